Context: an optimization exercise on an open-source flow, tuned for small area and a short achievable clock period. The choices shown serve that exercise and are no tape-out recipe. RTL that was checked went through simulation tests only; none was proved equivalent to the original. Runs are listed by start time; runs that overlapped did not see each other's results, and the first one shown may already differ from the original design. Not every run is shown, and edits may drop behaviour that the tests do not exercise. Function not checked in runs 2 to 5: the RTL went through the layout flow alone. Power figures rest on the tool's default switching activity, not on a simulated workload.

==> flow/constraint.sdc <==
create_clock -name core_clock -period 9.0 [get_ports {clk}]
set_input_delay 1.8000 -clock core_clock [delete_from_list [all_inputs] [get_ports {clk}]]
set_output_delay 1.8000 -clock core_clock [all_outputs]
set_load 0.01 [all_outputs]
==> flow/design.v <==
`timescale 1ns / 1ps
module reg_32x32(clk,WE,RA,RB,RW,busA,busB,busW
    );
	input clk,WE;
	input [4:0]RA,RB,RW;
	input [31:0]busW;
	output [31:0]busA,busB;
	reg[31:0] file_array[31:1];
	assign busA=(RA==0)?32'd0:file_array[RA];
	assign busB=(RB==0)?32'd0:file_array[RB];
	always@(negedge clk)
		if(WE&&(RW!=0)) file_array[RW]<=busW;
endmodule
==> flow/run.sh <==
#!/bin/bash
# synth_recipe.tcl (not shown) runs the flow's synth.tcl, then flattens the netlist and writes it again
# the make line also repeats each setting of config.mk as NAME=value (left out here)
make -C /OpenROAD-flow-scripts/flow DESIGN_CONFIG=/design/flow/config.mk WORK_HOME=/design/flow/orfs CLKGATE_MAP_FILE= SYNTH_SCRIPT=/design/flow/synth_recipe.tcl finish
==> flow/config.mk <==
export PLATFORM = sky130hd
export DESIGN_NAME = reg_32x32
export DESIGN_NICKNAME = reg_32x32
export VERILOG_FILES = /design/flow/design.v
export SDC_FILE = /design/flow/constraint.sdc
export NUM_CORES = 4
export LEC_CHECK = 0
export CAP_MARGIN = 20
export CORE_MARGIN = 2
export CORE_UTILIZATION = 40
export SETUP_SLACK_MARGIN = 0.3
export SLEW_MARGIN = 20
==> flow_summary.yaml, run 1 <==
outcome:
  status: "finished clean"
synth:
  synthCells: 2756
  post_synth_and_or_nand_nor_area_fraction: 0.0307
  ys_seq_area_frac: 0.645
  ys_types: 39
  ys_seq_elements: 992
  synth_mux_area_frac: 0.236
  yosysTopAreaCell: "edfxtp_1"
  synth.avg_cell_area_um2: 16.8
  synth_compound_area_frac: 0.0671
  synth_xor_area_frac: 0
  synth-adder-area-share: 0
  ys_warn_count: 1
  syn-cell-area_um2: 46200
  synth_top_area_share: 0.645
  yosys-top-cells-area: "edfxtp_1 64%, mux4_2 11%, mux2i_1 8.4%, mux2_2 4.0%, o22ai_1 1.8%"
  syn-num-nets: 2805
  synth_top_family_by_area: "multiplexers"
sta:
  hold_viol: 0
  slew_headroom: 0.157
  fin_tns_setup_ns: 0
  fin_ws_ns: 0.140
  setup_viol: 0
  tightest_slew_ns: 1.26
  rsz0062_at_grt: "true"
  slew_viol_final: 0
setup_path:
  critical_path_class: "flop to primary output"
  critPathTopFamily: "multiplexers"
  endpoint_kind: "primary output"
  cp-start-kind: "flop"
  path_cells: "mux4_2 > mux2_4 > a221oi_4 > buf_6 > a211oi_2 > buf_2"
  path_buf_inv: 2
  slowest_stage: "mux4_2"
  critPathMaxFanout: 2
  cp.required_ns: 7.20
  crit_arrival_ns: 7.06
  worst_path_largest_cell_delay_ns: 0.49
job:
  cap_violations: 0
clocking:
  path_clk_slew_ns: 0.06
  cts_made_buffers: 105
  cts_max_level: 3
  clkSinkCount: 992
  cts_root_buffer: "clkbuf_16"
  clockBufferDepth: 3
  cts_tree: "done"
hold_path:
  worstHoldEndpoint: "busA[31]"
  hold_start: "RA[2]"
  whs_path_depth: 4
  hp-class: "input port to primary output"
placed_design:
  placed_cell_area_um2: 50000
  port_buffers: 112
  dp_hpwl_mm: 91.1
  place_inst: 4292
  place_ws_ns: 0.298
  place.gp.congestion: 0.848
finish:
  regMostFlops: "file_array"
  final_area_um2: 58000
  nets: 3946
  largest_reg_flops: 992
  top_regs: "file_array (992)"
  final_cells: 5495
  synthToLayoutAreaGrowth_pct: 25.6
  finish.utilization: 0.507
  final_layout_size_suffix_gt1_frac: 0.224
die:
  std_cell_rows: 124
  dieArea_um2: 118000
  die_h_um: 344
  start_util: 0.403
  dieWidth_um: 344
  core_um2: 115000
  ios: 113
route:
  post_drt_wl_per_cell_um: 30.9
  wirelength_mm: 170
  num_vias: 33700
  first_pass_iters: 5
  via_per_inst: 6.13
  drt_first_iter_violations: 4093
  drcViolationCount: 0
  detail-route-antenna-nets: 0
grt:
  grt_max_degree: 119
  use_met1: 0.354
  antenna_found_initial: 12
  busiest_layer: "met2"
  overflow: 0
  grt_pass1_vias: 36400
  grt_usage: 0.285
  grt_util_met2: 0.449
  grt_use_met3: 0.0860
  grt_pass1_wl_mm: 239
power_and_ir_drop:
  vdd_ir_drop_max_mv: 0.215
  leakage_uw: 0.0233
  power_density_nw_per_um2: 217
==> through the flow <==
step,hold WS [ns],power [µW]
after CTS,4.43,12600
after detailed placement,4.80,6890
after floorplan,3.97,6430
final,4.41,12600
after global placement,4.81,6880
after global routing,4.47,13200
==> what timing repair did <==
item                                    CTS  global route
pin swaps                                61            42
hold buffers                              0             0
resized for setup                       300            63
setup buffers                            11             8
endpoints found under the setup margin   63            49
==> report_power, final <==
part | leakage (µW) | total (µW) | internal (µW) | switching [µW]
logic | 0.00727 | 1030 | 380 | 647
clock network | 0.00708 | 6340 | 3320 | 3020
registers | 0.00894 | 5210 | 5180 | 24.4
total | 0.0233 | 12600 | 8880 | 3690
==> layout make-up <==
class                      instances  area, µm²
tap                             1512       1890
fill                            9700      56500
sequential                       992      29800
clock inverter                  1074       4610
clock buffer                     109       2730
multi-input combinational       1546      16500
timing repair buffer             260       2490
antenna                            2       5.00
==> placed cells by master, fill, tap and decap left out, types with 26 or more instances in the layout <==
cell             count
a211oi_1            31
a21oi_1             31
a22oi_1             85
buf_12              34
buf_2               38
buf_4              114
clkbuf_16          109
clkdlybuf4s50_1     33
clkinvlp_2          26
edfxtp_1           992
inv_1             1015
mux2_2             139
mux2i_1            386
mux4_2             218
nand2_1             58
nand3_1             37
nand4_1             30
nor2_1              98
nor2_4              37
o21ai_1             31
o221ai_1            32
o22ai_1            132
==> how the worst max path moves through the flow <==
| stage | start | to | slack (ns) | cells past startpoint |
|---|---|---|---|---|
| 6_report | file_array[29][9] | busB[9] | 0.14 | 6 |
| 5_1_grt | file_array[29][9] | busB[9] | 0.09 | 6 |
| 4_1_cts | file_array[29][9] | busB[9] | 0.09 | 6 |
| 3_5_place_dp | file_array[29][9] | busB[9] | 0.30 | 6 |
| 3_3_place_gp | file_array[29][9] | busB[9] | 0.31 | 6 |
| 2_1_floorplan | RW[1] | file_array[12][0] | 0.28 | 3 |
==> routing by layer <==
metal	part of all wire	up-vias
li1	-	13800
met1	0.37	17100
met2	0.47	2319
met3	0.11	443
met4	0.042	6
met5	0.00026	-
==> cells by family after synthesis <==
family / count (synthesis)
compound gates: 442
buf+inv: 218
flops: 992
mux: 793
simple gates: 311
==> synth_stat cells <==
cell       instances
a2111oi_0         14
a211o_1            2
a211oi_1          44
a21oi_1           39
a221oi_1          50
a22oi_1           93
a31oi_1            2
a32oi_1            1
and2_1             4
buf_1             18
buf_2             63
buf_4             17
buf_6              4
clkbuf_1         115
edfxtp_1         992
inv_1              1
mux2_1            25
mux2_2           164
mux2i_1          386
mux4_2           218
nand2_1           62
nand2b_1           4
nand3_1           37
nand3b_1           9
nand4_1           30
nand4b_1           1
nor2_1           145
nor2b_1            7
nor3_1             1
nor3_2             1
nor3b_2            1
o211ai_1           1
o21ai_1           31
o221ai_1          32
o22ai_1          133
or2_2              1
or3_1              4
or3_4              1
or3b_2             3
==> run 2, diff against run 1 <==
==> flow/design.v (replaced) <==
`timescale 1ns / 1ps
module rf_rdsel(A, WE, RW, wen, sel);
	input [4:0] A, RW;
	input WE;
	input [31:1] wen;
	output [31:0] sel;
	genvar r;
	generate for (r = 1; r < 32; r = r + 1) begin : g
		assign sel[r] = (A == r) && !wen[r];
	end endgenerate
	assign sel[0] = WE && (RW == A) && (A != 0);
endmodule
module rf_rdbit(sel, d, y);
	input [31:0] sel, d;
	output y;
	assign y = |(sel & d);
endmodule
module reg_32x32(clk,WE,RA,RB,RW,busA,busB,busW
    );
	input clk,WE;
	input [4:0]RA,RB,RW;
	input [31:0]busW;
	output [31:0]busA,busB;
	reg [31:0] file_array [31:1];
	wire [31:1] wen;
	wire [31:0] selA, selB;
	genvar r, j;
	generate for (r = 1; r < 32; r = r + 1) begin : g
		assign wen[r] = WE && (RW == r);
		always @(posedge clk)
			if (wen[r]) file_array[r] <= busW;
	end endgenerate
	rf_rdsel sa(.A(RA), .WE(WE), .RW(RW), .wen(wen), .sel(selA));
	rf_rdsel sb(.A(RB), .WE(WE), .RW(RW), .wen(wen), .sel(selB));
	generate for (j = 0; j < 32; j = j + 1) begin : b
		wire [31:0] col;
		assign col[0] = busW[j];
		for (r = 1; r < 32; r = r + 1) begin : c
			assign col[r] = file_array[r][j];
		end
		rf_rdbit ra(.sel(selA), .d(col), .y(busA[j]));
		rf_rdbit rb(.sel(selB), .d(col), .y(busB[j]));
	end endgenerate
endmodule
--- a/flow/config.mk
+++ b/flow/config.mk
@@ -10,3 +10,4 @@
 export CORE_UTILIZATION = 40
-export SETUP_SLACK_MARGIN = 0.3
+export SETUP_SLACK_MARGIN = 5
 export SLEW_MARGIN = 20
+export SYNTH_HIERARCHICAL = 1
==> flow_summary.yaml, run 2 <==
finish:
  top_regs: "file_array (992)"
  mostFrequentLayoutCells: "992 x edfxtp_1, 824 x a22oi_1, 257 x nand4_1, 248 x buf_4, 200 x a22oi_2"
  nets: 3151
  final_area_um2: 53900
  final_layout_size_suffix_gt1_frac: 0.325
  final_common_cell: "edfxtp_1"
  synthToLayoutAreaGrowth_pct: 31.6
  largest_reg_flops: 992
  regMostFlops: "file_array"
  fillers: 8027
route:
  drcViolationCount: 0
  first_pass_iters: 8
  wirelength_mm: 177
  post_drt_wl_per_cell_um: 38.7
  detail-route-antenna-nets: 0
  drt_first_iter_violations: 5645
  via_per_inst: 7.25
  num_vias: 33100
die:
  die_h_um: 324
  core_um2: 102000
  start_util: 0.403
  ios: 113
  dieArea_um2: 105000
  dieWidth_um: 324
  std_cell_rows: 117
power_and_ir_drop:
  clkPwrFrac: 0.435
  net-switching-power_uw: 2350
  combPwrFrac: 0.073
  switching_share: 0.224
  vdd_ir_drop_max_mv: 0.180
  finalPower_uw: 10500
  pwr-share-seq: 0.492
  leakage_uw: 0.0166
  power_density_nw_per_um2: 195
  p_int_uw: 8160
job:
  cap_violations: 0
synth:
  synth_ff_type: "edfxtp_1"
  yosysTopAreaCell: "edfxtp_1"
  synth_edf_count: 992
  ys_seq_area_frac: 0.727
  synth_most_common_cell: "edfxtp_1"
  async_flop_share: 0
  syn-num-nets: 2554
  syn-cell-area_um2: 41000
  ys_seq_elements: 992
  synth_top_area_share: 0.727
  yosys-top-cells-area: "edfxtp_1 73%, a22oi_1 18%, nand4_1 3.9%, a22oi_2 2.0%, or4_1 1.2%"
  synth.avg_cell_area_um2: 16.3
  ys_types: 24
  ys_warn_count: 8
  synthCells: 2505
  synth_common_cells: "992 x edfxtp_1, 960 x a22oi_1, 257 x nand4_1, 64 x a22oi_2, 64 x or4_1"
clocking:
  cts_hold_repair.buffers: 0
  cts_max_level: 3
  cts_made_buffers: 101
  clkSinkCount: 992
  clockBufferDepth: 3
  cts_tree: "done"
  cts_root_buffer: "clkbuf_16"
  path_clk_slew_ns: 0.06
setup_path:
  slowest_stage: "or4b_4"
  worst_path_largest_cell_delay_ns: 0.60
  cp.required_ns: 7.20
  critPathMaxFanout: 8
  crit_path_end: "busA[3]"
  crit_arrival_ns: 4.43
  endpoint_kind: "primary output"
  cp-start-kind: "input port"
  path_cells: "buf_16 > or4b_4 > buf_6 > nor2_4 > nor3_4 > buf_12 > buf_16 > buf_4 > a22oi_1 > nand4_1 > or4_4 > buf_2"
  crit_top_cell: "buf_16"
  critical_path_class: "input port to primary output"
  crit_start: "RW[0]"
grt:
  grt_pass1_vias: 31900
  overflow: 0
  grt_pass1_wl_mm: 237
  antenna_found_initial: 9
  grt_usage: 0.324
  grt_max_degree: 34
placed_design:
  port_buffers: 112
  placed_cell_area_um2: 45800
  dp_hpwl_mm: 97.3
  place.gp.congestion: 0.927
sta:
  fin_tns_setup_ns: 0
  slew_viol_final: 0
  fmax_ghz: 0.160
  post-route-period-util: 0.692
  tightest_slew_ns: 1.05
  rsz0062_at_grt: "true"
  hold_viol: 0
  setup_viol: 0
  fin_crit_ns: 6.23
  slew_headroom: 0.297
hold_path:
  hp-class: "input port to flop"
  hold_start: "busW[27]"
outcome:
  status: "finished clean"
## run 2: changes by cell type after synthesis, sizes merged, moves of 67 or more
cell and delta:
clkbuf -110, mux2i -386, nor2 -117, buf -91, a22oi +931, o22ai -133, nor3 +67, mux2 -189
nand4 +227, mux4 -218
## run 2: layer usage
layer	GRT usage	share of wire	wire, µm
met5	0	0.00044	78
met4	0.182	0.070	12300
met3	0.122	0.15	27100
met2	0.489	0.44	77300
met1	0.401	0.34	59800
## run 2: kinds of logic (layout without fill, tap and decap cells)
logic type / count (synthesis) / after routing / share of synthesized area
AOI/OAI and AO/OA: 1028 / 1028 / 0.196
xor gates and xnor gates: 8 / 8 / 0.00171
buffers and inverters: 16 / 699 / 0.00272
DFF: 992 / 992 / 0.727
other: 0 / 3 / 0
and+or+nand+nor: 461 / 461 / 0.0719
## run 2: Yosys stat by module, one instance, submodules excluded
module | cells | cell area, µm² | copies in the design
reg_32x32 | 1041 | 30000 | 1
rf_rdsel | 60 | 412 | 2
rf_rdbit | 21 | 158 | 64
## run 2: how the worst min path moves through the flow
stage,endpoint,slack [ns],depth (start not counted)
2_1_floorplan,file_array[10][0],1.90,0
3_3_place_gp,file_array[23][22],2.63,2
3_5_place_dp,file_array[22][10],2.40,1
4_1_cts,file_array[5][10],1.67,1
5_1_grt,file_array[17][18],1.65,1
6_report,file_array[1][27],1.63,1
## run 2: power groups by stage
stage	clock network [µW]	logic, µW	registers (µW)
floorplan	0	236	5260
global placement	0	606	5260
detailed placement	0	616	5270
CTS	4570	728	5170
global route	4770	793	5170
finish	4570	772	5170
## run 2: layout make-up
type	count	area [µm²]	share of cell area
Clock inverter	77	1050	0.0195
Tap cell	1368	1710	0.0318
Sequential cell	992	29800	0.553
Antenna cell	3	7.51	0.000139
Clock buffer	112	2570	0.0477
Multi-Input combinational cell	1497	13000	0.241
Timing Repair Buffer	510	5780	0.107
## run 2: stage by stage
stage,instances,utilization,hold slack (ns),worst slack (ns)
2_1_floorplan,2505,-,1.90,2.49
3_3_place_gp,4117,0.450,2.63,1.03
3_5_place_dp,4121,0.451,2.40,0.939
4_1_cts,4513,0.521,1.67,2.88
5_1_grt,4556,0.530,1.65,2.74
6_report,4559,0.530,1.63,2.77
## run 2: timing repair
action	4_1_cts	5_1_grt
pin swaps	228	138
gates resized for setup	714	114
cloned	20	6
endpoints found under the setup margin	201	64
setup buffers	183	37
## run 2: critical path, delay by kind of cell
family | cells | cell delay (ns)
simple gates | 5 | 1.53
buf+inv | 6 | 0.91
compound gates | 1 | 0.19
==> run 3, diff against run 2 <==
==> flow/design.v (replaced) <==
`timescale 1ns / 1ps
module rf_inv(a, y);
	input a;
	output y;
	assign y = !a;
endmodule
module rf_nand2(a, b, y);
	input a, b;
	output y;
	assign y = !(a & b);
endmodule
module rf_nand3(a, b, c, y);
	input a, b, c;
	output y;
	assign y = !(a & b & c);
endmodule
module rf_nand4(a, b, c, d, y);
	input a, b, c, d;
	output y;
	assign y = !(a & b & c & d);
endmodule
module rf_nor2(a, b, y);
	input a, b;
	output y;
	assign y = !(a | b);
endmodule
module rf_nor3(a, b, c, y);
	input a, b, c;
	output y;
	assign y = !(a | b | c);
endmodule
module rf_xnor2(a, b, y);
	input a, b;
	output y;
	assign y = !(a ^ b);
endmodule
module rf_aoi22(s0, d0, s1, d1, y);
	input s0, d0, s1, d1;
	output y;
	assign y = !((s0 & d0) | (s1 & d1));
endmodule
module rf_aoi222(s0, d0, s1, d1, s2, d2, y);
	input s0, d0, s1, d1, s2, d2;
	output y;
	assign y = !((s0 & d0) | (s1 & d1) | (s2 & d2));
endmodule
module rf_next(q, b, we, nwe, d);
	input q, b, we, nwe;
	output d;
	assign d = (q & nwe) | (b & we);
endmodule
module rf_pdec2(a, an, yn);
	input [1:0] a, an;
	output [3:0] yn;
	genvar k;
	generate for (k = 0; k < 4; k = k + 1) begin : g
		rf_nand2 n(.a(k[0] ? a[0] : an[0]), .b(k[1] ? a[1] : an[1]), .y(yn[k]));
	end endgenerate
endmodule
module rf_pdec3(a, an, yn);
	input [2:0] a, an;
	output [7:0] yn;
	genvar k;
	generate for (k = 0; k < 8; k = k + 1) begin : g
		rf_nand3 n(.a(k[0] ? a[0] : an[0]), .b(k[1] ? a[1] : an[1]),
		           .c(k[2] ? a[2] : an[2]), .y(yn[k]));
	end endgenerate
endmodule
module rf_rdsel(A, RW, WE, wnz, we, sel);
	input [4:0] A, RW;
	input WE, wnz;
	input [31:1] we;
	output [31:0] sel;
	wire [4:0] An, eq;
	wire [3:0] lo;
	wire [7:0] hi;
	wire h1, h2;
	genvar i, r;
	generate for (i = 0; i < 5; i = i + 1) begin : b
		rf_inv inv(.a(A[i]), .y(An[i]));
		rf_xnor2 x(.a(A[i]), .b(RW[i]), .y(eq[i]));
	end endgenerate
	rf_pdec2 pl(.a(A[1:0]), .an(An[1:0]), .yn(lo));
	rf_pdec3 ph(.a(A[4:2]), .an(An[4:2]), .yn(hi));
	generate for (r = 1; r < 32; r = r + 1) begin : s
		rf_nor3 n(.a(lo[r % 4]), .b(hi[r / 4]), .c(we[r]), .y(sel[r]));
	end endgenerate
	rf_nand3 n1(.a(eq[0]), .b(eq[1]), .c(eq[2]), .y(h1));
	rf_nand4 n2(.a(eq[3]), .b(eq[4]), .c(WE), .d(wnz), .y(h2));
	rf_nor2 n3(.a(h1), .b(h2), .y(sel[0]));
endmodule
module rf_rdbit(sel, d, y);
	input [31:0] sel, d;
	output y;
	wire [10:0] g;
	wire [2:0] o;
	wire yn;
	genvar k;
	generate for (k = 0; k < 10; k = k + 1) begin : a
		rf_aoi222 x(.s0(sel[3*k]), .d0(d[3*k]), .s1(sel[3*k+1]), .d1(d[3*k+1]),
		            .s2(sel[3*k+2]), .d2(d[3*k+2]), .y(g[k]));
	end endgenerate
	rf_aoi22 x10(.s0(sel[30]), .d0(d[30]), .s1(sel[31]), .d1(d[31]), .y(g[10]));
	rf_nand4 n0(.a(g[0]), .b(g[1]), .c(g[2]), .d(g[3]), .y(o[0]));
	rf_nand4 n1(.a(g[4]), .b(g[5]), .c(g[6]), .d(g[7]), .y(o[1]));
	rf_nand3 n2(.a(g[8]), .b(g[9]), .c(g[10]), .y(o[2]));
	rf_nor3 n3(.a(o[0]), .b(o[1]), .c(o[2]), .y(yn));
	rf_inv n4(.a(yn), .y(y));
endmodule
module reg_32x32(clk,WE,RA,RB,RW,busA,busB,busW
    );
	input clk,WE;
	input [4:0]RA,RB,RW;
	input [31:0]busW;
	output [31:0]busA,busB;
	wire [4:0] RWn;
	wire WEn, z1, z2, wnz;
	wire [3:0] wlo;
	wire [7:0] whi;
	wire [31:1] we, nwe;
	wire [31:0] selA, selB;
	genvar i, r, j;
	generate for (i = 0; i < 5; i = i + 1) begin : wb
		rf_inv inv(.a(RW[i]), .y(RWn[i]));
	end endgenerate
	rf_inv wei(.a(WE), .y(WEn));
	rf_pdec2 wpl(.a(RW[1:0]), .an(RWn[1:0]), .yn(wlo));
	rf_pdec3 wph(.a(RW[4:2]), .an(RWn[4:2]), .yn(whi));
	rf_nor3 wz1(.a(RW[0]), .b(RW[1]), .c(RW[2]), .y(z1));
	rf_nor2 wz2(.a(RW[3]), .b(RW[4]), .y(z2));
	rf_nand2 wz(.a(z1), .b(z2), .y(wnz));
	generate for (r = 1; r < 32; r = r + 1) begin : g
		reg [31:0] q;
		wire [31:0] d;
		rf_nor3 w(.a(wlo[r % 4]), .b(whi[r / 4]), .c(WEn), .y(we[r]));
		rf_inv wn(.a(we[r]), .y(nwe[r]));
		for (j = 0; j < 32; j = j + 1) begin : n
			rf_next n(.q(q[j]), .b(busW[j]), .we(we[r]), .nwe(nwe[r]), .d(d[j]));
		end
		always @(posedge clk)
			q <= d;
	end endgenerate
	rf_rdsel sa(.A(RA), .RW(RW), .WE(WE), .wnz(wnz), .we(we), .sel(selA));
	rf_rdsel sb(.A(RB), .RW(RW), .WE(WE), .wnz(wnz), .we(we), .sel(selB));
	generate for (j = 0; j < 32; j = j + 1) begin : b
		wire [31:0] col;
		assign col[0] = busW[j];
		for (r = 1; r < 32; r = r + 1) begin : c
			assign col[r] = g[r].q[j];
		end
		rf_rdbit ra(.sel(selA), .d(col), .y(busA[j]));
		rf_rdbit rb(.sel(selB), .d(col), .y(busB[j]));
	end endgenerate
endmodule
--- a/flow/config.mk
+++ b/flow/config.mk
@@ -9,3 +9,3 @@
 export CORE_MARGIN = 2
-export CORE_UTILIZATION = 40
+export CORE_UTILIZATION = 55
 export SETUP_SLACK_MARGIN = 5
==> flow_summary.yaml, run 3 <==
grt:
  grt_max_degree: 34
  grt_pass1_wl_mm: 268
  grt_pass1_vias: 39100
  overflow: 0
  antenna_found_initial: 3
  grt_usage: 0.484
synth:
  ys_warn_count: 7
  ys_seq_area_frac: 0.507
  yosys-top-cells-area: "dfxtp_1 51%, a22o_1 22%, a222oi_1 16%, nor3_2 4.0%, nand4_1 2.1%"
  synth_ff_type: "dfxtp_1"
  synth.avg_cell_area_um2: 12.2
  synthCells: 3203
  syn-cell-area_um2: 39200
  synth_top_area_share: 0.507
  synth_common_cells: "992 x a22o_1, 992 x dfxtp_1, 640 x a222oi_1, 158 x nor3_2, 130 x nand4_1"
  ys_seq_elements: 992
  yosysTopAreaCell: "dfxtp_1"
  async_flop_share: 0
  syn-num-nets: 3252
  ys_types: 11
  synth_edf_count: 0
placed_design:
  place_inst: 4435
  place.gp.congestion: 0.952
  dp_hpwl_mm: 110
  port_buffers: 112
  placed_cell_area_um2: 43500
die:
  std_cell_rows: 97
  dieWidth_um: 271
  start_util: 0.557
  die_h_um: 271
  ios: 113
  dieArea_um2: 73400
  core_um2: 70300
power_and_ir_drop:
  combPwrFrac: 0.147
  pwr-share-seq: 0.486
  finalPower_uw: 12400
  net-switching-power_uw: 3420
  switching_share: 0.276
  leakage_uw: 0.0197
  clkPwrFrac: 0.367
  vdd_ir_drop_max_mv: 0.191
  power_density_nw_per_um2: 243
  p_int_uw: 8970
sta:
  fin_crit_ns: 6.48
  holdWs_ns: 0.512
  hold_viol: 0
  post-route-period-util: 0.720
  tightest_slew_ns: 1.23
  slew_viol_final: 0
  setup_viol: 0
  slew_headroom: 0.178
  fin_tns_setup_ns: 0
  fmax_ghz: 0.154
  rsz0062_at_grt: "true"
  fin_skew_ns: 0
clocking:
  clk_latency_ns: 0.68
  clockBufferDepth: 3
  path_clk_slew_ns: 0.06
  cts_made_buffers: 100
  cts_root_buffer: "clkbuf_16"
  clkSinkCount: 992
  cts_tree: "done"
  cts_max_level: 3
finish:
  final_area_um2: 50900
  diodes: 0
  nets: 3903
  regMostFlops: "g.q"
  top_regs: "g.q (992)"
  synthToLayoutAreaGrowth_pct: 30.0
  mostFrequentLayoutCells: "992 x a22o_1, 992 x dfxtp_1, 640 x a222oi_1, 271 x buf_4, 130 x nand4_1"
  final_layout_size_suffix_gt1_frac: 0.248
  largest_reg_flops: 992
  fillers: 4777
  final_cells: 4875
setup_path:
  critical_path_class: "input port to primary output"
  endpoint_kind: "primary output"
  critPathMaxFanout: 8
  cp-start-kind: "input port"
  cp.required_ns: 7.20
  crit_arrival_ns: 4.68
route:
  detail-route-antenna-nets: 0
  wirelength_mm: 189
  drcViolationCount: 0
  drt_first_iter_violations: 10900
  num_vias: 42100
  first_pass_iters: 22
  via_per_inst: 8.63
  post_drt_wl_per_cell_um: 38.8
hold_path:
  hp-class: "flop to flop"
job:
  cap_violations: 0
outcome:
  status: "finished clean"
==> run 3: logic make-up (layout without fill, tap and decap cells) <==
kind of cell / after synthesis / count (layout) / share of synthesized area
AO/OA/AOI/OAI: 1696 / 1696 / 0.406
XOR/XNOR: 10 / 10 / 0.00224
buffers and inverters: 111 / 841 / 0.0106
AND/OR/NAND/NOR: 394 / 396 / 0.0742
flip-flops: 992 / 992 / 0.507
==> run 3: layer usage <==
metal / vias to the layer above / track usage / wire length (µm)
li1: 16200 / - / -
met4: 8 / 0.239 / 13200
met3: 1124 / 0.199 / 33400
met2: 4453 / 0.703 / 77700
met5: - / 0 / 69
met1: 20200 / 0.619 / 64900
==> run 3: power by group through the flow <==
stage	Sequential [µW]	Combinational, µW	Clock [µW]
final	6020	1820	4540
after global routing	6100	1890	4670
after CTS	5960	1730	4500
after detailed placement	6040	1710	0
after global placement	5970	1650	0
after floorplan	5850	1130	0
==> run 3: through the flow <==
step	setup slack [ns]	utilization
after CTS	2.79	0.712
after floorplan	2.33	-
final	2.52	0.724
after detailed placement	0.997	0.619
after global routing	2.54	0.724
after global placement	0.897	0.617
==> run 3: worst max-delay path: stages <==
cell	delay, ns
clkdlybuf4s15_2	0.33
inv_2	0.15
nand2_8	0.24
nor3_4	0.13
buf_4	0.17
buf_6	0.13
a222oi_1	0.55
nand4_1	0.53
nor3_2	0.41
inv_1	0.08
buf_2	0.15
==> run 3: final timing paths <==
check / endpoint / from / cells past startpoint / slack [ns]
setup reg to reg: g[14].q[2] / g[14].q[2] / 1 / 8.26
hold reg to reg: g[4].q[18] / g[4].q[18] / 1 / 0.51
setup / recovery: busB[17] / RB[1] / 11 / 2.52
hold / removal: g[4].q[18] / g[4].q[18] / 1 / 0.51
==> run 3: repair_timing <==
action                                  4_1_cts  5_1_grt
endpoints found under the setup margin      797       75
cloned                                       31        7
pin swaps                                   327      134
setup buffers                               153       66
hold buffers                                  0        0
resized for setup                           589       55
==> run 3: cell type report <==
cell class / count / area, µm² / area share
Clock buffer: 144 / 2980 / 0.0585
Clock inverter: 39 / 579 / 0.0114
Timing Repair Buffer: 547 / 5910 / 0.116
Sequential cell: 992 / 19900 / 0.390
Inverter: 111 / 464 / 0.00912
Multi-Input combinational cell: 2102 / 19900 / 0.392
Tap cell: 940 / 1180 / 0.0231
==> run 3: modules after synthesis (local to each module, per instance), excerpt <==
module     cells  copies in the design
rf_nand3       1                    90
rf_xnor2       1                    10
rf_next        1                   992
rf_nor3        1                   158
rf_nand4       1                   130
rf_inv         1                   111
rf_aoi22       1                    64
reg_32x32    992                     1
rf_aoi222      1                   640
rf_nand2       1                    13
==> run 4, diff against run 3 <==
--- a/flow/config.mk
+++ b/flow/config.mk
@@ -10,2 +10,3 @@
 export CORE_UTILIZATION = 55
+export CTS_BUF_LIST = sky130_fd_sc_hd__clkbuf_8
 export SETUP_SLACK_MARGIN = 5
==> flow_summary.yaml, run 4 <==
job:
  cap_violations: 0
sta:
  fin_crit_ns: 6.53
  fin_skew_ns: 0
  fin_ws_ns: 2.47
  setup_viol: 0
  rsz0062_at_grt: "true"
  slew_viol_final: 0
  post-route-period-util: 0.725
  tightest_slew_ns: 1.22
  slew_headroom: 0.181
  fmax_ghz: 0.153
  hold_viol: 0
  fin_tns_setup_ns: 0
hold_path:
  hp-class: "flop to flop"
synth:
  synth_common_cells: "992 x a22o_1, 992 x dfxtp_1, 640 x a222oi_1, 158 x nor3_2, 130 x nand4_1"
  ys_types: 11
  yosys-top-cells-area: "dfxtp_1 51%, a22o_1 22%, a222oi_1 16%, nor3_2 4.0%, nand4_1 2.1%"
  synth_edf_count: 0
  synth_top_area_share: 0.507
  ys_seq_elements: 992
  syn-num-nets: 3252
  synthCells: 3203
  synth.avg_cell_area_um2: 12.2
  ys_seq_area_frac: 0.507
  ys_warn_count: 7
  yosysTopAreaCell: "dfxtp_1"
  synth_ff_type: "dfxtp_1"
  async_flop_share: 0
  syn-cell-area_um2: 39200
route:
  via_per_inst: 8.40
  num_vias: 42300
  drcViolationCount: 0
  post_drt_wl_per_cell_um: 37.5
  first_pass_iters: 17
  detail-route-antenna-nets: 0
  wirelength_mm: 189
  drt_first_iter_violations: 10800
finish:
  final_layout_size_suffix_gt1_frac: 0.265
  seq_area_um2: 19900
  nets: 4008
  final_area_um2: 51200
  fillers: 4748
  regMostFlops: "g.q"
  largest_reg_flops: 992
  multi_input_area_um2: 20000
  mostFrequentLayoutCells: "992 x a22o_1, 992 x dfxtp_1, 640 x a222oi_1, 281 x buf_4, 198 x clkbuf_8"
  synthToLayoutAreaGrowth_pct: 30.7
  top_regs: "g.q (992)"
setup_path:
  path_buf_inv: 9
  critPathTopFamily: "simple AND/OR/NAND/NOR gates"
  endpoint_kind: "primary output"
  critPathMaxFanout: 7
  critical_path_class: "input port to primary output"
  crit_top_cell: "buf_8"
  slowest_stage: "a222oi_1"
  cp-start-kind: "input port"
  path_cells: "buf_8 > clkinvlp_4 > buf_12 > buf_8 > nor3_4 > buf_12 > nor3_4 > buf_4 > buf_8 > a222oi_1 > nand4_1 > nor3_2 > inv_1 > buf_2"
  crit_arrival_ns: 4.73
  cp.required_ns: 7.20
  worst_path_largest_cell_delay_ns: 0.61
clocking:
  cts_max_level: 4
  clk_latency_ns: 0.80
  cts_root_buffer: "clkbuf_8"
  cts_tree: "done"
  clkSinkCount: 992
  clockBufferDepth: 3
  path_clk_slew_ns: 0.05
  cts_hold_repair.buffers: 0
  cts_made_buffers: 160
grt:
  use_met1: 0.616
  grt_pass1_wl_mm: 267
  busiest_layer: "met2"
  grt_use_met3: 0.201
  grt_usage: 0.481
  antenna_found_initial: 2
  overflow: 0
  grt_pass1_vias: 39400
  grt_util_met2: 0.698
  grt_max_degree: 35
placed_design:
  port_buffers: 112
  placed_cell_area_um2: 43500
  dp_hpwl_mm: 110
  place_ws_ns: 0.997
  place.gp.congestion: 0.952
die:
  die_h_um: 271
  start_util: 0.557
  core_um2: 70300
  dieWidth_um: 271
  dieArea_um2: 73400
  std_cell_rows: 97
  ios: 113
power_and_ir_drop:
  power_density_nw_per_um2: 233
  vdd_ir_drop_max_mv: 0.179
  leakage_uw: 0.0202
outcome:
  status: "finished clean"
==> run 4: worst paths after layout <==
kind / cells after the start / slack (ns) / to / from
setup reg to reg: 1 / 8.27 / g[31].q[20] / g[31].q[20]
hold / removal: 1 / 0.51 / g[13].q[1] / g[13].q[1]
hold reg to reg: 1 / 0.51 / g[13].q[1] / g[13].q[1]
setup / recovery: 14 / 2.47 / busB[31] / WE
==> run 4: logic make-up after synthesis <==
group	share of synthesized area
AO/OA/AOI/OAI	0.406
XOR/XNOR	0.00224
buffers and inverters	0.0106
flip-flops	0.507
AND/OR/NAND/NOR	0.0742
==> run 4: layer usage <==
metal | routed length [µm] | share of wire
met1 | 63700 | 0.34
met2 | 77300 | 0.41
met3 | 34500 | 0.18
met4 | 13200 | 0.070
met5 | 106 | 0.00056
==> run 4: area by class of cell <==
| type | instances | share of cell area |
|---|---|---|
| Antenna cell | 1 | 0.0000489 |
| Clock buffer | 198 | 0.0532 |
| Clock inverter | 96 | 0.0124 |
| Inverter | 111 | 0.00904 |
| Multi-Input combinational cell | 2102 | 0.390 |
| Sequential cell | 992 | 0.388 |
| Tap cell | 940 | 0.0230 |
| Timing Repair Buffer | 592 | 0.125 |
==> run 4: repair_timing <==
| action | in CTS | in global routing |
|---|---|---|
| pin swaps | 343 | 173 |
| resized for setup | 594 | 97 |
| endpoints found under the setup margin | 698 | 64 |
| cloned | 29 | 5 |
| buffers inserted | 170 | 98 |
==> run 4: power breakdown <==
part	switching, µW	internal [µW]	total [µW]
Sequential	746	5270	6020
Combinational	819	1010	1830
Clock	1920	2180	4100
==> run 4: through the flow <==
stage               total power, µW  hold WS [ns]  cells  utilization
floorplan                      6990         0.475   3203            -
global placement               7620         0.486   4427        0.617
detailed placement             7760         0.494   4435        0.619
CTS                           11700         0.509   4928        0.711
global route                  12300         0.522   5032        0.729
finish                        11900         0.510   5032        0.729
==> run 4: per-module statistics from Yosys, one instance, submodules excluded, a selection <==
module / cell area, µm² / flip-flops and latches
rf_next: 8.76 / 0
rf_nand2: 3.75 / 0
rf_xnor2: 8.76 / 0
rf_nor3: 10.0 / 0
rf_aoi22: 12.5 / 0
rf_nand4: 6.26 / 0
==> run 5, diff against run 4 <==
--- a/flow/design.v
+++ b/flow/design.v
@@ -35,12 +35,2 @@
 	assign y = !(a ^ b);
-endmodule
-module rf_aoi22(s0, d0, s1, d1, y);
-	input s0, d0, s1, d1;
-	output y;
-	assign y = !((s0 & d0) | (s1 & d1));
-endmodule
-module rf_aoi222(s0, d0, s1, d1, s2, d2, y);
-	input s0, d0, s1, d1, s2, d2;
-	output y;
-	assign y = !((s0 & d0) | (s1 & d1) | (s2 & d2));
 endmodule
@@ -91,2 +81,7 @@
 endmodule
+module rf_or8(s, d, y);
+	input [7:0] s, d;
+	output y;
+	assign y = |(s & d);
+endmodule
 module rf_rdbit(sel, d, y);
@@ -94,16 +89,11 @@
 	output y;
-	wire [10:0] g;
-	wire [2:0] o;
-	wire yn;
+	wire [3:0] o;
+	wire [1:0] p;
 	genvar k;
-	generate for (k = 0; k < 10; k = k + 1) begin : a
-		rf_aoi222 x(.s0(sel[3*k]), .d0(d[3*k]), .s1(sel[3*k+1]), .d1(d[3*k+1]),
-		            .s2(sel[3*k+2]), .d2(d[3*k+2]), .y(g[k]));
+	generate for (k = 0; k < 4; k = k + 1) begin : n
+		rf_or8 x(.s(sel[8*k+7:8*k]), .d(d[8*k+7:8*k]), .y(o[k]));
 	end endgenerate
-	rf_aoi22 x10(.s0(sel[30]), .d0(d[30]), .s1(sel[31]), .d1(d[31]), .y(g[10]));
-	rf_nand4 n0(.a(g[0]), .b(g[1]), .c(g[2]), .d(g[3]), .y(o[0]));
-	rf_nand4 n1(.a(g[4]), .b(g[5]), .c(g[6]), .d(g[7]), .y(o[1]));
-	rf_nand3 n2(.a(g[8]), .b(g[9]), .c(g[10]), .y(o[2]));
-	rf_nor3 n3(.a(o[0]), .b(o[1]), .c(o[2]), .y(yn));
-	rf_inv n4(.a(yn), .y(y));
+	rf_nor2 r0(.a(o[0]), .b(o[1]), .y(p[0]));
+	rf_nor2 r1(.a(o[2]), .b(o[3]), .y(p[1]));
+	rf_nand2 f(.a(p[0]), .b(p[1]), .y(y));
 endmodule
==> flow/config.mk (replaced) <==
export PLATFORM = sky130hd
export DESIGN_NAME = reg_32x32
export DESIGN_NICKNAME = reg_32x32
export VERILOG_FILES = /design/flow/design.v
export SDC_FILE = /design/flow/constraint.sdc
export NUM_CORES = 4
export LEC_CHECK = 0
export CAP_MARGIN = 10
export CORE_MARGIN = 2
export CORE_UTILIZATION = 45
export SETUP_SLACK_MARGIN = 3.5
export SLEW_MARGIN = 10
export SYNTH_HIERARCHICAL = 1
==> flow_summary.yaml, run 5 <==
outcome:
  status: "finished clean"
die:
  std_cell_rows: 109
  start_util: 0.453
  dieArea_um2: 91200
  ios: 113
  core_um2: 88200
  die_h_um: 302
  dieWidth_um: 302
setup_path:
  critPathTopFamily: "buffers and inverters"
  crit_arrival_ns: 4.29
  critPathMaxFanout: 8
  path_buf_inv: 9
  slowest_stage: "nand4_1"
  crit_cells: 16
  cp-start-kind: "input port"
  r2r_setup_slack_ns: 8.24
  critical_path_class: "input port to primary output"
  endpoint_kind: "primary output"
  worst_path_largest_cell_delay_ns: 0.32
  path_cells: "buf_6 > inv_4 > nand2_8 > nor3_4 > buf_6 > buf_12 > nor3_4 > buf_12 > buf_12 > buf_4 > buf_6 > a22oi_2 > nand4_1 > nor2_2 > nand2_1 > buf_2"
  r2r_cells: 1
  worstReg2RegStart: "g[13].q[27]"
  worstReg2RegEnd: "g[13].q[27]"
  cp.required_ns: 7.20
synth:
  ys_types: 10
  synth_common_cells: "1,024 x a22oi_1, 992 x a22o_1, 992 x dfxtp_1, 258 x nand4_1, 131 x nor2_1"
  synth_top_area_share: 0.497
  synthCells: 3651
  synth_edf_count: 0
  yosysTopAreaCell: "dfxtp_1"
  ys_warn_count: 7
  synth_xor_area_frac: 0.00219
  syn-cell-area_um2: 40000
  post_synth_and_or_nand_nor_area_fraction: 0.0867
  synth-adder-area-share: 0
  synth_most_common_cell: "a22oi_1"
  yosys-top-cells-area: "dfxtp_1 50%, a22o_1 22%, a22oi_1 19%, nand4_1 4.0%, nor3_2 2.4%"
  synth_ff_type: "dfxtp_1"
  syn-num-nets: 3700
  ys_seq_elements: 992
  synth_mux_area_frac: 0
  synth_top_family_by_area: "compound AO/OA/AOI/OAI gates"
  synth_compound_area_frac: 0.410
  synth.avg_cell_area_um2: 10.9
  ys_seq_area_frac: 0.497
  async_flop_share: 0
power_and_ir_drop:
  pwr-share-seq: 0.482
  combPwrFrac: 0.154
  leakage_uw: 0.0205
  clkPwrFrac: 0.364
  switching_share: 0.282
  vdd_ir_drop_max_mv: 0.203
  net-switching-power_uw: 3530
  power_density_nw_per_um2: 229
  p_int_uw: 8990
finish:
  largest_reg_flops: 992
  nets: 4449
  mostFrequentLayoutCells: "992 x a22o_1, 992 x dfxtp_1, 848 x a22oi_1, 297 x buf_4, 258 x nand4_1"
  final_layout_size_suffix_gt1_frac: 0.274
  synthToLayoutAreaGrowth_pct: 37.0
  top_regs: "g.q (992)"
  fillers: 6955
  regMostFlops: "g.q"
hold_path:
  hold_start: "g[17].q[8]"
  hp-class: "flop to flop"
  whs_path_depth: 1
  worstHoldEndpoint: "g[17].q[8]"
sta:
  fin_tns_setup_ns: 0
  fmax_ghz: 0.164
  fin_crit_ns: 6.09
  slew_headroom: 0.158
  rsz0062_at_grt: "true"
  setup_viol: 0
  slew_viol_final: 0
  post-route-period-util: 0.677
  fin_skew_ns: 0
  tightest_slew_ns: 1.26
  fin_ws_ns: 2.91
  hold_viol: 0
job:
  cap_violations: 0
grt:
  grt_pass1_vias: 40200
  overflow: 0
  antenna_found_initial: 4
  grt_max_degree: 34
  grt_pass1_wl_mm: 289
  grt_usage: 0.431
clocking:
  cts_tree: "done"
  cts_root_buffer: "clkbuf_16"
  clkSinkCount: 992
  cts_made_buffers: 105
  path_clk_slew_ns: 0.06
  clockBufferDepth: 3
  cts_max_level: 3
  clk_latency_ns: 0.69
  cts_hold_repair.buffers: 0
route:
  num_vias: 43300
  via_per_inst: 7.65
  post_drt_wl_per_cell_um: 36.6
  first_pass_iters: 7
  detail-route-antenna-nets: 0
  wirelength_mm: 207
  drcViolationCount: 0
  drt_first_iter_violations: 6856
placed_design:
  port_buffers: 112
  place_ws_ns: 1.18
  place.gp.congestion: 0.953
  dp_hpwl_mm: 113
-- run 5: cell count changes after synthesis --
cell and delta:
nand4_1 +128, nand3_1 -64, nor3_2 -64, a22oi_2 -64
a22oi_1 +1024, a222oi_1 -640, nand2_1 +64, nor2_1 +128
inv_1 -64
-- run 5: kinds of logic (layout without fill, tap and decap cells) --
kind of cell | count (synthesis) | in the layout
compound gates | 2016 | 2016
xor+xnor | 10 | 10
buf+inv | 47 | 879
flops | 992 | 992
other cells | 0 | 2
simple gates | 586 | 591
-- run 5: modules after synthesis, one instance, submodules excluded, a selection --
| module | cells inside | copies in the design | flip-flops and latches | cell area [µm²] |
|---|---|---|---|---|
| rf_nand3 | 1 | 26 | 0 | 5.00 |
| rf_nand4 | 1 | 2 | 0 | 6.26 |
| rf_inv | 1 | 47 | 0 | 3.75 |
| rf_nor2 | 1 | 131 | 0 | 3.75 |
| reg_32x32 | 992 | 1 | 992 | 19900 |
| rf_nor3 | 1 | 94 | 0 | 10.0 |
| rf_or8 | 5 | 256 | 0 | 36.3 |
| rf_nand2 | 1 | 77 | 0 | 3.75 |
| rf_next | 1 | 992 | 0 | 8.76 |
| rf_xnor2 | 1 | 10 | 0 | 8.76 |
-- run 5: power by group through the flow --
| stage | Sequential [µW] | Clock, µW | Combinational (µW) |
|---|---|---|---|
| final | 6030 | 4560 | 1920 |
| after global placement | 6010 | 0 | 1640 |
| after floorplan | 5850 | 0 | 1090 |
| after global routing | 6140 | 4710 | 2010 |
| after detailed placement | 6010 | 0 | 1680 |
| after CTS | 5960 | 4530 | 1800 |
-- run 5: per-layer routing --
metal  wire length (µm)  up-vias  global-route usage
met5                 14        -             0.00466
met4              14700        4               0.221
met3              30000     1019               0.139
met2              86500     3839               0.640
met1              75600    21100               0.561
li1                   -    17400                   -
-- run 5: worst max path at each step --
stage	start	to	slack (ns)
after floorplan	WE	busA[0]	2.59
after global placement	RW[1]	busA[31]	1.19
after detailed placement	RW[1]	busA[31]	1.18
after CTS	WE	busA[31]	2.87
after global routing	RW[1]	busA[15]	2.88
final	RW[1]	busA[25]	2.91
-- run 5: what timing repair did --
action	CTS	global route
gates cloned	27	11
endpoints found under the setup margin	64	64
buffers inserted	231	71
gates resized for setup	909	247
pin swaps	282	268
-- run 5: stage by stage --
step,cells,hold slack (ns),cell area (µm²),power [µW],utilization
final,5655,0.510,54700,12500,0.620
after global routing,5653,0.522,54700,12900,0.620
after CTS,5571,0.509,52900,12300,0.600
after detailed placement,5118,0.495,44600,7690,0.505
after global placement,5118,0.489,44600,7650,0.505
after floorplan,3651,0.478,40000,6930,-
-- run 5: layout make-up --
type	instances	area (µm²)	share of cell area
Multi-Input combinational cell	2617	22500	0.411
Timing Repair Buffer	637	7130	0.130
Antenna cell	2	5.00	0.0000914
Sequential cell	992	19900	0.363
Clock buffer	154	3130	0.0571
Clock inverter	41	453	0.00828
Inverter	47	220	0.00402
Tap cell	1165	1460	0.0266
==> run 6, diff against run 5 <==
--- a/flow/design.v
+++ b/flow/design.v
@@ -35,7 +35,2 @@
 	assign y = !(a ^ b);
-endmodule
-module rf_next(q, b, we, nwe, d);
-	input q, b, we, nwe;
-	output d;
-	assign d = (q & nwe) | (b & we);
 endmodule
@@ -109,3 +104,3 @@
 	wire [7:0] whi;
-	wire [31:1] we, nwe;
+	wire [31:1] we;
 	wire [31:0] selA, selB;
@@ -121,12 +116,8 @@
 	rf_nand2 wz(.a(z1), .b(z2), .y(wnz));
+	reg [31:0] file_array [31:1];
+	always @(posedge clk)
+		if (WE && (RW != 0)) file_array[RW] <= busW;
 	generate for (r = 1; r < 32; r = r + 1) begin : g
-		reg [31:0] q;
-		wire [31:0] d;
+		wire [31:0] q = file_array[r];
 		rf_nor3 w(.a(wlo[r % 4]), .b(whi[r / 4]), .c(WEn), .y(we[r]));
-		rf_inv wn(.a(we[r]), .y(nwe[r]));
-		for (j = 0; j < 32; j = j + 1) begin : n
-			rf_next n(.q(q[j]), .b(busW[j]), .we(we[r]), .nwe(nwe[r]), .d(d[j]));
-		end
-		always @(posedge clk)
-			q <= d;
 	end endgenerate
--- a/flow/config.mk
+++ b/flow/config.mk
@@ -10,3 +10,6 @@
 export CORE_UTILIZATION = 45
-export SETUP_SLACK_MARGIN = 3.5
+export CTS_BUF_LIST = sky130_fd_sc_hd__clkbuf_4 sky130_fd_sc_hd__clkbuf_8 sky130_fd_sc_hd__clkbuf_16
+export CTS_CLUSTER_DIAMETER = 100
+export CTS_CLUSTER_SIZE = 25
+export SETUP_SLACK_MARGIN = 3.0
 export SLEW_MARGIN = 10
==> flow_summary.yaml, run 6 <==
synth:
  synth_edf_count: 992
  async_flop_share: 0
  synth.avg_cell_area_um2: 15.5
  syn-num-nets: 2723
  ys_seq_area_frac: 0.721
  yosys-top-cells-area: "edfxtp_1 72%, a22oi_1 19%, nand4_1 3.9%, nor3_2 2.3%, nor2_1 1.5%"
  synth_top_area_share: 0.721
  yosysTopAreaCell: "edfxtp_1"
  syn-cell-area_um2: 41300
  ys_warn_count: 7
  synthCells: 2674
  ys_seq_elements: 992
  ys_types: 15
  synth_most_common_cell: "a22oi_1"
  synth_ff_type: "edfxtp_1"
  synth_common_cells: "1,024 x a22oi_1, 992 x edfxtp_1, 259 x nand4_1, 162 x nor2_1, 94 x nor3_2"
die:
  dieArea_um2: 94300
  core_um2: 91400
  start_util: 0.452
  die_h_um: 307
  std_cell_rows: 111
  ios: 113
  dieWidth_um: 307
finish:
  nets: 3239
  mostFrequentLayoutCells: "996 x a22oi_1, 992 x edfxtp_1, 281 x buf_4, 259 x nand4_1, 93 x nor3_4"
  fillers: 7157
  final_common_cell: "a22oi_1"
  top_regs: "file_array (992)"
  final_layout_size_suffix_gt1_frac: 0.231
  largest_reg_flops: 992
  synthToLayoutAreaGrowth_pct: 22.1
  regMostFlops: "file_array"
sta:
  fmax_ghz: 0.161
  tightest_slew_ns: 1.14
  slew_viol_final: 0
  rsz0062_at_grt: "true"
  setup_viol: 0
  slew_headroom: 0.241
  hold_viol: 0
  fin_tns_setup_ns: 0
  holdWs_ns: 2.00
  fin_crit_ns: 6.22
  post-route-period-util: 0.691
clocking:
  path_clk_slew_ns: 0.09
  cts_hold_repair.buffers: 0
  cts_root_buffer: "clkbuf_16"
  cts_made_buffers: 46
  clkSinkCount: 992
  cts_tree: "done"
  cts_max_level: 2
  clockBufferDepth: 3
setup_path:
  cp.required_ns: 7.20
  critPathTopFamily: "buffers and inverters"
  endpoint_kind: "primary output"
  cp-start-kind: "input port"
  crit_arrival_ns: 4.42
  critPathMaxFanout: 32
  path_cells: "buf_4 > inv_2 > nand2_8 > nor3_4 > buf_4 > nor3_4 > buf_12 > a22oi_1 > nand4_1 > nor2_4 > nand2_1 > clkdlybuf4s50_1"
  slowest_stage: "clkdlybuf4s50_1"
  worst_path_largest_cell_delay_ns: 0.48
  critical_path_class: "input port to primary output"
  path_buf_inv: 5
route:
  detail-route-antenna-nets: 0
  wirelength_mm: 159
  post_drt_wl_per_cell_um: 36.3
  first_pass_iters: 6
  num_vias: 32400
  drt_first_iter_violations: 5357
  drcViolationCount: 0
  via_per_inst: 7.38
placed_design:
  place.gp.congestion: 0.924
  dp_hpwl_mm: 92.0
  port_buffers: 112
grt:
  grt_pass1_wl_mm: 223
  antenna_found_initial: 4
  grt_usage: 0.327
  grt_max_degree: 34
  grt_pass1_vias: 31400
  overflow: 0
job:
  cap_violations: 0
power_and_ir_drop:
  leakage_uw: 0.0155
  power_density_nw_per_um2: 166
  vdd_ir_drop_max_mv: 0.134
outcome:
  status: "finished clean"
hold_path:
  hp-class: "input port to flop"
[run 6: cell types whose count changed after synthesis, moves of 31 or more]
cell / change
nor2_1: +31
a22o_1: -992
dfxtp_1: -992
edfxtp_1: +992
inv_1: -31
[run 6: area by class of cell]
cell class	count	area, µm²	area share
diodes	2	5.00	0.0000992
clock buffers	49	1230	0.0243
well taps	1186	1480	0.0294
flip-flops and latches	992	29800	0.590
inverters	16	83.8	0.00166
repair buffers	469	4590	0.0910
multi-input cells	1665	13200	0.262
clock inverters	5	68.8	0.00136
[run 6: repair_timing]
action	4_1_cts	5_1_grt
pin swaps	153	106
buffers inserted	155	20
cloned	3	5
setup endpoints to repair	64	63
gates resized for setup	381	101
[run 6: layer usage]
metal	vias to the layer above	wire length, µm	GRT usage
li1	12800	-	-
met1	16200	57000	0.437
met2	2739	72100	0.511
met3	608	20400	0.0727
met4	4	9520	0.157
met5	-	27	0
[run 6: cells by family after synthesis]
group | Yosys count | synth area share
buf+inv | 19 | 0.00173
xor+xnor | 10 | 0.00212
compound gates | 1024 | 0.186
simple gates | 629 | 0.0891
flops | 992 | 0.721
[run 6: per-module statistics from Yosys, one instance, submodules excluded, a selection]
module     times used  flip-flops and latches
rf_nor3            94                       0
rf_xnor2           10                       0
rf_nor2           131                       0
reg_32x32           1                     992
rf_inv             16                       0
rf_nand2           77                       0
rf_nand3           26                       0
rf_nand4            2                       0
rf_or8            256                       0
[run 6: power by group]
group / total, µW / internal, µW / switching (µW) / leakage, µW
registers: 5160 / 5130 / 27.1 / 0.00894
logic: 772 / 249 / 523 / 0.00596
clock network: 2440 / 1010 / 1430 / 0.000638
total: 8370 / 6390 / 1980 / 0.0155
[run 6: final timing paths]
path / from / end / slack (ns) / depth (start not counted)
hold / removal: busW[19] / file_array[14][19] / 2.00 / 2
setup / recovery: RW[0] / busA[29] / 2.78 / 12
[run 6: metrics by stage]
step	instances	area (µm²)	utilization	setup WS (ns)	power [µW]
2_1_floorplan	2674	41500	-	3.00	5500
3_3_place_gp	4145	45900	0.502	1.39	5920
3_5_place_dp	4145	45900	0.502	1.38	5930
4_1_cts	4357	49900	0.546	2.81	8340
5_1_grt	4382	50400	0.552	2.70	8550
6_report	4384	50500	0.552	2.78	8370
==> run 7, diff against run 6 <==
==> flow/flow/run.sh (new file) <==
#!/bin/bash
set -euo pipefail
export BUFFER_PORTS_ARGS="-buffer_cell sky130_fd_sc_hd__buf_2"
export CTS_ARGS="-sink_clustering_enable -repair_clock_nets -dont_use_dummy_load -buf_list {sky130_fd_sc_hd__clkbuf_4 sky130_fd_sc_hd__clkbuf_8 sky130_fd_sc_hd__clkbuf_16} -sink_clustering_size 25 -sink_clustering_max_diameter 100"
bash standard.sh > flow.log 2>&1
==> flow/standard.sh (new file) <==
#!/bin/bash
# synth_recipe.tcl (not shown) runs the flow's synth.tcl, then flattens the netlist and writes it again
# the make line also repeats each setting of config.mk as NAME=value (left out here)
make -C /OpenROAD-flow-scripts/flow DESIGN_CONFIG=/design/flow/config.mk WORK_HOME=/design/flow/orfs CLKGATE_MAP_FILE= SYNTH_SCRIPT=/design/flow/synth_recipe.tcl "${@:-finish}"
--- a/flow/config.mk
+++ b/flow/config.mk
@@ -10,6 +10,3 @@
 export CORE_UTILIZATION = 45
-export CTS_BUF_LIST = sky130_fd_sc_hd__clkbuf_4 sky130_fd_sc_hd__clkbuf_8 sky130_fd_sc_hd__clkbuf_16
-export CTS_CLUSTER_DIAMETER = 100
-export CTS_CLUSTER_SIZE = 25
-export SETUP_SLACK_MARGIN = 3.0
+export SETUP_SLACK_MARGIN = 3.3
 export SLEW_MARGIN = 10
removed: flow/run.sh
==> flow_summary.yaml, run 7 <==
outcome:
  status: "finished clean"
die:
  ios: 113
  dieWidth_um: 307
  die_h_um: 307
  dieArea_um2: 94300
  core_um2: 91400
  start_util: 0.452
  std_cell_rows: 111
synth:
  ys_types: 15
  async_flop_share: 0
  synth_most_common_cell: "a22oi_1"
  synthCells: 2674
  ys_seq_elements: 992
  synth_ff_type: "edfxtp_1"
  ys_seq_area_frac: 0.721
  yosysTopAreaCell: "edfxtp_1"
  ys_warn_count: 7
  synth.avg_cell_area_um2: 15.5
  synth_edf_count: 992
  syn-cell-area_um2: 41300
  syn-num-nets: 2723
  synth_common_cells: "1,024 x a22oi_1, 992 x edfxtp_1, 259 x nand4_1, 162 x nor2_1, 94 x nor3_2"
  yosys-top-cells-area: "edfxtp_1 72%, a22oi_1 19%, nand4_1 3.9%, nor3_2 2.3%, nor2_1 1.5%"
  synth_top_area_share: 0.721
power_and_ir_drop:
  finalPower_uw: 8230
  power_density_nw_per_um2: 167
  net-switching-power_uw: 1950
  pwr-share-seq: 0.627
  leakage_uw: 0.0147
  combPwrFrac: 0.093
  p_int_uw: 6270
  switching_share: 0.237
  vdd_ir_drop_max_mv: 0.138
  clkPwrFrac: 0.280
route:
  drt_first_iter_violations: 5286
  post_drt_wl_per_cell_um: 38.4
  wirelength_mm: 162
  detail-route-antenna-nets: 0
  num_vias: 31900
  via_per_inst: 7.58
  drcViolationCount: 0
  first_pass_iters: 6
placed_design:
  place.gp.congestion: 0.959
  placed_cell_area_um2: 44800
  dp_hpwl_mm: 85.4
  place_ws_ns: 2.23
  port_buffers: 112
finish:
  regMostFlops: "file_array"
  final_common_cell: "edfxtp_1"
  nets: 3078
  mostFrequentLayoutCells: "992 x edfxtp_1, 955 x a22oi_1, 259 x nand4_1, 94 x nor2_4, 93 x nor3_4"
  final_layout_size_suffix_gt1_frac: 0.230
  fillers: 7265
  final_area_um2: 49300
  top_regs: "file_array (992)"
  largest_reg_flops: 992
  finish.utilization: 0.540
  synthToLayoutAreaGrowth_pct: 19.4
grt:
  grt_usage: 0.318
  grt_pass1_wl_mm: 214
  overflow: 0
  grt_max_degree: 34
  antenna_found_initial: 5
  grt_pass1_vias: 31000
clocking:
  cts_made_buffers: 46
  path_clk_slew_ns: 0.10
  clkSinkCount: 992
  cts_root_buffer: "clkbuf_16"
  clockBufferDepth: 3
  cts_tree: "done"
  cts_max_level: 2
  cts_hold_repair.buffers: 0
sta:
  slew_viol_final: 0
  fmax_ghz: 0.170
  fin_ws_ns: 3.13
  fin_tns_setup_ns: 0
  fin_crit_ns: 5.87
  post-route-period-util: 0.652
  hold_viol: 0
  slew_headroom: 0.289
  setup_viol: 0
  rsz0062_at_grt: "true"
  tightest_slew_ns: 1.07
setup_path:
  critical_path_class: "input port to primary output"
  path_cells: "buf_16 > clkinvlp_4 > buf_12 > nand3_4 > nor3_4 > buf_6 > nor3_4 > buf_12 > a22oi_1 > nand4_1 > nor2_4 > nand2_2 > buf_2"
  slowest_stage: "nand4_1"
  critPathMaxFanout: 5
  cp.required_ns: 7.20
  worst_path_largest_cell_delay_ns: 0.36
  crit_arrival_ns: 4.07
  cp-start-kind: "input port"
  endpoint_kind: "primary output"
job:
  cap_violations: 0
hold_path:
  hp-class: "input port to flop"
  whs_path_depth: 2
==> run 7: critical path, delay by kind of cell <==
family / cells / cell delay, ns
buffers and inverters: 6 / 0.83
AOI/OAI and AO/OA: 1 / 0.19
and+or+nand+nor: 6 / 1.24
==> run 7: modules after synthesis, one instance, submodules excluded, a selection <==
| module | cells inside | area, µm² | copies in the design | flops+latches |
|---|---|---|---|---|
| rf_inv | 1 | 3.75 | 16 | 0 |
| rf_nand2 | 1 | 3.75 | 77 | 0 |
| rf_or8 | 5 | 36.3 | 256 | 0 |
| rf_nor2 | 1 | 3.75 | 131 | 0 |
| rf_nor3 | 1 | 10.0 | 94 | 0 |
| reg_32x32 | 1038 | 30000 | 1 | 992 |
| rf_xnor2 | 1 | 8.76 | 10 | 0 |
| rf_nand4 | 1 | 6.26 | 2 | 0 |
| rf_nand3 | 1 | 5.00 | 26 | 0 |
==> run 7: final cells by class <==
class,instances,area (µm²),share of cell area
sequential,992,29800,0.604
tap,1186,1480,0.0301
multi-input combinational,1664,13400,0.273
timing repair inverter,1,7.51,0.000152
antenna,1,2.50,0.0000507
inverter,16,95.1,0.00193
clock buffer,46,1150,0.0233
timing repair buffer,308,3360,0.0681
==> run 7: path summary, 6_finish.rpt <==
path / startpoint / to / slack, ns
worst max-delay path: RW[2] / busA[6] / 3.13
worst min-delay path: busW[19] / file_array[16][19] / 1.68
==> run 7: cell families (layout without fill, tap and decap cells) <==
group                     after synthesis  in the layout  share of synthesized area
AOI/OAI and AO/OA                    1024           1024                      0.186
DFF                                   992            992                      0.721
and+or+nand+nor                       629            630                     0.0891
buffers and inverters                  19            371                    0.00173
xor gates and xnor gates               10             10                    0.00212
other                                   0              1                          0
==> run 7: per-stage QoR <==
step	instances	hold WS, ns
after floorplan	2674	1.90
after global placement	4079	2.32
after detailed placement	4079	2.35
after CTS	4143	1.65
after global routing	4213	1.69
final	4214	1.68
==> run 7: per-layer routing <==
metal,up-vias,share of wire,GRT usage
li1,12500,-,-
met1,16100,0.35,0.408
met2,2746,0.46,0.497
met3,638,0.13,0.0796
met4,8,0.063,0.174
met5,-,0.00027,0
==> run 7: power by group through the flow <==
| stage | sequential [µW] | combinational [µW] | clock (µW) |
|---|---|---|---|
| 6_report | 5160 | 764 | 2300 |
| 3_5_place_dp | 5270 | 599 | 0 |
| 2_1_floorplan | 5260 | 249 | 0 |
| 5_1_grt | 5170 | 784 | 2460 |
| 3_3_place_gp | 5260 | 588 | 0 |
| 4_1_cts | 5160 | 662 | 2310 |
==> run 7: what timing repair did <==
| item | CTS | global route |
|---|---|---|
| pin swaps | 66 | 174 |
| endpoints found under the setup margin | 64 | 64 |
| buffers inserted | 16 | 47 |
| gates resized for setup | 294 | 239 |
| gates cloned | 2 | 23 |
==> run 8, diff against run 7 <==
--- a/flow/design.v
+++ b/flow/design.v
@@ -53,2 +53,12 @@
 endmodule
+module rf_pdec3e(e, a, an, yn);
+	input e;
+	input [2:0] a, an;
+	output [7:0] yn;
+	genvar k;
+	generate for (k = 0; k < 8; k = k + 1) begin : g
+		rf_nand4 n(.a(e), .b(k[0] ? a[0] : an[0]), .c(k[1] ? a[1] : an[1]),
+		           .d(k[2] ? a[2] : an[2]), .y(yn[k]));
+	end endgenerate
+endmodule
 module rf_rdsel(A, RW, WE, wnz, we, sel);
@@ -101,3 +111,3 @@
 	wire [4:0] RWn;
-	wire WEn, z1, z2, wnz;
+	wire z1, z2, wnz;
 	wire [3:0] wlo;
@@ -110,5 +120,4 @@
 	end endgenerate
-	rf_inv wei(.a(WE), .y(WEn));
 	rf_pdec2 wpl(.a(RW[1:0]), .an(RWn[1:0]), .yn(wlo));
-	rf_pdec3 wph(.a(RW[4:2]), .an(RWn[4:2]), .yn(whi));
+	rf_pdec3e wph(.e(WE), .a(RW[4:2]), .an(RWn[4:2]), .yn(whi));
 	rf_nor3 wz1(.a(RW[0]), .b(RW[1]), .c(RW[2]), .y(z1));
@@ -121,3 +130,3 @@
 		wire [31:0] q = file_array[r];
-		rf_nor3 w(.a(wlo[r % 4]), .b(whi[r / 4]), .c(WEn), .y(we[r]));
+		rf_nor2 w(.a(wlo[r % 4]), .b(whi[r / 4]), .y(we[r]));
 	end endgenerate
==> flow/run.sh (new file) <==
#!/bin/bash
# synth_recipe.tcl (not shown) runs the flow's synth.tcl, then flattens the netlist and writes it again
# the make line also repeats each setting of config.mk as NAME=value (left out here)
make -C /OpenROAD-flow-scripts/flow DESIGN_CONFIG=/design/flow/config.mk WORK_HOME=/design/flow/orfs CLKGATE_MAP_FILE= SYNTH_SCRIPT=/design/flow/synth_recipe.tcl finish
--- a/flow/config.mk
+++ b/flow/config.mk
@@ -10,2 +10,5 @@
 export CORE_UTILIZATION = 45
+export CTS_BUF_LIST = sky130_fd_sc_hd__clkbuf_4 sky130_fd_sc_hd__clkbuf_8 sky130_fd_sc_hd__clkbuf_16
+export CTS_CLUSTER_DIAMETER = 100
+export CTS_CLUSTER_SIZE = 25
 export SETUP_SLACK_MARGIN = 3.3
removed: flow/flow/run.sh
removed: flow/standard.sh
==> flow_summary.yaml, run 8 <==
placed_design:
  place.gp.congestion: 0.911
  placed_cell_area_um2: 45300
  dp_hpwl_mm: 83.9
  port_buffers: 112
setup_path:
  path_cells: "clkdlybuf4s18_2 > nand3_4 > nor3_4 > buf_4 > buf_6 > a22oi_2 > nand4_1 > nor2_2 > nand2_2 > buf_2"
  critPathTopFamily: "simple AND/OR/NAND/NOR gates"
  critical_path_class: "input port to primary output"
  crit_path_end: "busB[5]"
  path_buf_inv: 4
  cp-start-kind: "input port"
  crit_start: "RB[3]"
  crit_cells: 10
  endpoint_kind: "primary output"
  critPathMaxFanout: 8
  slowest_stage: "nor3_4"
  crit_arrival_ns: 4.09
  worst_path_largest_cell_delay_ns: 0.55
  cp.required_ns: 7.20
synth:
  syn-num-nets: 2722
  ys_warn_count: 7
  synthCells: 2673
  ys_types: 15
  yosys-top-cells-area: "edfxtp_1 72%, a22oi_1 19%, nand4_1 4.1%, nor2_1 1.8%, nor3_2 1.5%"
  ys_seq_elements: 992
  ys_seq_area_frac: 0.724
  synth.avg_cell_area_um2: 15.4
  syn-cell-area_um2: 41100
  async_flop_share: 0
  synth_most_common_cell: "a22oi_1"
  synth_top_area_share: 0.724
  synth_ff_type: "edfxtp_1"
  synth_edf_count: 992
  synth_common_cells: "1,024 x a22oi_1, 992 x edfxtp_1, 267 x nand4_1, 193 x nor2_1, 78 x nand2_1"
  yosysTopAreaCell: "edfxtp_1"
finish:
  final_layout_size_suffix_gt1_frac: 0.231
  finish.utilization: 0.555
  regMostFlops: "file_array"
  nets: 3114
  top_regs: "file_array (992)"
  synthToLayoutAreaGrowth_pct: 21.8
  final_area_um2: 50100
  mostFrequentLayoutCells: "992 x edfxtp_1, 938 x a22oi_1, 267 x nand4_1, 127 x buf_4, 110 x nor2_4"
  final_common_cell: "edfxtp_1"
  fillers: 7040
  diodes: 0
  largest_reg_flops: 992
route:
  highest_layer: "met5"
  first_pass_iters: 6
  detail-route-antenna-nets: 0
  dr_wl_met3_mm: 18.8
  met1Wirelength_mm: 56.1
  wirelength_mm: 158
  drcViolationCount: 0
  drt_first_iter_violations: 4461
  num_vias: 31100
  wl_met2_mm: 73.9
  via_per_inst: 7.34
  post_drt_wl_per_cell_um: 37.1
clocking:
  cts_max_level: 2
  cts_made_buffers: 45
  clockBufferDepth: 3
  clkSinkCount: 992
  cts_root_buffer: "clkbuf_16"
  path_clk_slew_ns: 0.10
  cts_hold_repair.buffers: 0
  cts_tree: "done"
die:
  core_um2: 90300
  dieArea_um2: 93800
  std_cell_rows: 110
  dieWidth_um: 306
  start_util: 0.456
  die_h_um: 306
  ios: 113
sta:
  slew_headroom: 0.148
  post-route-period-util: 0.655
  setup_viol: 0
  fin_crit_ns: 5.89
  rsz0062_at_grt: "true"
  fin_tns_setup_ns: 0
  fmax_ghz: 0.170
  hold_viol: 0
  tightest_slew_ns: 1.28
  slew_viol_final: 0
grt:
  grt_pass1_wl_mm: 219
  grt_pass1_vias: 30500
  overflow: 0
  grt_usage: 0.324
  antenna_found_initial: 2
  grt_max_degree: 34
power_and_ir_drop:
  vdd_ir_drop_max_mv: 0.117
  finalPower_uw: 8260
  power_density_nw_per_um2: 165
  leakage_uw: 0.0147
hold_path:
  hp-class: "input port to flop"
job:
  cap_violations: 0
outcome:
  status: "finished clean"
## run 8: cell count changes after synthesis, sizes merged
cell / previous run / this run
nor3: 94 / 63
nand4: 259 / 267
inv: 16 / 15
nand3: 26 / 18
nor2: 162 / 193
## run 8: where the power goes
group          internal (µW)  switching, µW
sequential              5130           26.9
combinational            241            530
clock                    940           1380
total                   6310           1940
## run 8: routing by layer
metal / vias up / global-route usage
met4: 2 / 0.151
met1: 15700 / 0.420
met5: - / 0
li1: 12600 / -
met2: 2398 / 0.522
met3: 509 / 0.0738
## run 8: timing repair
item | in CTS | in global routing
gates cloned | 13 | 7
endpoints found under the setup margin | 64 | 63
resized for setup | 693 | 173
setup buffers | 62 | 25
pin swaps | 177 | 129
## run 8: per-stage QoR
step	hold slack (ns)	instances	setup WS [ns]
after floorplan	1.90	2673	3.58
after global placement	2.65	4086	1.84
after detailed placement	2.66	4086	1.79
after CTS	1.98	4211	3.19
after global routing	1.74	4244	3.14
final	1.74	4244	3.11
## run 8: per-module statistics from Yosys, one instance, submodules excluded, excerpt
module     flops+latches  cell area, µm²
reg_32x32            992           30000
rf_inv                 0            3.75
rf_nand2               0            3.75
rf_nand3               0            5.00
rf_nand4               0            6.26
rf_nor2                0            3.75
rf_nor3                0            10.0
rf_or8                 0            36.3
rf_xnor2               0            8.76
## run 8: logic make-up (layout without fill, tap and decap cells)
kind of cell,count (synthesis),in the layout,share of synthesized area
xor+xnor,10,10,0.00213
buf+inv,18,411,0.00164
compound gates,1024,1024,0.187
flops,992,992,0.724
simple gates,629,631,0.0850
## run 8: how the worst min path moves through the flow
stage,startpoint,to,slack (ns),cells after the start
6_report,busW[6],file_array[29][6],1.74,1
5_1_grt,busW[6],file_array[18][6],1.74,1
4_1_cts,busW[23],file_array[24][23],1.98,2
3_5_place_dp,busW[4],file_array[24][4],2.66,2
3_3_place_gp,busW[13],file_array[9][13],2.65,2
2_1_floorplan,busW[0],file_array[10][0],1.90,0
## run 8: cell type report
cell class,instances,area (µm²),area share
Clock buffer,47,1180,0.0235
Clock inverter,3,21.3,0.000425
Inverter,15,121,0.00242
Multi-Input combinational cell,1665,13500,0.269
Sequential cell,992,29800,0.595
Tap cell,1176,1470,0.0294
Timing Repair Buffer,346,4040,0.0807
==> run 9, diff against run 8 <==
--- a/flow/design.v
+++ b/flow/design.v
@@ -31,2 +31,7 @@
 endmodule
+module rf_nor4(a, b, c, d, y);
+	input a, b, c, d;
+	output y;
+	assign y = !(a | b | c | d);
+endmodule
 module rf_xnor2(a, b, y);
@@ -36,33 +41,23 @@
 endmodule
-module rf_pdec2(a, an, yn);
+module rf_pdec2(a, an, y);
 	input [1:0] a, an;
-	output [3:0] yn;
+	output [3:0] y;
 	genvar k;
 	generate for (k = 0; k < 4; k = k + 1) begin : g
-		rf_nand2 n(.a(k[0] ? a[0] : an[0]), .b(k[1] ? a[1] : an[1]), .y(yn[k]));
+		rf_nor2 n(.a(k[0] ? an[0] : a[0]), .b(k[1] ? an[1] : a[1]), .y(y[k]));
 	end endgenerate
 endmodule
-module rf_pdec3(a, an, yn);
+module rf_pdec3(a, an, y);
 	input [2:0] a, an;
-	output [7:0] yn;
+	output [7:0] y;
 	genvar k;
 	generate for (k = 0; k < 8; k = k + 1) begin : g
-		rf_nand3 n(.a(k[0] ? a[0] : an[0]), .b(k[1] ? a[1] : an[1]),
-		           .c(k[2] ? a[2] : an[2]), .y(yn[k]));
+		rf_nor3 n(.a(k[0] ? an[0] : a[0]), .b(k[1] ? an[1] : a[1]),
+		          .c(k[2] ? an[2] : a[2]), .y(y[k]));
 	end endgenerate
 endmodule
-module rf_pdec3e(e, a, an, yn);
-	input e;
-	input [2:0] a, an;
-	output [7:0] yn;
-	genvar k;
-	generate for (k = 0; k < 8; k = k + 1) begin : g
-		rf_nand4 n(.a(e), .b(k[0] ? a[0] : an[0]), .c(k[1] ? a[1] : an[1]),
-		           .d(k[2] ? a[2] : an[2]), .y(yn[k]));
-	end endgenerate
-endmodule
-module rf_rdsel(A, RW, WE, wnz, we, sel);
+module rf_rdsel(A, RW, WE, wnz, nwe, sel);
 	input [4:0] A, RW;
 	input WE, wnz;
-	input [31:1] we;
+	input [31:1] nwe;
 	output [31:0] sel;
@@ -71,2 +66,3 @@
 	wire [7:0] hi;
+	wire [31:1] seln;
 	wire h1, h2;
@@ -77,6 +73,7 @@
 	end endgenerate
-	rf_pdec2 pl(.a(A[1:0]), .an(An[1:0]), .yn(lo));
-	rf_pdec3 ph(.a(A[4:2]), .an(An[4:2]), .yn(hi));
+	rf_pdec2 pl(.a(A[1:0]), .an(An[1:0]), .y(lo));
+	rf_pdec3 ph(.a(A[4:2]), .an(An[4:2]), .y(hi));
 	generate for (r = 1; r < 32; r = r + 1) begin : s
-		rf_nor3 n(.a(lo[r % 4]), .b(hi[r / 4]), .c(we[r]), .y(sel[r]));
+		rf_nand3 n(.a(lo[r % 4]), .b(hi[r / 4]), .c(nwe[r]), .y(seln[r]));
+		rf_inv d(.a(seln[r]), .y(sel[r]));
 	end endgenerate
@@ -111,6 +108,6 @@
 	wire [4:0] RWn;
-	wire z1, z2, wnz;
+	wire WEn, z1, z2, wnz;
 	wire [3:0] wlo;
 	wire [7:0] whi;
-	wire [31:1] we;
+	wire [31:1] nwe;
 	wire [31:0] selA, selB;
@@ -120,4 +117,8 @@
 	end endgenerate
-	rf_pdec2 wpl(.a(RW[1:0]), .an(RWn[1:0]), .yn(wlo));
-	rf_pdec3e wph(.e(WE), .a(RW[4:2]), .an(RWn[4:2]), .yn(whi));
+	rf_inv wei(.a(WE), .y(WEn));
+	rf_pdec2 wpl(.a(RW[1:0]), .an(RWn[1:0]), .y(wlo));
+	generate for (i = 0; i < 8; i = i + 1) begin : wh
+		rf_nor4 n(.a(WEn), .b(i[0] ? RWn[2] : RW[2]), .c(i[1] ? RWn[3] : RW[3]),
+		          .d(i[2] ? RWn[4] : RW[4]), .y(whi[i]));
+	end endgenerate
 	rf_nor3 wz1(.a(RW[0]), .b(RW[1]), .c(RW[2]), .y(z1));
@@ -130,6 +131,6 @@
 		wire [31:0] q = file_array[r];
-		rf_nor2 w(.a(wlo[r % 4]), .b(whi[r / 4]), .y(we[r]));
+		rf_nand2 w(.a(wlo[r % 4]), .b(whi[r / 4]), .y(nwe[r]));
 	end endgenerate
-	rf_rdsel sa(.A(RA), .RW(RW), .WE(WE), .wnz(wnz), .we(we), .sel(selA));
-	rf_rdsel sb(.A(RB), .RW(RW), .WE(WE), .wnz(wnz), .we(we), .sel(selB));
+	rf_rdsel sa(.A(RA), .RW(RW), .WE(WE), .wnz(wnz), .nwe(nwe), .sel(selA));
+	rf_rdsel sb(.A(RB), .RW(RW), .WE(WE), .wnz(wnz), .nwe(nwe), .sel(selB));
 	generate for (j = 0; j < 32; j = j + 1) begin : b
==> flow/flow/run.sh (new file) <==
#!/bin/bash
set -euo pipefail
export BUFFER_PORTS_ARGS="-buffer_cell sky130_fd_sc_hd__buf_2"
export CTS_ARGS="-sink_clustering_enable -repair_clock_nets -dont_use_dummy_load -buf_list {sky130_fd_sc_hd__clkbuf_4 sky130_fd_sc_hd__clkbuf_8 sky130_fd_sc_hd__clkbuf_16} -sink_clustering_size 25 -sink_clustering_max_diameter 100"
bash standard.sh > flow.log 2>&1
==> flow/standard.sh (new file) <==
#!/bin/bash
# synth_recipe.tcl (not shown) runs the flow's synth.tcl, then flattens the netlist and writes it again
# the make line also repeats each setting of config.mk as NAME=value (left out here)
make -C /OpenROAD-flow-scripts/flow DESIGN_CONFIG=/design/flow/config.mk WORK_HOME=/design/flow/orfs CLKGATE_MAP_FILE= SYNTH_SCRIPT=/design/flow/synth_recipe.tcl "${@:-finish}"
--- a/flow/config.mk
+++ b/flow/config.mk
@@ -10,5 +10,2 @@
 export CORE_UTILIZATION = 45
-export CTS_BUF_LIST = sky130_fd_sc_hd__clkbuf_4 sky130_fd_sc_hd__clkbuf_8 sky130_fd_sc_hd__clkbuf_16
-export CTS_CLUSTER_DIAMETER = 100
-export CTS_CLUSTER_SIZE = 25
 export SETUP_SLACK_MARGIN = 3.3
removed: flow/run.sh
==> flow_summary.yaml, run 9 <==
outcome:
  status: "finished clean"
grt:
  overflow: 0
  grt_max_degree: 34
  grt_usage: 0.352
  antenna_found_initial: 5
  grt_pass1_vias: 31500
  grt_pass1_wl_mm: 234
clocking:
  clockBufferDepth: 3
  cts_tree: "done"
  cts_root_buffer: "clkbuf_16"
  cts_made_buffers: 46
  cts_max_level: 2
  path_clk_slew_ns: 0.10
  clkSinkCount: 992
die:
  ios: 113
  std_cell_rows: 110
  start_util: 0.455
  dieArea_um2: 94000
  core_um2: 90400
  die_h_um: 307
  dieWidth_um: 307
synth:
  ys_seq_area_frac: 0.723
  yosysTopAreaCell: "edfxtp_1"
  async_flop_share: 0
  ys_seq_elements: 992
  synth_common_cells: "1,024 x a22oi_1, 992 x edfxtp_1, 259 x nand4_1, 174 x nor2_1, 97 x nand2_1"
  syn-num-nets: 2785
  synthCells: 2736
  ys_warn_count: 7
  synth_most_common_cell: "a22oi_1"
  synth_edf_count: 992
  yosys-top-cells-area: "edfxtp_1 72%, a22oi_1 19%, nand4_1 3.9%, nor2_1 1.6%, nand2_1 0.88%"
  synth.avg_cell_area_um2: 15.1
  synth_ff_type: "edfxtp_1"
  syn-cell-area_um2: 41200
  ys_types: 16
  synth_top_area_share: 0.723
placed_design:
  dp_hpwl_mm: 83.9
  place_ws_ns: 2.56
  port_buffers: 112
  place.gp.congestion: 0.939
  placed_cell_area_um2: 44200
sta:
  hold_viol: 0
  setup_viol: 0
  fin_crit_ns: 5.96
  slew_headroom: 0.267
  fin_tns_setup_ns: 0
  fmax_ghz: 0.168
  post-route-period-util: 0.662
  fin_ws_ns: 3.04
  tightest_slew_ns: 1.10
  rsz0062_at_grt: "true"
  slew_viol_final: 0
setup_path:
  endpoint_kind: "primary output"
  critical_path_class: "input port to primary output"
  cp-start-kind: "input port"
  cp.required_ns: 7.20
  crit_arrival_ns: 4.16
  critPathMaxFanout: 32
power_and_ir_drop:
  leakage_uw: 0.0156
  clkPwrFrac: 0.277
  finalPower_uw: 8280
  p_int_uw: 6320
  net-switching-power_uw: 1960
  switching_share: 0.237
  power_density_nw_per_um2: 161
  vdd_ir_drop_max_mv: 0.137
  pwr-share-seq: 0.624
  combPwrFrac: 0.099
finish:
  largest_reg_flops: 992
  top_regs: "file_array (992)"
  fillers: 6869
  final_common_cell: "edfxtp_1"
  regMostFlops: "file_array"
  synthToLayoutAreaGrowth_pct: 25.2
  mostFrequentLayoutCells: "992 x edfxtp_1, 760 x a22oi_1, 264 x a22oi_2, 259 x nand4_1, 103 x nor2_4"
  diodes: 0
  finish.utilization: 0.570
  nets: 3180
  final_layout_size_suffix_gt1_frac: 0.306
  final_area_um2: 51600
route:
  drcViolationCount: 0
  num_vias: 32600
  wirelength_mm: 171
  detail-route-antenna-nets: 0
  via_per_inst: 7.57
  post_drt_wl_per_cell_um: 39.8
  first_pass_iters: 8
  drt_first_iter_violations: 5596
job:
  cap_violations: 0
hold_path:
  hp-class: "input port to flop"
[run 9: changes by cell type after synthesis]
cell     before  now
inv_1        15   78
nand2_1      78   97
nand3_1      18   64
nand4_1     267  259
nor2_1      193  174
nor3_2       63   17
nor4_2        0    8
[run 9: critical path, stage by stage]
cell	delay [ns]
buf_4	0.20
inv_1	0.15
nor2_4	0.35
nand2_1	0.13
nand3_1	0.10
inv_1	0.07
buf_8	0.18
a22oi_1	0.26
nand4_1	0.25
nor2_4	0.27
nand2_1	0.14
buf_2	0.17
[run 9: layout make-up]
type | instances | area (µm²) | area share
sequential | 992 | 29800 | 0.578
multi-input combinational | 1665 | 13900 | 0.270
timing repair buffer | 348 | 4750 | 0.0920
tap | 1176 | 1470 | 0.0285
clock buffer | 46 | 1150 | 0.0223
inverter | 78 | 483 | 0.00936
[run 9: through the flow]
step / std cells / hold WS (ns)
after detailed placement: 4120 / 2.35
after CTS: 4269 / 1.67
final: 4305 / 1.70
after global placement: 4120 / 2.33
after floorplan: 2736 / 1.90
after global routing: 4305 / 1.71
[run 9: kinds of logic (layout without fill, tap and decap cells)]
logic type | count (synthesis) | after routing | synth area share
compound gates | 1024 | 1024 | 0.187
simple gates | 629 | 631 | 0.0805
flops | 992 | 992 | 0.723
xor+xnor | 10 | 10 | 0.00213
buf+inv | 81 | 472 | 0.00738
[run 9: final timing paths]
| check | startpoint | end | slack, ns | depth (start not counted) |
|---|---|---|---|---|
| worst max-delay path | RW[0] | busA[19] | 3.04 | 12 |
| worst min-delay path | busW[10] | file_array[3][10] | 1.70 | 1 |
[run 9: per-module statistics from Yosys (local to each module, per instance), a selection]
module | times used | area (µm²) | flops+latches | cells inside
rf_nor4 | 8 | 12.5 | 0 | 1
rf_nor3 | 17 | 10.0 | 0 | 1
rf_xnor2 | 10 | 8.76 | 0 | 1
rf_nand3 | 64 | 5.00 | 0 | 1
rf_nor2 | 143 | 3.75 | 0 | 1
rf_nand2 | 96 | 3.75 | 0 | 1
rf_inv | 78 | 3.75 | 0 | 1
[run 9: layer usage]
layer	up-vias	track usage	wire, µm
met5	-	0	52
met4	8	0.185	11200
met3	662	0.111	24900
met2	2821	0.542	76900
met1	16400	0.446	58300
li1	12700	-	-
[run 9: power by group through the flow]
stage          combinational, µW  sequential [µW]  clock [µW]
4_1_cts                      742             5160        2300
3_5_place_dp                 577             5270           0
2_1_floorplan                227             5260           0
6_report                     823             5170        2290
5_1_grt                      840             5170        2450
3_3_place_gp                 568             5260           0
[run 9: what timing repair did]
item	in CTS	in global routing
buffers inserted	49	25
cloned	54	11
resized for setup	713	265
endpoints found under the setup margin	64	64
hold buffers	0	0
pin swaps	234	227
==> run 10, diff against run 9 <==
==> flow/design.v: back to that of run 8 <==
==> flow_summary.yaml, run 10 <==
route:
  num_vias: 31200
  detail-route-antenna-nets: 0
  post_drt_wl_per_cell_um: 37.3
  via_per_inst: 7.45
  first_pass_iters: 6
  wirelength_mm: 156
  drcViolationCount: 0
  drt_first_iter_violations: 5363
power_and_ir_drop:
  leakage_uw: 0.0142
  power_density_nw_per_um2: 169
  vdd_ir_drop_max_mv: 0.107
synth:
  synth_edf_count: 992
  ys_seq_elements: 992
  syn-num-nets: 2722
  syn-cell-area_um2: 41100
  ys_types: 15
  async_flop_share: 0
  synth_top_area_share: 0.724
  yosysTopAreaCell: "edfxtp_1"
  ys_seq_area_frac: 0.724
  synth.avg_cell_area_um2: 15.4
  synthCells: 2673
  ys_warn_count: 7
  synth_common_cells: "1,024 x a22oi_1, 992 x edfxtp_1, 267 x nand4_1, 193 x nor2_1, 78 x nand2_1"
  synth_ff_type: "edfxtp_1"
  yosys-top-cells-area: "edfxtp_1 72%, a22oi_1 19%, nand4_1 4.1%, nor2_1 1.8%, nor3_2 1.5%"
  synth_most_common_cell: "a22oi_1"
setup_path:
  endpoint_kind: "primary output"
  crit_start: "RW[1]"
  crit_path_end: "busB[4]"
  cp-start-kind: "input port"
  crit_arrival_ns: 3.96
  cp.required_ns: 7.20
  critical_path_class: "input port to primary output"
  critPathMaxFanout: 10
sta:
  setup_viol: 0
  fin_crit_ns: 5.76
  post-route-period-util: 0.640
  slew_viol_final: 0
  fmax_ghz: 0.174
  hold_viol: 0
  slew_headroom: 0.345
  rsz0062_at_grt: "true"
  fin_tns_setup_ns: 0
  tightest_slew_ns: 0.983
finish:
  mostFrequentLayoutCells: "993 x a22oi_1, 992 x edfxtp_1, 267 x nand4_1, 112 x nor2_4, 106 x buf_2"
  largest_reg_flops: 992
  final_layout_size_suffix_gt1_frac: 0.205
  finish.utilization: 0.532
  final_common_cell: "a22oi_1"
  regMostFlops: "file_array"
  nets: 3064
  top_regs: "file_array (992)"
  synthToLayoutAreaGrowth_pct: 16.9
placed_design:
  place.gp.congestion: 0.885
  dp_hpwl_mm: 86.8
  port_buffers: 112
clocking:
  cts_max_level: 2
  cts_made_buffers: 46
  cts_tree: "done"
  cts_hold_repair.buffers: 0
  path_clk_slew_ns: 0.10
  cts_root_buffer: "clkbuf_16"
  clockBufferDepth: 3
  clkSinkCount: 992
die:
  dieWidth_um: 306
  ios: 113
  dieArea_um2: 93800
  core_um2: 90300
  die_h_um: 306
  std_cell_rows: 110
  start_util: 0.456
grt:
  antenna_found_initial: 11
  grt_max_degree: 34
  grt_usage: 0.320
  grt_pass1_wl_mm: 216
  grt_pass1_vias: 30100
  overflow: 0
job:
  cap_violations: 0
outcome:
  status: "finished clean"
hold_path:
  hp-class: "input port to flop"
==> run 10: power by group <==
group          internal, µW  switching, µW
sequential             5130           26.4
combinational           186            501
clock                   917           1360
==> run 10: critical path, stage by stage <==
cell	delay [ns]
clkbuf_4	0.24
inv_4	0.10
nand2_8	0.15
nor2_4	0.08
nor3_4	0.51
clkbuf_16	0.30
a22oi_1	0.10
nand4_1	0.25
nor2_4	0.10
nand2_1	0.15
buf_2	0.16
==> run 10: repair_timing <==
action                     CTS  global route
pin swaps                   68            78
gates resized for setup    248           131
buffers inserted            67            12
cloned                       0             5
setup endpoints to repair   64            64
==> run 10: per-stage QoR <==
stage	worst slack [ns]	instance area, µm²	hold slack [ns]	instances	power (µW)
after floorplan	3.58	41100	1.90	2673	5490
after global placement	2.57	44600	2.33	4059	5840
after detailed placement	2.47	44600	2.36	4059	5850
after CTS	3.25	47300	1.68	4172	8090
after global routing	3.25	48100	1.71	4189	8320
final	3.24	48100	1.72	4193	8120
==> run 10: layout make-up <==
cell class	instances	area [µm²]
fill	7238	42200
sequential	992	29800
multi-input combinational	1663	12900
timing repair buffer	297	2670
tap	1176	1470
clock buffer	46	1150
inverter	15	68.8
antenna	4	10.0
==> run 10: metal layers <==
metal | GRT usage | routed length, µm
met4 | 0.133 | 8070
met3 | 0.0760 | 20200
met5 | 0 | 77
met1 | 0.421 | 55700
met2 | 0.511 | 72500
==> run 10: logic make-up after synthesis <==
family                    count (synthesis)  synth area share
DFF                                     992             0.724
xor gates and xnor gates                 10           0.00213
buffers and inverters                    18           0.00164
and+or+nand+nor                         629            0.0850
AOI/OAI and AO/OA                      1024             0.187
==> run 10: how the worst min path moves through the flow <==
stage / cells past startpoint / to / from
2_1_floorplan: 0 / file_array[10][0] / busW[0]
3_3_place_gp: 1 / file_array[3][20] / busW[20]
3_5_place_dp: 1 / file_array[16][17] / busW[17]
4_1_cts: 1 / file_array[25][17] / busW[17]
5_1_grt: 1 / file_array[12][20] / busW[20]
6_report: 1 / file_array[16][17] / busW[17]
==> run 10: modules after synthesis (local to each module, per instance), a selection <==
module / flops+latches / times used / cells / cell area (µm²)
rf_nand4: 0 / 10 / 1 / 6.26
rf_nand2: 0 / 77 / 1 / 3.75
rf_nor3: 0 / 63 / 1 / 10.0
rf_nor2: 0 / 162 / 1 / 3.75
rf_or8: 0 / 256 / 5 / 36.3
rf_inv: 0 / 15 / 1 / 3.75
reg_32x32: 992 / 1 / 1038 / 30000
rf_xnor2: 0 / 10 / 1 / 8.76
rf_nand3: 0 / 18 / 1 / 5.00
==> run 11, diff against run 10 <==
--- a/flow/config.mk
+++ b/flow/config.mk
@@ -10,3 +10,3 @@
 export CORE_UTILIZATION = 45
-export SETUP_SLACK_MARGIN = 3.3
+export SETUP_SLACK_MARGIN = 3.1
 export SLEW_MARGIN = 10
==> flow_summary.yaml, run 11 <==
outcome:
  status: "finished clean"
grt:
  antenna_found_initial: 11
  grt_max_degree: 34
  grt_usage: 0.319
  grt_pass1_wl_mm: 215
  grt_use_met3: 0.0758
  use_met1: 0.420
  busiest_layer: "met2"
  overflow: 0
  grt_util_met2: 0.507
  grt_pass1_vias: 29900
finish:
  final_cells: 4176
  synthToLayoutAreaGrowth_pct: 14.8
  final_layout_size_suffix_gt1_frac: 0.182
  fillers: 7331
  mostFrequentLayoutCells: "1,017 x a22oi_1, 992 x edfxtp_1, 267 x nand4_1, 121 x buf_4, 107 x buf_2"
  final_area_um2: 47200
  final_common_cell: "a22oi_1"
  finish.utilization: 0.523
  largest_reg_flops: 992
  top_regs: "file_array (992)"
  regMostFlops: "file_array"
  nets: 3047
placed_design:
  dp_hpwl_mm: 86.8
  placed_cell_area_um2: 44600
  port_buffers: 112
  place.gp.congestion: 0.885
  place_inst: 4059
route:
  post_drt_wl_per_cell_um: 36.7
  num_vias: 30800
  drcViolationCount: 0
  first_pass_iters: 7
  wirelength_mm: 153
  drt_first_iter_violations: 5093
  via_per_inst: 7.38
  detail-route-antenna-nets: 0
sta:
  fin_crit_ns: 5.88
  slew_viol_final: 0
  hold_viol: 0
  slew_headroom: 0.347
  fmax_ghz: 0.170
  rsz0062_at_grt: "false"
  tightest_slew_ns: 0.979
  setup_viol: 0
  post-route-period-util: 0.654
  fin_tns_setup_ns: 0
die:
  ios: 113
  start_util: 0.456
  std_cell_rows: 110
  core_um2: 90300
  die_h_um: 306
  dieWidth_um: 306
  dieArea_um2: 93800
synth:
  synth.avg_cell_area_um2: 15.4
  post_synth_and_or_nand_nor_area_fraction: 0.0850
  synth_xor_area_frac: 0.00213
  synth_top_family_by_area: "compound AO/OA/AOI/OAI gates"
  synth_most_common_cell: "a22oi_1"
  synth_mux_area_frac: 0
  synth-adder-area-share: 0
  async_flop_share: 0
  syn-num-nets: 2722
  yosysTopAreaCell: "edfxtp_1"
  synth_common_cells: "1,024 x a22oi_1, 992 x edfxtp_1, 267 x nand4_1, 193 x nor2_1, 78 x nand2_1"
  yosys-top-cells-area: "edfxtp_1 72%, a22oi_1 19%, nand4_1 4.1%, nor2_1 1.8%, nor3_2 1.5%"
  ys_warn_count: 7
  syn-cell-area_um2: 41100
  ys_seq_area_frac: 0.724
  synth_top_area_share: 0.724
  synth_compound_area_frac: 0.187
  synth_ff_type: "edfxtp_1"
  synth_edf_count: 992
  ys_seq_elements: 992
  synthCells: 2673
  ys_types: 15
clocking:
  cts_made_buffers: 46
  clkSinkCount: 992
  cts_hold_repair.buffers: 0
  cts_tree: "done"
  cts_max_level: 2
  cts_root_buffer: "clkbuf_16"
  clockBufferDepth: 3
  path_clk_slew_ns: 0.10
setup_path:
  cp.required_ns: 7.20
  crit_arrival_ns: 4.08
  crit_start: "RW[1]"
  critPathMaxFanout: 32
  critical_path_class: "input port to primary output"
  cp-start-kind: "input port"
  endpoint_kind: "primary output"
  crit_path_end: "busB[22]"
power_and_ir_drop:
  combPwrFrac: 0.081
  vdd_ir_drop_max_mv: 0.106
  net-switching-power_uw: 1870
  switching_share: 0.231
  power_density_nw_per_um2: 171
  pwr-share-seq: 0.638
  leakage_uw: 0.0139
  p_int_uw: 6220
  clkPwrFrac: 0.281
hold_path:
  hp-class: "input port to flop"
job:
  cap_violations: 0
-- run 11: cell counts after synthesis --
Identical to the previous run, type by type.
-- run 11: timing repair --
action | CTS | global route
buffers inserted | 66 | 1
pin swaps | 34 | 19
gates resized for setup | 149 | 79
cloned | 0 | 0
setup endpoints to repair | 64 | 64
-- run 11: layout make-up --
| class | count | area [µm²] | area share |
|---|---|---|---|
| diodes | 4 | 10.0 | 0.000212 |
| clock buffers | 46 | 1150 | 0.0244 |
| inverters | 15 | 56.3 | 0.00119 |
| multi-input cells | 1663 | 12500 | 0.265 |
| flip-flops and latches | 992 | 29800 | 0.631 |
| well taps | 1176 | 1470 | 0.0312 |
| repair buffers | 280 | 2190 | 0.0465 |
-- run 11: stage by stage --
step,hold WS (ns),total power [µW],worst slack [ns]
5_1_grt,1.72,8290,3.09
4_1_cts,1.68,8070,3.07
3_3_place_gp,2.33,5840,2.57
2_1_floorplan,1.90,5490,3.58
3_5_place_dp,2.36,5850,2.47
6_report,1.72,8090,3.12
-- run 11: critical path, cell delays in order --
cell and delay, ns:
buf_2 0.19, inv_1 0.19, nand2_4 0.18, nor2_2 0.26, nor3_4 0.05, buf_4 0.31, a22oi_1 0.26, nand4_1 0.22
nor2_1 0.31, nand2_1 0.12, buf_2 0.16
-- run 11: worst min path at each step --
stage	startpoint	to	slack, ns	cells past startpoint
6_report	busW[17]	file_array[16][17]	1.72	1
5_1_grt	busW[20]	file_array[12][20]	1.72	1
4_1_cts	busW[17]	file_array[25][17]	1.68	1
3_5_place_dp	busW[17]	file_array[16][17]	2.36	1
3_3_place_gp	busW[20]	file_array[3][20]	2.33	1
2_1_floorplan	busW[0]	file_array[10][0]	1.90	0
-- run 11: metal layers --
layer | vias up | wire length [µm]
met5 | - | 65
met4 | 12 | 7670
met3 | 431 | 19700
met2 | 2415 | 71100
met1 | 15600 | 54700
li1 | 12400 | -
-- run 11: cells by family (layout without fill, tap and decap cells) --
kind of cell	count (synthesis)	after routing
compound gates	1024	1024
flops	992	992
simple gates	629	629
buf+inv	18	341
xor+xnor	10	10
other cells	0	4
-- run 11: power groups by stage --
stage	Clock, µW	Sequential [µW]	Combinational [µW]
global placement	0	5260	580
CTS	2290	5160	623
detailed placement	0	5270	589
finish	2270	5160	656
floorplan	0	5260	230
global route	2440	5170	679
-- run 11: Yosys stat by module (local to each module, per instance), excerpt --
| module | area [µm²] | times used | cells inside |
|---|---|---|---|
| rf_nor3 | 10.0 | 63 | 1 |
| rf_xnor2 | 8.76 | 10 | 1 |
| rf_inv | 3.75 | 15 | 1 |
| rf_nand4 | 6.26 | 10 | 1 |
| rf_nor2 | 3.75 | 162 | 1 |
| rf_or8 | 36.3 | 256 | 5 |
| reg_32x32 | 30000 | 1 | 1038 |
| rf_nand2 | 3.75 | 77 | 1 |
| rf_nand3 | 5.00 | 18 | 1 |
==> run 12, diff against run 11 <==
--- a/flow/design.v
+++ b/flow/design.v
@@ -79,4 +79,7 @@
 	rf_pdec3 ph(.a(A[4:2]), .an(An[4:2]), .yn(hi));
+	wire [31:1] s1, s2;
 	generate for (r = 1; r < 32; r = r + 1) begin : s
-		rf_nor3 n(.a(lo[r % 4]), .b(hi[r / 4]), .c(we[r]), .y(sel[r]));
+		rf_nor3 n(.a(lo[r % 4]), .b(hi[r / 4]), .c(we[r]), .y(s1[r]));
+		rf_inv i1(.a(s1[r]), .y(s2[r]));
+		rf_inv i2(.a(s2[r]), .y(sel[r]));
 	end endgenerate
--- a/flow/config.mk
+++ b/flow/config.mk
@@ -10,3 +10,3 @@
 export CORE_UTILIZATION = 45
-export SETUP_SLACK_MARGIN = 3.1
+export SETUP_SLACK_MARGIN = 3.3
 export SLEW_MARGIN = 10
==> flow_summary.yaml, run 12 <==
route:
  wirelength_mm: 162
  drt_first_iter_violations: 5613
  num_vias: 32100
  wl_met2_mm: 74.6
  met1Wirelength_mm: 57.4
  detail-route-antenna-nets: 0
  highest_layer: "met5"
  dr_wl_met3_mm: 20.2
  drcViolationCount: 0
  via_per_inst: 7.39
  first_pass_iters: 7
  post_drt_wl_per_cell_um: 37.2
finish:
  seq_area_um2: 29800
  nets: 3200
  mostFrequentLayoutCells: "992 x edfxtp_1, 971 x a22oi_1, 267 x nand4_1, 101 x buf_2, 99 x buf_4"
  final_common_cell: "edfxtp_1"
  top_regs: "file_array (992)"
  regMostFlops: "file_array"
  synthToLayoutAreaGrowth_pct: 17.6
  final_layout_size_suffix_gt1_frac: 0.230
  fillers: 7408
  largest_reg_flops: 992
  multi_input_area_um2: 12600
clocking:
  path_clk_slew_ns: 0.10
  clockBufferDepth: 3
  cts_tree: "done"
  cts_max_level: 2
  cts_made_buffers: 45
  cts_root_buffer: "clkbuf_16"
  cts_hold_repair.buffers: 0
  clkSinkCount: 992
sta:
  fin_tns_setup_ns: 0
  fin_ws_ns: 3.15
  slew_viol_final: 0
  fmax_ghz: 0.171
  post-route-period-util: 0.650
  setup_viol: 0
  hold_viol: 0
  slew_headroom: 0.279
  tightest_slew_ns: 1.08
  rsz0062_at_grt: "true"
  fin_crit_ns: 5.85
synth:
  synth_top_area_share: 0.716
  yosysTopAreaCell: "edfxtp_1"
  synth_most_common_cell: "a22oi_1"
  yosys-top-cells-area: "edfxtp_1 72%, a22oi_1 18%, nand4_1 4.0%, nor2_1 1.7%, nor3_2 1.5%"
  synth_common_cells: "1,024 x a22oi_1, 992 x edfxtp_1, 267 x nand4_1, 193 x nor2_1, 139 x inv_1"
  ys_seq_area_frac: 0.716
  ys_warn_count: 7
  synth_edf_count: 992
  synth.avg_cell_area_um2: 14.9
  ys_types: 15
  syn-num-nets: 2846
  syn-cell-area_um2: 41600
  ys_seq_elements: 992
  synth_ff_type: "edfxtp_1"
  async_flop_share: 0
  synthCells: 2797
setup_path:
  path_buf_inv: 8
  critPathMaxFanout: 9
  cp.required_ns: 7.20
  worst_path_largest_cell_delay_ns: 0.36
  crit_arrival_ns: 4.05
  crit_cells: 15
  path_cells: "buf_12 > inv_8 > nand4_1 > buf_6 > nor2_4 > nor3_2 > inv_1 > clkinvlp_4 > buf_12 > buf_4 > a22oi_2 > nand4_1 > nor2_2 > nand2_1 > buf_2"
  critical_path_class: "input port to primary output"
  endpoint_kind: "primary output"
  critPathTopFamily: "simple AND/OR/NAND/NOR gates"
  slowest_stage: "nand4_1"
  cp-start-kind: "input port"
job:
  cap_violations: 0
placed_design:
  place.gp.congestion: 0.977
  port_buffers: 112
  dp_hpwl_mm: 88.9
  place_ws_ns: 2.56
die:
  dieWidth_um: 308
  core_um2: 91700
  die_h_um: 308
  ios: 113
  dieArea_um2: 94900
  start_util: 0.454
  std_cell_rows: 111
power_and_ir_drop:
  power_density_nw_per_um2: 167
  leakage_uw: 0.0147
  vdd_ir_drop_max_mv: 0.152
hold_path:
  hp-class: "input port to flop"
  whs_path_depth: 1
grt:
  overflow: 0
  grt_usage: 0.325
  grt_max_degree: 34
  grt_pass1_wl_mm: 221
  grt_pass1_vias: 30800
  antenna_found_initial: 7
outcome:
  status: "finished clean"
run 12: changes by cell type after synthesis:
cell	previous run	this run
inv_1	15	139
run 12: cell families (layout without fill, tap and decap cells):
family	after synthesis	after routing	synth area share
other cells	0	2	0
buf+inv	142	494	0.0128
xor+xnor	10	10	0.00211
compound gates	1024	1024	0.185
flops	992	992	0.716
simple gates	629	629	0.0841
run 12: metal layers:
layer	vias up	GRT usage
met4	6	0.164
met1	16000	0.425
met3	629	0.0753
met2	2774	0.512
li1	12700	-
met5	-	0
run 12: where the power goes:
part	switching, µW	total (µW)	internal [µW]
sequential	28.2	5160	5130
combinational	505	709	204
clock	1390	2290	899
run 12: final timing paths:
check  startpoint                 end  slack, ns
max         RW[4]             busA[5]       3.15
min      busW[22]  file_array[16][22]       1.71
run 12: cell type report:
| class | instances | share of cell area |
|---|---|---|
| flip-flops and latches | 992 | 0.609 |
| multi-input cells | 1663 | 0.257 |
| repair buffers | 309 | 0.0657 |
| well taps | 1186 | 0.0303 |
| clock buffers | 45 | 0.0230 |
| inverters | 139 | 0.0143 |
| repair inverters | 1 | 0.000179 |
| diodes | 2 | 0.000102 |
run 12: Yosys stat by module (local to each module, per instance), excerpt:
module / cells / copies in the design / cell area (µm²)
reg_32x32: 1038 / 1 / 30000
rf_nand3: 1 / 18 / 5.00
rf_xnor2: 1 / 10 / 8.76
rf_nand2: 1 / 77 / 3.75
rf_nor3: 1 / 63 / 10.0
rf_nor2: 1 / 162 / 3.75
rf_or8: 5 / 256 / 36.3
rf_nand4: 1 / 10 / 6.26
rf_inv: 1 / 139 / 3.75
run 12: metrics by stage:
stage               hold WS, ns  utilization  power, µW  area, µm²  cells
finish                     1.71        0.534       8160      48900   4337
global route               1.72        0.534       8320      48900   4336
CTS                        1.67        0.516       8080      47300   4281
detailed placement         2.35        0.487       5850      44600   4189
global placement           2.32        0.487       5840      44600   4189
floorplan                  1.90            -       5490      41600   2797
run 12: repair_timing:
action                                  CTS  global route
endpoints found under the setup margin   64            64
pin swaps                                69           128
endpoints found under the hold margin     0             0
setup buffers                            41            37
gates resized for setup                 303           218
cloned                                    6            17
==> run 13, diff against run 12 <==
--- a/flow/design.v
+++ b/flow/design.v
@@ -79,7 +79,4 @@
 	rf_pdec3 ph(.a(A[4:2]), .an(An[4:2]), .yn(hi));
-	wire [31:1] s1, s2;
 	generate for (r = 1; r < 32; r = r + 1) begin : s
-		rf_nor3 n(.a(lo[r % 4]), .b(hi[r / 4]), .c(we[r]), .y(s1[r]));
-		rf_inv i1(.a(s1[r]), .y(s2[r]));
-		rf_inv i2(.a(s2[r]), .y(sel[r]));
+		rf_nor3 n(.a(lo[r % 4]), .b(hi[r / 4]), .c(we[r]), .y(sel[r]));
 	end endgenerate
--- a/flow/config.mk
+++ b/flow/config.mk
@@ -13 +13,2 @@
 export SYNTH_HIERARCHICAL = 1
+export TNS_END_PERCENT = 10
==> flow_summary.yaml, run 13 <==
synth:
  synth_top_area_share: 0.724
  synth_most_common_cell: "a22oi_1"
  syn-cell-area_um2: 41100
  synth_common_cells: "1,024 x a22oi_1, 992 x edfxtp_1, 267 x nand4_1, 193 x nor2_1, 78 x nand2_1"
  synth.avg_cell_area_um2: 15.4
  ys_types: 15
  yosysTopAreaCell: "edfxtp_1"
  syn-num-nets: 2722
  yosys-top-cells-area: "edfxtp_1 72%, a22oi_1 19%, nand4_1 4.1%, nor2_1 1.8%, nor3_2 1.5%"
  ys_warn_count: 7
  ys_seq_area_frac: 0.724
  synth_ff_type: "edfxtp_1"
  async_flop_share: 0
  ys_seq_elements: 992
  synth_edf_count: 992
  synthCells: 2673
setup_path:
  crit_top_cell: "buf_4"
  slowest_stage: "nor2_1"
  cp-start-kind: "input port"
  endpoint_kind: "primary output"
  cp.required_ns: 7.20
  critPathMaxFanout: 14
  crit_arrival_ns: 3.96
  worst_path_largest_cell_delay_ns: 0.29
  path_cells: "buf_4 > inv_2 > nand2_4 > nor2_4 > nor3_4 > buf_4 > buf_4 > a22oi_1 > nand4_1 > nor2_1 > nand2_1 > buf_2"
  critical_path_class: "input port to primary output"
sta:
  hold_viol: 0
  fmax_ghz: 0.174
  tightest_slew_ns: 0.988
  setup_viol: 0
  post-route-period-util: 0.640
  fin_tns_setup_ns: 0
  rsz0062_at_grt: "true"
  slew_viol_final: 0
  slew_headroom: 0.342
  fin_crit_ns: 5.76
finish:
  nets: 3057
  mostFrequentLayoutCells: "992 x a22oi_1, 992 x edfxtp_1, 267 x nand4_1, 115 x nor2_4, 109 x buf_4"
  final_cells: 4185
  largest_reg_flops: 992
  top_regs: "file_array (992)"
  final_area_um2: 47900
  synthToLayoutAreaGrowth_pct: 16.4
  regMostFlops: "file_array"
  final_layout_size_suffix_gt1_frac: 0.201
route:
  drcViolationCount: 0
  first_pass_iters: 6
  drt_first_iter_violations: 5010
  via_per_inst: 7.44
  post_drt_wl_per_cell_um: 37.1
  num_vias: 31200
  detail-route-antenna-nets: 0
  wirelength_mm: 155
outcome:
  status: "finished clean"
grt:
  grt_pass1_wl_mm: 215
  antenna_found_initial: 11
  overflow: 0
  grt_pass1_vias: 30100
  grt_usage: 0.320
  grt_max_degree: 34
die:
  core_um2: 90300
  start_util: 0.456
  dieArea_um2: 93800
  dieWidth_um: 306
  ios: 113
  std_cell_rows: 110
  die_h_um: 306
placed_design:
  place.gp.congestion: 0.885
  dp_hpwl_mm: 86.8
  place_inst: 4059
  port_buffers: 112
  placed_cell_area_um2: 44600
clocking:
  cts_tree: "done"
  path_clk_slew_ns: 0.10
  cts_root_buffer: "clkbuf_16"
  cts_hold_repair.buffers: 0
  cts_made_buffers: 46
  clkSinkCount: 992
  cts_max_level: 2
  clockBufferDepth: 3
power_and_ir_drop:
  power_density_nw_per_um2: 170
  vdd_ir_drop_max_mv: 0.107
  leakage_uw: 0.0141
job:
  cap_violations: 0
hold_path:
  hp-class: "input port to flop"
run 13: cell count changes after synthesis:
cell / change
inv_1: -124
run 13: worst paths after layout:
| path | startpoint | depth (start not counted) | end | slack, ns |
|---|---|---|---|---|
| max | RW[0] | 12 | busB[23] | 3.24 |
| min | busW[20] | 1 | file_array[12][20] | 1.72 |
run 13: area by class of cell:
cell class | count | area (µm²)
Fill cell | 7273 | 42400
Clock buffer | 46 | 1150
Antenna cell | 3 | 7.51
Timing Repair Buffer | 290 | 2540
Multi-Input combinational cell | 1663 | 12900
Inverter | 15 | 63.8
Sequential cell | 992 | 29800
Tap cell | 1176 | 1470
run 13: per-module statistics from Yosys (local to each module, per instance), excerpt:
module     area (µm²)  times used  cells inside
rf_inv           3.75          15             1
reg_32x32       30000           1          1038
rf_nand4         6.26          10             1
rf_or8           36.3         256             5
rf_nor3          10.0          63             1
rf_nand3         5.00          18             1
rf_nor2          3.75         162             1
rf_xnor2         8.76          10             1
rf_nand2         3.75          77             1
run 13: kinds of logic after synthesis:
| family | after synthesis | synth area share |
|---|---|---|
| compound gates | 1024 | 0.187 |
| xor+xnor | 10 | 0.00213 |
| buf+inv | 18 | 0.00164 |
| flops | 992 | 0.724 |
| simple gates | 629 | 0.0850 |
run 13: layer usage:
layer	up-vias	global-route usage	wire, µm
met2	2490	0.511	71700
li1	12400	-	-
met3	469	0.0771	20200
met5	-	0	77
met4	14	0.136	7980
met1	15800	0.420	55400
run 13: critical path, delay by kind of cell:
| kind | cells | cell delay [ns] |
|---|---|---|
| AND/OR/NAND/NOR | 6 | 1.08 |
| buffers and inverters | 5 | 0.83 |
| AO/OA/AOI/OAI | 1 | 0.22 |
run 13: per-stage QoR:
step           utilization  power [µW]  hold WS (ns)  setup WS [ns]
6_report             0.530        8120          1.72           3.24
5_1_grt              0.530        8310          1.71           3.23
4_1_cts              0.522        8080          1.68           3.25
3_5_place_dp         0.494        5850          2.36           2.47
3_3_place_gp         0.494        5840          2.33           2.57
2_1_floorplan            -        5490          1.90           3.58
run 13: report_power, final:
group | total (µW) | internal [µW] | leakage (µW) | switching (µW)
combinational | 681 | 183 | 0.00462 | 499
clock | 2280 | 917 | 0.000567 | 1360
sequential | 5160 | 5130 | 0.00894 | 26.5
total | 8120 | 6230 | 0.0141 | 1890
run 13: repair_timing:
action | 4_1_cts | 5_1_grt
gates cloned | 0 | 2
pin swaps | 55 | 74
setup buffers | 67 | 8
setup endpoints to repair | 64 | 64
gates resized for setup | 214 | 149
==> run 14, diff against run 13 <==
--- a/flow/config.mk
+++ b/flow/config.mk
@@ -10,3 +10,3 @@
 export CORE_UTILIZATION = 45
-export SETUP_SLACK_MARGIN = 3.3
+export SETUP_SLACK_MARGIN = 3.1
 export SLEW_MARGIN = 10
==> flow_summary.yaml, run 14 <==
finish:
  fillers: 7344
  largest_reg_flops: 992
  nets: 3046
  synthToLayoutAreaGrowth_pct: 14.3
  regMostFlops: "file_array"
  final_common_cell: "a22oi_1"
  mostFrequentLayoutCells: "1,021 x a22oi_1, 992 x edfxtp_1, 267 x nand4_1, 120 x buf_4, 109 x buf_2"
  top_regs: "file_array (992)"
  final_layout_size_suffix_gt1_frac: 0.175
setup_path:
  cp.required_ns: 7.20
  critical_path_class: "input port to primary output"
  cp-start-kind: "input port"
  crit_arrival_ns: 4.12
  path_cells: "clkbuf_4 > inv_2 > nand4_1 > nor2_4 > nor3_4 > buf_4 > buf_4 > a22oi_1 > nand4_1 > nor2_2 > nand2_1 > buf_2"
  critPathTopFamily: "simple AND/OR/NAND/NOR gates"
  critPathMaxFanout: 18
  slowest_stage: "a22oi_1"
  worst_path_largest_cell_delay_ns: 0.31
  path_buf_inv: 5
  endpoint_kind: "primary output"
grt:
  overflow: 0
  grt_pass1_vias: 29900
  grt_max_degree: 34
  grt_pass1_wl_mm: 215
  antenna_found_initial: 11
  grt_usage: 0.318
power_and_ir_drop:
  leakage_uw: 0.0139
  clkPwrFrac: 0.282
  p_int_uw: 6220
  combPwrFrac: 0.080
  power_density_nw_per_um2: 172
  switching_share: 0.231
  vdd_ir_drop_max_mv: 0.106
  net-switching-power_uw: 1870
  pwr-share-seq: 0.638
synth:
  ys_types: 15
  syn-cell-area_um2: 41100
  synth.avg_cell_area_um2: 15.4
  synth_top_area_share: 0.724
  synth_common_cells: "1,024 x a22oi_1, 992 x edfxtp_1, 267 x nand4_1, 193 x nor2_1, 78 x nand2_1"
  yosys-top-cells-area: "edfxtp_1 72%, a22oi_1 19%, nand4_1 4.1%, nor2_1 1.8%, nor3_2 1.5%"
  async_flop_share: 0
  yosysTopAreaCell: "edfxtp_1"
  synth_edf_count: 992
  synth_most_common_cell: "a22oi_1"
  synth_ff_type: "edfxtp_1"
  synthCells: 2673
  ys_seq_elements: 992
  ys_seq_area_frac: 0.724
  syn-num-nets: 2722
  ys_warn_count: 7
route:
  drt_first_iter_violations: 5039
  via_per_inst: 7.36
  num_vias: 30700
  post_drt_wl_per_cell_um: 36.7
  detail-route-antenna-nets: 0
  wirelength_mm: 153
  first_pass_iters: 6
  drcViolationCount: 0
clocking:
  clkSinkCount: 992
  cts_tree: "done"
  clockBufferDepth: 3
  cts_max_level: 2
  path_clk_slew_ns: 0.10
  cts_root_buffer: "clkbuf_16"
  cts_made_buffers: 46
  cts_hold_repair.buffers: 0
die:
  start_util: 0.456
  die_h_um: 306
  std_cell_rows: 110
  ios: 113
  dieArea_um2: 93800
  dieWidth_um: 306
  core_um2: 90300
placed_design:
  place.gp.congestion: 0.885
  port_buffers: 112
  dp_hpwl_mm: 86.8
sta:
  slew_viol_final: 0
  post-route-period-util: 0.658
  fin_tns_setup_ns: 0
  slew_headroom: 0.342
  hold_viol: 0
  setup_viol: 0
  fmax_ghz: 0.169
  holdWs_ns: 1.71
  rsz0062_at_grt: "true"
  tightest_slew_ns: 0.987
  fin_crit_ns: 5.92
job:
  cap_violations: 0
outcome:
  status: "finished clean"
hold_path:
  hp-class: "input port to flop"
run 14: cell counts after synthesis:
No cell type changed its count.
run 14: layout make-up:
| cell class | instances | area [µm²] | area share |
|---|---|---|---|
| Antenna cell | 2 | 5.00 | 0.000106 |
| Clock buffer | 46 | 1150 | 0.0245 |
| Inverter | 15 | 56.3 | 0.00120 |
| Multi-Input combinational cell | 1663 | 12400 | 0.264 |
| Sequential cell | 992 | 29800 | 0.633 |
| Tap cell | 1176 | 1470 | 0.0313 |
| Timing Repair Buffer | 279 | 2160 | 0.0459 |
run 14: repair_timing:
action	4_1_cts	5_1_grt
buffers inserted	66	0
endpoints found under the setup margin	64	64
resized for setup	104	79
cloned	0	0
pin swaps	32	12
run 14: final timing paths:
kind,cells after the start,start,to,slack [ns]
worst max-delay path,12,RW[3],busB[26],3.08
worst min-delay path,1,busW[20],file_array[12][20],1.71
run 14: Yosys stat by module, one instance, submodules excluded, a selection:
| module | cell area [µm²] | cells | flops+latches | copies in the design |
|---|---|---|---|---|
| rf_nand3 | 5.00 | 1 | 0 | 18 |
| rf_inv | 3.75 | 1 | 0 | 15 |
| rf_nor2 | 3.75 | 1 | 0 | 162 |
| rf_xnor2 | 8.76 | 1 | 0 | 10 |
| rf_nor3 | 10.0 | 1 | 0 | 63 |
| rf_nand4 | 6.26 | 1 | 0 | 10 |
| reg_32x32 | 30000 | 1038 | 992 | 1 |
| rf_or8 | 36.3 | 5 | 0 | 256 |
| rf_nand2 | 3.75 | 1 | 0 | 77 |
run 14: power by group through the flow:
stage | sequential [µW] | clock [µW] | combinational, µW
2_1_floorplan | 5260 | 0 | 230
3_3_place_gp | 5260 | 0 | 580
3_5_place_dp | 5270 | 0 | 589
4_1_cts | 5160 | 2290 | 616
5_1_grt | 5170 | 2440 | 670
6_report | 5160 | 2280 | 648
run 14: cell families (layout without fill, tap and decap cells):
| group | Yosys count | count (layout) | synth area share |
|---|---|---|---|
| buf+inv | 18 | 340 | 0.00164 |
| compound gates | 1024 | 1024 | 0.187 |
| xor+xnor | 10 | 10 | 0.00213 |
| flops | 992 | 992 | 0.724 |
| other cells | 0 | 2 | 0 |
| simple gates | 629 | 629 | 0.0850 |
run 14: metal layers:
layer,vias to the layer above,track usage,wire length [µm]
met5,-,0,78
met4,14,0.137,7630
met3,407,0.0785,19300
met2,2364,0.508,71400
met1,15600,0.416,54900
li1,12400,-,-
run 14: per-stage QoR:
stage	cells	cell area, µm²	utilization	setup slack (ns)	power, µW
after floorplan	2673	41100	-	3.58	5490
after global placement	4059	44600	0.494	2.57	5840
after detailed placement	4059	44600	0.494	2.47	5850
after CTS	4171	46700	0.518	3.02	8070
after global routing	4171	47000	0.521	3.04	8280
final	4173	47000	0.521	3.08	8090

what the ideal ports hide:
How much do the figures lean on ideal ports? The routed layouts below were timed once more, with nothing changed but the port constraints.
Step 1 (the two cells are an assumption about what drives the block):
set clk [get_ports {clk}]
set_driving_cell -lib_cell sky130_fd_sc_hd__clkbuf_16 $clk
set_driving_cell -lib_cell sky130_fd_sc_hd__buf_2 [delete_from_list [all_inputs] $clk]
Step 2 adds t to the input delays and takes it off the output delays; t is the mean of the earliest and latest rising clock arrival at the registers after step 1. Input paths then give back, and output paths get back, about the clock's delay inside the block.
Slacks: no drivers / after step 1 / after step 2; pairs: no drivers / after step 1.
run | t, ns | setup WS [ns] | latest minus earliest clock arrival (ns) | cell pins on the clock port's net
run 2 | 0.771 | 2.768 / 2.705 / 2.705 | 0.032 / 0.032 | 1
run 3 | 0.732 | 2.523 / 2.469 / 2.469 | 0.029 / 0.029 | 1
run 4 | 0.891 | 2.472 / 2.422 / 2.422 | 0.058 / 0.058 | 1
run 5 | 0.756 | 2.909 / 2.855 / 2.855 | 0.036 / 0.035 | 1
run 6 | 0.710 | 2.782 / 2.747 / 2.747 | 0.019 / 0.020 | 1
run 7 | 0.703 | 3.128 / 3.032 / 3.032 | 0.045 / 0.045 | 1
run 8 | 0.696 | 3.107 / 3.065 / 3.065 | 0.044 / 0.043 | 1
run 9 | 0.692 | 3.042 / 2.985 / 2.985 | 0.066 / 0.066 | 1
run 10 | 0.675 | 3.242 / 3.210 / 3.210 | 0.060 / 0.060 | 1
run 11 | 0.680 | 3.118 / 3.099 / 3.099 | 0.058 / 0.058 | 1
run 12 | 0.698 | 3.148 / 3.065 / 3.065 | 0.043 / 0.043 | 1
run 13 | 0.681 | 3.241 / 3.216 / 3.216 | 0.062 / 0.062 | 1
run 14 | 0.682 | 3.075 / 3.055 / 3.055 | 0.065 / 0.065 | 1
After both steps every run listed still meets setup and hold. For run 7, which loses most, drivers alone change the setup slack by -0.096 ns; drivers and shift together by -0.096 ns.
